Source: an optimization exercise on an open RTL-to-GDS flow (aim: small area, a short achievable clock period and few clock cycles). Production flows keep margins and buffers that such runs may drop. In this exercise RTL edits were held to simulation tests only and were not proved equivalent to the original. Order is by start time. A run may have started before the one above it ended, and the first run may already hold edits. The series may have gaps, and a smaller design here may also do less where the tests do not look. Power figures rest on the tool's default switching activity, not on a simulated workload.

--- flow/design.v ---
/*verilator lint_off DECLFILENAME*/
module CPU (
    input             Clk,
    input             Reset,
    input      [31:0] Input_Data,
    output     [31:0] Address,
    output     [31:0] Output_Data,
    output     [ 3:0] Write_Enable
);
  wire        fetch_phase;
  wire        decode_phase;
  wire        execute_phase;
  wire        state_advance;
  reg  [ 1:0] fsm_instruction_state;
  wire        branch_taken;
  wire        signed_comparator;
  wire        unsigned_comparator;
  wire        equality_comparator;
  reg         combined_comparator;
  wire [31:0] branch_address;
  reg  [31:0] program_counter_r;
  reg  [31:0] fetch_data_r;
  wire [11:0] i_immediate;
  wire [11:0] s_immediate;
  wire [12:0] b_immediate;
  wire [20:0] j_immediate;
  reg  [31:0] immediate_r;
  wire [ 3:0] immediate_s;
  reg  [ 4:0] opcode_rs1_r;
  reg  [ 4:0] opcode_rs2_r;
  reg  [ 4:0] opcode_rd_r;
  reg  [ 2:0] funct3_r;
  reg  [ 6:0] funct7_r;
  wire        format_r;
  wire        format_i;
  wire        format_s;
  wire        format_b;
  wire        format_u;
  wire        format_j;
  wire        jarl;
  wire        auipc;
  wire        valid_funct7;
  reg  [31:0] r_regs [1:31];
  wire        r_write;
  wire [31:0] rd_data;
  wire [31:0] rs1_data;
  wire [31:0] rs2_data;
  reg  [31:0] alu_output;
  wire [31:0] alu_input;
  wire        alu_op;
  wire        alu_sub;
  wire [31:0] alu_add;
  wire [31:0] alu_xor;
  wire [31:0] alu_or;
  wire [31:0] alu_and;
  wire [31:0] alu_slti;
  wire [31:0] alu_sltiu;
  wire        shift_op;
  wire        shift_done;
  wire [ 1:0] shift_type;
  reg  [ 4:0] shift_amount_r;
  reg  [31:0] shifted_data;
  reg         shift_right_r;
  reg         shift_arythmetic_r;
  reg  [31:0] shift_output_r;
  reg         shift_fetch_r;
  wire        memory_load;
  wire        memory_store;
  wire        memory_access;
  wire [31:0] access_address;
  wire [ 1:0] access_offset;
  wire        ovb_access;
  reg  [ 3:0] access_width;
  wire        ovb_access_phase;
  reg         ovb_access_phase_done_r;
  wire [ 7:0] store_write_enable;
  wire [31:0] internal_store_data;
  wire [ 3:0] internal_write_enable;
  reg  [31:0] load_reg_r;
  wire [31:0] internal_load_data;
  wire [ 7:0] mux_load_data_3;
  wire [ 7:0] mux_load_data_2;
  wire [ 7:0] mux_load_data_1;
  wire [ 7:0] mux_load_data_0;
  wire [ 7:0] masked_load_data_3;
  wire [ 7:0] masked_load_data_2;
  wire [ 7:0] masked_load_data_1;
  wire [ 7:0] masked_load_data_0;
  wire [31:0] extended_load_data;
  wire [ 7:0] ext_byte;
  wire [ 7:0] ext_half;
  wire [31:0] internal_address;
  wire [ 2:0] ovb_offset;
  always @(posedge Clk) begin
    if (Reset) begin
      fsm_instruction_state <= 2'b00;
    end else if (state_advance) begin
      case (fsm_instruction_state)
        2'b00:   fsm_instruction_state <= 2'b01;
        2'b01:   fsm_instruction_state <= 2'b10;
        default: fsm_instruction_state <= 2'b00;
      endcase
    end
  end
  assign fetch_phase   = (fsm_instruction_state == 2'b00);
  assign decode_phase  = (fsm_instruction_state == 2'b01);
  assign execute_phase = (fsm_instruction_state == 2'b10);
  assign state_advance = shift_done & ~shift_fetch_r &
                         (~ovb_access_phase | ovb_access_phase_done_r);
  always @(posedge Clk) begin
    if (Reset) begin
      program_counter_r <= 32'h00000000;
    end else if (fetch_phase) begin
      program_counter_r <= program_counter_r + 32'h00000004;
    end else if (execute_phase & branch_taken & format_b) begin
      program_counter_r <= branch_address;
    end else if (execute_phase & format_j) begin
      program_counter_r <= branch_address;
    end else if (execute_phase & jarl) begin
      program_counter_r <= alu_output;
    end
  end
  assign branch_address = program_counter_r + immediate_r - 32'h00000004;
  assign signed_comparator   = ($signed(rs1_data) < $signed(rs2_data));
  assign unsigned_comparator = (rs1_data < rs2_data);
  assign equality_comparator = (rs1_data == rs2_data);
  always @(*) begin
    case (funct3_r[2:1])
      2'b11:   combined_comparator = unsigned_comparator;
      2'b10:   combined_comparator = signed_comparator;
      default: combined_comparator = equality_comparator;
    endcase
  end
  assign branch_taken = combined_comparator ^ funct3_r[0];
  always @(posedge Clk) begin
    if (Reset) begin
      fetch_data_r <= 32'h00000000;
    end else if (fetch_phase) begin
      fetch_data_r <= Input_Data;
    end
  end
  always @(posedge Clk) begin
    if (Reset) begin
      opcode_rs1_r <= 5'b00000;
      opcode_rs2_r <= 5'b00000;
      opcode_rd_r  <= 5'b00000;
      funct3_r     <= 3'b000;
      funct7_r     <= 7'b0000000;
      immediate_r  <= 32'h00000000;
    end else if (decode_phase) begin
      opcode_rd_r  <= fetch_data_r[11:7];
      opcode_rs1_r <= fetch_data_r[19:15];
      opcode_rs2_r <= fetch_data_r[24:20];
      funct3_r     <= fetch_data_r[14:12];
      funct7_r     <= fetch_data_r[31:25];
      case (immediate_s)
        4'b1000: immediate_r <= {{20{i_immediate[11]}}, i_immediate};
        4'b0100: immediate_r <= {{20{s_immediate[11]}}, s_immediate};
        4'b0010: immediate_r <= {{19{b_immediate[12]}}, b_immediate};
        4'b0001: immediate_r <= {{11{j_immediate[20]}}, j_immediate};
        default: immediate_r <= {fetch_data_r[31:12], 12'h000};
      endcase
    end
  end
  assign i_immediate = fetch_data_r[31:20];
  assign s_immediate = {fetch_data_r[31:25], fetch_data_r[11:7]};
  assign b_immediate = {fetch_data_r[31], fetch_data_r[7],
                        fetch_data_r[30:25], fetch_data_r[11:8], 1'b0};
  assign j_immediate = {fetch_data_r[31], fetch_data_r[19:12],
                        fetch_data_r[20], fetch_data_r[30:25],
                        fetch_data_r[24:21], 1'b0};
  assign immediate_s = {format_i, format_s, format_b, format_j};
  assign format_r = (fetch_data_r[6:0] == 7'b0110011);
  assign format_i = (fetch_data_r[6:0] == 7'b0000011) |
                    (fetch_data_r[6:0] == 7'b0010011) | jarl;
  assign format_s = (fetch_data_r[6:0] == 7'b0100011);
  assign format_b = (fetch_data_r[6:0] == 7'b1100011);
  assign format_u = (fetch_data_r[6:0] == 7'b0010111) |
                    (fetch_data_r[6:0] == 7'b0110111);
  assign format_j = (fetch_data_r[6:0] == 7'b1101111);
  assign jarl  = (fetch_data_r[6:0] == 7'b1100111);
  assign auipc = (fetch_data_r[6:0] == 7'b0010111);
  assign valid_funct7 = (funct7_r == 7'b0000000) | (funct7_r == 7'b0100000);
  always @(posedge Clk) begin
    if (r_write && opcode_rd_r != 5'b00000)
      r_regs[opcode_rd_r] <= rd_data;
  end
  assign rs1_data = (opcode_rs1_r == 5'd0) ? 32'h00000000 : r_regs[opcode_rs1_r];
  assign rs2_data = (opcode_rs2_r == 5'd0) ? 32'h00000000 : r_regs[opcode_rs2_r];
  assign r_write = (opcode_rd_r != 5'b00000 && execute_phase) &
                   ((((format_i | (format_r & valid_funct7)) & shift_done &
                      ~shift_fetch_r)) |
                    (format_u | format_j | jarl | auipc | memory_load)) &
                   (~ovb_access_phase | ovb_access_phase_done_r);
  assign rd_data = auipc            ? branch_address :
                   memory_load      ? extended_load_data :
                   format_u         ? immediate_r :
                   (format_j | jarl) ? program_counter_r :
                   alu_op           ? alu_output : shift_output_r;
  assign alu_sub   = funct7_r[5] & format_r;
  assign alu_add   = alu_sub ? (rs1_data - alu_input) : (rs1_data + alu_input);
  assign alu_xor   = rs1_data ^ alu_input;
  assign alu_and   = rs1_data & alu_input;
  assign alu_or    = rs1_data | alu_input;
  assign alu_slti  = {31'd0, ($signed(rs1_data) < $signed(alu_input))};
  assign alu_sltiu = {31'd0, (rs1_data < alu_input)};
  always @(*) begin
    case (funct3_r)
      3'b000:  alu_output = alu_add;
      3'b010:  alu_output = alu_slti;
      3'b011:  alu_output = alu_sltiu;
      3'b100:  alu_output = alu_xor;
      3'b110:  alu_output = alu_or;
      3'b111:  alu_output = alu_and;
      default: alu_output = 32'h00000000;
    endcase
  end
  assign alu_op    = (funct3_r[1:0] != 2'b01);
  assign alu_input = (format_i | jarl) ? immediate_r : rs2_data;
  always @(posedge Clk) begin
    if (Reset) begin
      shift_amount_r     <= 5'b00000;
      shift_right_r      <= 1'b0;
      shift_arythmetic_r <= 1'b0;
      shift_output_r     <= 32'h00000000;
      shift_fetch_r      <= 1'b0;
    end else if (shift_op & decode_phase) begin
      shift_right_r      <= fetch_data_r[14];
      shift_arythmetic_r <= fetch_data_r[30];
      shift_fetch_r      <= 1'b1;
    end else if (shift_op & execute_phase) begin
      if (shift_fetch_r) begin
        shift_fetch_r  <= 1'b0;
        shift_output_r <= rs1_data;
        shift_amount_r <= alu_input[4:0];
      end else begin
        if (!shift_done)
          shift_amount_r <= shift_amount_r - 5'd1;
        shift_output_r <= shifted_data;
      end
    end
  end
  assign shift_op   = ~fetch_data_r[13] & fetch_data_r[12] & fetch_data_r[4] &
                      (format_i | format_r);
  assign shift_done = (shift_amount_r == 5'b00000);
  assign shift_type = {shift_right_r, shift_arythmetic_r};
  always @(*) begin
    case (shift_type)
      2'b10:   shifted_data = {1'b0, shift_output_r[31:1]};                
      2'b11:   shifted_data = {shift_output_r[31], shift_output_r[31:1]};  
      default: shifted_data = {shift_output_r[30:0], 1'b0};                
    endcase
  end
  assign access_address = rs1_data + immediate_r;
  assign access_offset  = access_address[1:0];
  assign memory_load    = execute_phase & (fetch_data_r[6:0] == 7'b0000011);
  assign memory_store   = execute_phase & format_s;
  assign memory_access  = memory_store | memory_load;
  assign ovb_access = (funct3_r[1:0] == 2'b10) ? (access_address[0] | access_address[1]) :
                      (funct3_r[1:0] == 2'b01) ? (access_address[0] & access_address[1]) :
                      1'b0;
  always @(*) begin
    case (funct3_r[1:0])
      2'b00:   access_width = 4'h1;
      2'b01:   access_width = 4'h3;
      2'b10:   access_width = 4'hf;
      default: access_width = 4'h0;
    endcase
  end
  assign ovb_access_phase = memory_access & ovb_access;
  always @(posedge Clk) begin
    if (Reset)
      ovb_access_phase_done_r <= 1'b0;
    else
      ovb_access_phase_done_r <= ovb_access_phase;
  end
  assign store_write_enable =
      (access_offset == 2'b11) ? {1'b0,    access_width, 3'b000} :
      (access_offset == 2'b10) ? {2'b00,   access_width, 2'b00 } :
      (access_offset == 2'b01) ? {3'b000,  access_width, 1'b0  } :
                                 {4'b0000, access_width        };
  assign internal_store_data =
      (access_offset == 2'b11) ? {rs2_data[ 7: 0], rs2_data[31:24], rs2_data[23:16], rs2_data[15: 8]} :
      (access_offset == 2'b10) ? {rs2_data[15: 8], rs2_data[ 7: 0], rs2_data[31:24], rs2_data[23:16]} :
      (access_offset == 2'b01) ? {rs2_data[23:16], rs2_data[15: 8], rs2_data[ 7: 0], rs2_data[31:24]} :
                                 {rs2_data[31:24], rs2_data[23:16], rs2_data[15: 8], rs2_data[ 7: 0]};
  assign internal_write_enable = ovb_access_phase_done_r ? store_write_enable[7:4] :
                                                           store_write_enable[3:0];
  always @(posedge Clk) begin
    if (Reset)
      load_reg_r <= 32'h00000000;
    else if (!ovb_access_phase_done_r)
      load_reg_r <= internal_load_data;
  end
  assign internal_load_data =
      (access_offset == 2'b11) ? {Input_Data[23:16], Input_Data[15: 8], Input_Data[ 7: 0], Input_Data[31:24]} :
      (access_offset == 2'b10) ? {Input_Data[15: 8], Input_Data[ 7: 0], Input_Data[31:24], Input_Data[23:16]} :
      (access_offset == 2'b01) ? {Input_Data[ 7: 0], Input_Data[31:24], Input_Data[23:16], Input_Data[15: 8]} :
                                 {Input_Data[31:24], Input_Data[23:16], Input_Data[15: 8], Input_Data[ 7: 0]};
  assign mux_load_data_3 = (store_write_enable[0] & ovb_access) ? load_reg_r[31:24] : internal_load_data[31:24];
  assign mux_load_data_2 = (store_write_enable[1] & ovb_access) ? load_reg_r[23:16] : internal_load_data[23:16];
  assign mux_load_data_1 = (store_write_enable[2] & ovb_access) ? load_reg_r[15: 8] : internal_load_data[15: 8];
  assign mux_load_data_0 = (store_write_enable[3] & ovb_access) ? load_reg_r[ 7: 0] : internal_load_data[ 7: 0];
  assign masked_load_data_3 = access_width[3] ? mux_load_data_3 : 8'h00;
  assign masked_load_data_2 = access_width[2] ? mux_load_data_2 : 8'h00;
  assign masked_load_data_1 = access_width[1] ? mux_load_data_1 : 8'h00;
  assign masked_load_data_0 = access_width[0] ? mux_load_data_0 : 8'h00;
  assign ext_byte = (funct3_r == 3'b000 && internal_load_data[7]) ? 8'hff : 8'h00;
  assign ext_half = ((funct3_r == 3'b001 && internal_load_data[15]) || ext_byte[0]) ? 8'hff : 8'h00;
  assign extended_load_data = {masked_load_data_3 | ext_half,
                               masked_load_data_2 | ext_half,
                               masked_load_data_1 | ext_byte,
                               masked_load_data_0};
  assign ovb_offset = {ovb_access_phase_done_r, 2'b00};
  assign internal_address = memory_access ? (access_address + {29'd0, ovb_offset})
                                          : program_counter_r;
  assign Address      = internal_address;
  assign Output_Data  = (memory_access & format_s) ? internal_store_data : 32'h00000000;
  assign Write_Enable = (memory_access & format_s) ? internal_write_enable : 4'b0000;
endmodule
--- flow/run.sh ---
#!/bin/bash
# synth_recipe.tcl (not shown) runs the flow's synth.tcl, then flattens the netlist and writes it again
# the make line also repeats each setting of config.mk as NAME=value (left out here)
make -C /OpenROAD-flow-scripts/flow DESIGN_CONFIG=/design/flow/config.mk WORK_HOME=/design/flow/orfs CLKGATE_MAP_FILE= SYNTH_SCRIPT=/design/flow/synth_recipe.tcl finish
--- flow/config.mk ---
export PLATFORM = sky130hd
export DESIGN_NAME = CPU
export DESIGN_NICKNAME = CPU
export VERILOG_FILES = /design/flow/design.v
export SDC_FILE = /design/flow/constraint.sdc
export NUM_CORES = 4
export LEC_CHECK = 0
export CAP_MARGIN = 20
export CORE_MARGIN = 2
export CORE_UTILIZATION = 40
export SLEW_MARGIN = 20
--- flow/constraint.sdc ---
create_clock -name core_clock -period 15.0 [get_ports {Clk}]
set_input_delay 3.0000 -clock core_clock [delete_from_list [all_inputs] [get_ports {Clk}]]
set_output_delay 3.0000 -clock core_clock [all_outputs]
set_load 0.01 [all_outputs]
==> qor.csv, run 1 <==
metric,value,unit
Layout fillers,15423,
die width,419.7,um
Synth Flop Type,edfxtp_1,
clk sinks,1189,
vias per cell,6.428,
Clock Skew,38.02,ps
run status,timing/DRC/antenna clean,
Synth Instances,5471,
LEAKAGE,0.02561,uW
Post-DP HPWL,170200,um
Final Core Density,0.4508,
vias post-DR,50613,
drt total wl,258800,um
Netlist cell types,103,
sequential share of the synthesized area,0.4881,
area share of the largest cell type after synthesis,0.4310,
top-count cell post-synth,edfxtp_1,
share of layout cells above drive strength 1,0.2012,
Die Y,419.7,um
die footprint,176100,um^2
CTS Buf Count,121,
initial antenna violation count,5,
"EDFF count, synth",992,
Detailed Routing Iterations Pass 1,8,
routed len/inst,32.87,um
Max-Cap Viols,0,
max reg flops,992,
#FFs+latches synth,1189,
Slowest Stage Delay on Critical Path,950,ps
synth cell count leaders,"edfxtp_1, mux4_2, a21oi_1",
Slew headroom,0.2220,
CTS tree,built,
first-pass GRT wire length,362300,um
Post-Syn Area,69110,um^2
routability cong.,1.027,
I/O Buffers,101,
clk root buf,clkbuf_16,
First DRT Iteration DRCs,6718,
Worst-Margin Slew,1163,ps
endpoints failing setup,0,
CP Data Required Time,12000,ps
"Slowest-stage cell, CP",dfxtp_4,
io pins,102,
Biggest register,r_regs,
pwr dens,115.7,nW/um^2
fraction of registers with async set/reset,0,
total track usage,0.2898,
Starting Density,0.4029,
Row Count,152,
Hold WS,456.1,ps
power consumption,8947,uW
synthesis-to-layout area growth,11.89,%
final hold violations,0,
vias in the first global route,47973,
Most common cell on crit path,mux4_2,
hold buffers post-CTS,0,
setup bufs post-CTS,0,
Worst Path Buf+Inv,2,
maximum VDD drop,99.15,uV
Syn Nets,5740,
clk slew on worst S/H paths,60,ps
synthesized area per cell,12.63,um^2
CP Data Arrival Time,8620,ps
startpoint type of the worst setup path,flop,
post-CTS sizing,0,
Worst path top cell family by delay,simple AND/OR/NAND/NOR gates,
H-tree Lvls,3,
CTS max path bufs,3,
synth top area cells,"edfxtp_1, mux4_2, dfxtp_1",
worst-path maximum fanout,61,
post-layout min period,11620,ps
Worst Hold Class,reg2reg,
GRT overflow,0,
Setup CP Type,reg2out,
cell taking the most area after synthesis,edfxtp_1,
DRC,0,
setup TNS,0,ps
clk latency of the worst-skew pair,770,ps
Yosys warnings,1,
"Slew Viols, Final",0,
final net count,5726,
Core Region,171500,um^2
RSZ-0062 raised after global routing,false,
largest net degree at the start of global routing,140,
Detail Route Antenna Nets,0,
Peak Freq,86.08,MHz
crit-path cells,buf_4 -> mux4_2 -> mux4_2 -> mux2i_1 -> nor2_1 -> ha_4 -> fa_4 -> a211oi_2 -> o211ai_2 -> a311o_1 -> a21o_1 -> xor2_2 -> nor4b_4 -> or4b_4 -> nor4_4 -> nand3_1 -> xor2_1 -> o21ai_1 -> clkdlybuf4s50_1,
period utilization,0.7745,
Worst Setup End Kind,output port,
cell type report:
cell class | count | area, um^2 | area share
tap | 2310 | 2890 | 0.03738
sequential | 1189 | 33770 | 0.4367
antenna | 2 | 5.005 | 0.00006472
clock inverter | 83 | 865.8 | 0.01120
inverter | 276 | 1036 | 0.01340
multi-input combinational | 3605 | 33290 | 0.4305
clock buffer | 145 | 3158 | 0.04084
timing repair buffer | 264 | 2311 | 0.02989
worst paths after layout:
check / start / endpoint / slack [ps] / cells after the start
setup / recovery: flop / Address[27] / 3380 / 19
hold / removal: funct7_r[1] / funct7_r[1] / 460 / 2
setup reg to reg: flop / r_regs[22][20] / 5900 / 22
hold reg to reg: funct7_r[1] / funct7_r[1] / 460 / 2
worst reg2reg max path, cell delays in order (launching register included):
cell       delay [ps]
dfxtp_4           350
buf_12            450
buf_4            1000
buf_4             900
mux4_2            440
mux4_2            470
mux2i_1           140
nor2_1             60
buf_4             210
a21o_1            210
ha_1              460
nand3_1           120
o2111ai_1         380
a41oi_1           430
o31ai_1           680
a41o_1            420
and3_1            200
a31oi_1            50
xnor2_1           180
o22ai_1           570
mux2i_1           390
o31ai_4           270
buf_4             390
where the power goes:
group	internal, uW	leakage, uW	switching (uW)	total, uW
logic	665	0.0129	1340	2010
registers	3770	0.0107	76.4	3850
clock network	1760	0.00196	1340	3100
kinds of logic (layout without fill, tap and decap cells):
family	Yosys count	count (layout)	share of synthesized area
flip-flops	1189	1189	0.4881
buffers and inverters	677	768	0.03782
AND/OR/NAND/NOR	1276	1276	0.08433
multiplexers	822	822	0.2270
XOR/XNOR	108	108	0.01412
other	0	2	0
AO/OA/AOI/OAI	1164	1164	0.1056
adder cells (fa/ha/maj)	235	235	0.04298
routing by layer:
metal,global-route usage,part of all wire,vias up
met1,0.3793,0.39,25935
met2,0.4613,0.46,2770
met5,0,0.00021,-
met3,0.04435,0.086,626
li1,-,-,21274
met4,0.1634,0.065,8
metrics by stage:
stage	instances	setup WS [ps]	cell area, um^2
2_1_floorplan	5471	5740	69110
3_3_place_gp	7643	4054	73290
3_5_place_dp	7644	4102	73290
4_1_cts	7872	3248	77320
5_1_grt	7872	2855	77320
6_report	7874	3383	77330
placed cells by master, fill, tap and decap left out, types with 32 or more instances in the layout:
master,instances
a211oi_1,125
a21o_1,68
a21oi_1,446
a221oi_1,32
a31oi_1,35
and3_1,46
buf_4,157
clkbuf_16,121
clkdlybuf4s50_1,100
dfxtp_1,184
edfxtp_1,992
ha_1,230
inv_1,273
mux2_2,53
mux2i_1,178
mux4_2,591
nand2_1,392
nand3_1,77
nor2_1,420
nor2b_1,49
nor3_1,81
o21ai_0,168
xnor2_1,72
xor2_1,32
Testbench counts, summed over its fixed seeds: cycles 393,809.
==> run 2, diff against run 1 <==
==> flow/design.v (replaced) <==
/*verilator lint_off DECLFILENAME*/
module CPU (
    input             Clk,
    input             Reset,
    input      [31:0] Input_Data,
    output     [31:0] Address,
    output     [31:0] Output_Data,
    output     [ 3:0] Write_Enable
);
  reg  [31:0] addr_r;      
  reg  [31:2] pc_r;        
  reg  [31:2] ir_r;        
  reg         ir_v;        
  reg  [31:0] dout_r;      
  reg  [ 3:0] we_r;        
  reg         ph1;         
  reg         ph2;         
  reg         m_load;      
  reg         m_cross;     
  reg  [ 4:0] m_rd;        
  reg  [ 2:0] m_f3;        
  reg  [ 3:0] m_we2;       
  wire [31:0] ir = {ir_r, 2'b11};
  wire [ 4:0] opc = ir[6:2];
  wire [ 2:0] f3  = ir[14:12];
  wire [ 4:0] rd  = ir[11:7];
  wire [ 4:0] ra  = ir[19:15];
  wire [ 4:0] rb  = ir[24:20];
  wire op_lui    = (opc == 5'b01101);
  wire op_auipc  = (opc == 5'b00101);
  wire op_jal    = (opc == 5'b11011);
  wire op_jalr   = (opc == 5'b11001);
  wire op_branch = (opc == 5'b11000);
  wire op_load   = (opc == 5'b00000);
  wire op_store  = (opc == 5'b01000);
  wire op_imm    = (opc == 5'b00100);
  wire op_reg    = (opc == 5'b01100);
  wire [31:0] imm_i = {{20{ir[31]}}, ir[31:20]};
  wire [31:0] imm_s = {{20{ir[31]}}, ir[31:25], ir[11:7]};
  wire [31:0] imm_b = {{19{ir[31]}}, ir[31], ir[7], ir[30:25], ir[11:8], 1'b0};
  wire [31:0] imm_j = {{11{ir[31]}}, ir[31], ir[19:12], ir[20], ir[30:21], 1'b0};
  wire [31:0] imm_u = {ir[31:12], 12'h000};
  wire normal = ~ph1 & ~ph2;
  wire exec   = normal & ir_v;
  reg  [31:0] r_regs [1:31];
  wire        rf_we;
  wire [ 4:0] rf_wa;
  wire [31:0] rf_wd;
  always @(posedge Clk) begin
    if (rf_we && rf_wa != 5'd0)
      r_regs[rf_wa] <= rf_wd;
  end
  wire [31:0] rs1 = (ra == 5'd0) ? 32'h00000000 : r_regs[ra];
  wire [31:0] rs2 = (rb == 5'd0) ? 32'h00000000 : r_regs[rb];
  wire [31:0] opb = (op_reg | op_branch) ? rs2 :
                    op_store ? imm_s : imm_i;
  wire        sub = (op_reg & ir[30] & (f3 == 3'b000)) |
                    ((op_reg | op_imm) & (f3[2:1] == 2'b01)) | op_branch;
  wire [32:0] sum = {1'b0, rs1} + {1'b0, opb ^ {32{sub}}} + {32'd0, sub};
  wire        ltu = ~sum[32];
  wire        lts = (rs1[31] ^ opb[31]) ? rs1[31] : sum[31];
  wire [ 4:0] shamt = opb[4:0];
  wire        sh_left = ~f3[2];
  reg  [31:0] sh_in;
  reg  [31:0] sh_res;
  integer i;
  always @(*) begin
    for (i = 0; i < 32; i = i + 1)
      sh_in[i] = sh_left ? rs1[31 - i] : rs1[i];
  end
  wire [31:0] sh_r = $signed({ir[30] & ~sh_left & rs1[31], sh_in}) >>> shamt;
  always @(*) begin
    for (i = 0; i < 32; i = i + 1)
      sh_res[i] = sh_left ? sh_r[31 - i] : sh_r[i];
  end
  reg  [31:0] alu;
  always @(*) begin
    case (f3)
      3'b000:  alu = sum[31:0];
      3'b001:  alu = sh_res;
      3'b010:  alu = {31'd0, lts};
      3'b011:  alu = {31'd0, ltu};
      3'b100:  alu = rs1 ^ opb;
      3'b101:  alu = sh_res;
      3'b110:  alu = rs1 | opb;
      default: alu = rs1 & opb;
    endcase
  end
  wire        c_eq  = (rs1 == rs2);
  reg         cond;
  always @(*) begin
    case (f3[2:1])
      2'b11:   cond = ltu;
      2'b10:   cond = lts;
      default: cond = c_eq;
    endcase
  end
  wire        taken = op_jal | op_jalr | (op_branch & (cond ^ f3[0]));
  wire [31:0] pc_imm = op_jal ? imm_j : op_branch ? imm_b : imm_u;
  wire [31:0] pc_add = (op_lui ? 32'd0 : {pc_r, 2'b00}) + pc_imm;
  wire [31:2] target = op_jalr ? sum[31:2] : pc_add[31:2];
  wire [ 1:0] off = sum[1:0];
  wire [ 3:0] size_mask = (f3[1:0] == 2'b00) ? 4'b0001 :
                          (f3[1:0] == 2'b01) ? 4'b0011 : 4'b1111;
  wire [ 7:0] lane_mask = {4'b0000, size_mask} << off;
  wire        crosses = (lane_mask[7:4] != 4'b0000);
  reg  [31:0] st_data;
  always @(*) begin
    case (off)
      2'b00:   st_data = rs2;
      2'b01:   st_data = {rs2[23:0], rs2[31:24]};
      2'b10:   st_data = {rs2[15:0], rs2[31:16]};
      default: st_data = {rs2[ 7:0], rs2[31: 8]};
    endcase
  end
  wire [ 1:0] m_off = addr_r[1:0];
  wire [31:0] merged;
  genvar g;
  generate
    for (g = 0; g < 4; g = g + 1) begin : g_merge
      assign merged[8*g+7:8*g] = (ph2 && g >= m_off) ? dout_r[8*g+7:8*g]
                                                      : Input_Data[8*g+7:8*g];
    end
  endgenerate
  reg  [31:0] ld_rot;
  always @(*) begin
    case (m_off)
      2'b00:   ld_rot = merged;
      2'b01:   ld_rot = {merged[ 7:0], merged[31: 8]};
      2'b10:   ld_rot = {merged[15:0], merged[31:16]};
      default: ld_rot = {merged[23:0], merged[31:24]};
    endcase
  end
  reg  [31:0] ld_data;
  always @(*) begin
    case (m_f3)
      3'b000:  ld_data = {{24{ld_rot[7]}}, ld_rot[7:0]};
      3'b001:  ld_data = {{16{ld_rot[15]}}, ld_rot[15:0]};
      3'b100:  ld_data = {24'd0, ld_rot[7:0]};
      3'b101:  ld_data = {16'd0, ld_rot[15:0]};
      default: ld_data = ld_rot;
    endcase
  end
  wire ld_last = m_load & ((ph1 & ~m_cross) | ph2);
  wire wb_exec = exec & (op_lui | op_auipc | op_jal | op_jalr | op_imm | op_reg);
  assign rf_we = wb_exec | ld_last;
  assign rf_wa = normal ? rd : m_rd;
  assign rf_wd = ~normal ? ld_data :
                 (op_lui | op_auipc) ? pc_add :
                 (op_jal | op_jalr) ? {addr_r[31:2], 2'b00} : alu;
  wire        mem_op = exec & (op_load | op_store);
  wire        redirect = exec & taken;
  wire [31:2] inc_in = (ph1 & m_cross) ? addr_r[31:2] :
                       ~normal ? pc_r : addr_r[31:2];
  wire [31:2] inc = inc_in + 30'd1;
  always @(posedge Clk) begin
    if (Reset) begin
      addr_r  <= 32'h00000000;
      ir_v    <= 1'b0;
      we_r    <= 4'b0000;
      ph1     <= 1'b0;
      ph2     <= 1'b0;
    end else if (normal) begin
      ir_r <= Input_Data[31:2];
      pc_r <= addr_r[31:2];
      if (mem_op) begin
        addr_r  <= sum;
        ir_v    <= 1'b1;
        ph1     <= 1'b1;
        we_r    <= op_store ? lane_mask[3:0] : 4'b0000;
      end else if (redirect) begin
        addr_r  <= {target, 2'b00};
        ir_v    <= 1'b0;
      end else begin
        addr_r  <= {inc, 2'b00};
        ir_v    <= 1'b1;
      end
    end else if (ph1 & m_cross) begin
      addr_r  <= {inc, addr_r[1:0]};
      ph1     <= 1'b0;
      ph2     <= 1'b1;
      we_r    <= m_we2;
    end else begin
      addr_r  <= {inc, 2'b00};
      ph1     <= 1'b0;
      ph2     <= 1'b0;
      we_r    <= 4'b0000;
    end
  end
  always @(posedge Clk) begin
    if (mem_op) begin
      m_load  <= op_load;
      m_cross <= crosses;
      m_rd    <= rd;
      m_f3    <= f3;
      m_we2   <= op_store ? lane_mask[7:4] : 4'b0000;
      dout_r  <= st_data;
    end else if (ph1 & m_load) begin
      dout_r  <= Input_Data;
    end
  end
  assign Address      = addr_r;
  assign Output_Data  = dout_r;
  assign Write_Enable = we_r;
endmodule
==> run 2 against run 1 <==
- routed wire length increased by 7.5%
- largest cell class unchanged
- critical path depth increased by 3
- still clean on timing, DRC and antenna
- cell count decreased by 7.2%
- core utilization increased by 0.14 points
- clock power increased by 4%
- combinational power increased by 15%
- worst hold slack improved by 49 ps
- register-to-register slack got worse by 140 ps
- global-route usage increased by 3.3 points
==> qor.csv, run 2 <==
metric,value,unit,change
run status,timing/DRC/antenna clean,,
Die Y,411.2,um,-2.0%
Worst-Margin Slew,1216,ps,+53.60 ps
period utilization,0.6160,,-0.1584
clk slew on worst S/H paths,60,ps,about the same
Layout fillers,14770,,-4.2%
fraction of registers with async set/reset,0,,unchanged
Synth Instances,4922,,-10%
"EDFF count, synth",1097,,+11%
Slew headroom,0.1806,,-0.04144
share of layout cells above drive strength 1,0.2084,,+0.007261
"commonest cells after routing, fill and taps aside","edfxtp_1, mux4_2, nand2_1",,
final net count,5170,,-9.7%
io pins,102,,unchanged
"Slowest-stage cell, CP",dfxtp_4,,
"Slew Viols, Final",0,,unchanged
I/O Buffers,101,,unchanged
Syn Nets,5083,,-11%
die width,411.2,um,-2.0%
sequential share of the synthesized area,0.5115,,+0.02336
startpoint of the worst hold path,we_r[0],,
Clk network pwr share,0.346,,about the same
Detailed Routing Iterations Pass 1,11,,+3
Worst Setup End Kind,flop,,
vias per cell,6.818,,+6.1%
Clock Skew,44.73,ps,+6.713 ps
Most common cell on crit path,buf_4,,
routability cong.,1.045,,+1.8%
Peak Freq,108.2,MHz,+26%
drt total wl,278200,um,+7.5%
Core Region,164800,um^2,-3.9%
multi-input gate area in the final layout,30440,um^2,-8.6%
first-pass GRT wire length,380600,um,+5.1%
Netlist cell types,107,,+3.9%
Comb power frac,0.249,,+0.025
Starting Density,0.4024,,-0.0004129
pwr dens,124.8,nW/um^2,+7.8%
switching share of power,0.3279,,+0.01997
setup ws final,5759,ps,+2377 ps
"most common cell after layout, fill and taps aside",edfxtp_1,,
initial antenna violation count,15,,+10
register share of total power,0.405,,-0.025
First DRT Iteration DRCs,8318,,+24%
Hold WS,504.9,ps,+48.80 ps
Storage cell area,33960,um^2,+0.54%
Synth Flop Type,edfxtp_1,,
Slowest Stage Delay on Critical Path,740,ps,-210 ps
die footprint,169100,um^2,-4.0%
power consumption,9298,uW,+3.9%
vias in the first global route,47921,,-0.11%
hold path depth,2,,unchanged
H-tree Lvls,4,,+1
crit-path cells,buf_4 -> buf_4 -> buf_4 -> mux4_2 -> mux2_2 -> o22ai_1 -> a2111oi_2 -> buf_4 -> a21oi_1 -> xnor2_1 -> ha_1 -> nand4_1 -> nor2_1 -> nand2_1 -> a311oi_1 -> o21ai_0 -> a21oi_1 -> nor3b_1 -> o22ai_1 -> xnor2_1 -> a221oi_1 -> nor2_4,,
Biggest register,r_regs,,
Worst path top cell family by delay,compound AO/OA/AOI/OAI gates,,
startpoint type of the worst setup path,flop,,
top-count cell post-synth,edfxtp_1,,
R2R depth,22,,unchanged
Worst Hold Class,reg2reg,,
setup TNS,0,ps,unchanged
Post-Syn Area,66320,um^2,-4.0%
Psw,3049,uW,+11%
Yosys warnings,1,,unchanged
final hold violations,0,,unchanged
post-layout min period,9241,ps,-2377 ps
hold buffers post-CTS,0,,unchanged
total track usage,0.3230,,+0.03320
DRC,0,,unchanged
synthesized area per cell,13.48,um^2,+6.7%
setup bufs post-CTS,0,,unchanged
Max-Cap Viols,0,,unchanged
worst-path maximum fanout,50,,-18%
maximum VDD drop,107.0,uV,+7.9%
CTS Buf Count,134,,+11%
synth cell count leaders,"edfxtp_1, mux4_2, nand2_1",,
CP Data Arrival Time,9740,ps,+1120 ps
area share of the largest cell type after synthesis,0.4967,,+0.06563
flop2flop setup slack,5760,ps,-140 ps
cell taking the most area after synthesis,edfxtp_1,,
Setup CP Type,reg2reg,,
clk latency of the worst-skew pair,820,ps,+50 ps
RSZ-0062 raised after global routing,false,,
Post-DP HPWL,178800,um,+5.1%
vias post-DR,49826,,-1.6%
largest net degree at the start of global routing,99,,-29%
reg-to-reg endpoint,r_regs[12][29],,
CTS tree,built,,
GRT overflow,0,,unchanged
routed len/inst,38.07,um,+16%
clk root buf,clkbuf_16,,
CTS max path bufs,3,,unchanged
post-CTS sizing,0,,unchanged
Row Count,149,,-2.0%
clk sinks,1146,,-3.6%
Int Pwr,6249,uW,+0.92%
LEAKAGE,0.02565,uW,+0.13%
endpoints failing setup,0,,unchanged
Worst Hold End,we_r[0],,
max reg flops,992,,unchanged
CP Data Required Time,15500,ps,+3500 ps
synthesis-to-layout area growth,12.35,%,
Worst Path Buf+Inv,4,,+2
synth top area cells,"edfxtp_1, mux4_2, mux2i_1",,
Detail Route Antenna Nets,0,,unchanged
dpl ws,5639,ps,+1536 ps
biggest registers after layout,"r_regs (992), addr_r (32), dout_r (32)",,
#FFs+latches synth,1146,,-3.6%
==> run 2: changes by cell type after synthesis, sizes merged, moves of 65 or more <==
cell / delta
a21oi: -230
inv: -174
dfxtp: -148
clkbuf: -134
mux2i: +130
mux4: -112
ha: -106
edfxtp: +105
buf: +96
nor2: -80
o22ai: +65
==> run 2: per-layer routing <==
metal / vias up / track usage / part of all wire / routed length [um]
met5: - / 0 / 0.00036 / 100
met4: 10 / 0.1981 / 0.072 / 20040
met3: 882 / 0.07378 / 0.11 / 31980
met2: 3739 / 0.4824 / 0.44 / 121600
met1: 25399 / 0.4280 / 0.38 / 104500
li1: 19796 / - / - / -
==> run 2: area by class of cell <==
cell class	count	area share
Inverter	105	0.005289
Sequential cell	1146	0.4557
Timing Repair Buffer	315	0.03580
Multi-Input combinational cell	3307	0.4085
Tap cell	2189	0.03676
Antenna cell	5	0.0001679
Clock buffer	163	0.04660
Clock inverter	78	0.01120
==> run 2: how the worst max path moves through the flow <==
stage | slack, ps | depth (start not counted) | endpoint
finish | 5760 | 22 | r_regs[12][29]
global route | 5570 | 22 | r_regs[2][29]
detailed placement | 5640 | 21 | r_regs[13][29]
global placement | 5680 | 20 | r_regs[12][29]
CTS | 5600 | 21 | r_regs[12][29]
floorplan | 7580 | 28 | r_regs[10][30]
==> run 2: stage by stage <==
stage	cell area (um^2)	std cells	utilization
3_5_place_dp	70180	7062	0.4258
5_1_grt	74500	7303	0.4521
2_1_floorplan	66320	4922	-
3_3_place_gp	70150	7062	0.4257
4_1_cts	74490	7303	0.4520
6_report	74510	7308	0.4521
==> run 2: logic make-up after synthesis <==
kind of cell / count (synthesis) / synth area share
flip-flops: 1146 / 0.5115
AND/OR/NAND/NOR: 1124 / 0.07785
AO/OA/AOI/OAI: 1079 / 0.1109
multiplexers: 834 / 0.2180
buffers and inverters: 469 / 0.03875
XOR/XNOR: 143 / 0.01888
adder cells (fa/ha/maj): 127 / 0.02418
==> run 2: power by group through the flow <==
stage	Combinational, uW	Clock [uW]	Sequential [uW]
floorplan	1330	0	3780
detailed placement	2220	0	3830
finish	2310	3220	3770
global route	2380	3370	3760
global placement	2220	0	3830
CTS	2230	3250	3760
==> run 2: tightest hold or removal path: stages, from the launching register on <==
cell and delay (ps):
dfxtp_1 310, nor2_1 100, a211oi_1 50
Testbench counts for the RTL of run 2, summed over its fixed seeds: cycles 128,057.
==> run 3, diff against run 2 <==
--- a/flow/design.v
+++ b/flow/design.v
@@ -24,8 +24,6 @@
   wire [ 4:0] opc = ir[6:2];
   wire [ 2:0] f3  = ir[14:12];
   wire [ 4:0] rd  = ir[11:7];
-  wire [ 4:0] ra  = ir[19:15];
-  wire [ 4:0] rb  = ir[24:20];
   wire op_lui    = (opc == 5'b01101);
   wire op_auipc  = (opc == 5'b00101);
   wire op_jal    = (opc == 5'b11011);
@@ -50,8 +48,17 @@
     if (rf_we && rf_wa != 5'd0)
       r_regs[rf_wa] <= rf_wd;
   end
-  wire [31:0] rs1 = (ra == 5'd0) ? 32'h00000000 : r_regs[ra];
-  wire [31:0] rs2 = (rb == 5'd0) ? 32'h00000000 : r_regs[rb];
+  reg  [31:1] ra_oh, rb_oh;
+  reg  [31:0] rs1, rs2;
+  integer k;
+  always @(*) begin
+    rs1 = 32'h00000000;
+    rs2 = 32'h00000000;
+    for (k = 1; k < 32; k = k + 1) begin
+      rs1 = rs1 | (r_regs[k] & {32{ra_oh[k]}});
+      rs2 = rs2 | (r_regs[k] & {32{rb_oh[k]}});
+    end
+  end
   wire [31:0] opb = (op_reg | op_branch) ? rs2 :
                     op_store ? imm_s : imm_i;
   wire        sub = (op_reg & ir[30] & (f3 == 3'b000)) |
@@ -162,6 +169,10 @@
       ph2     <= 1'b0;
     end else if (normal) begin
       ir_r <= Input_Data[31:2];
+      for (k = 1; k < 32; k = k + 1) begin
+        ra_oh[k] <= (Input_Data[19:15] == k[4:0]);
+        rb_oh[k] <= (Input_Data[24:20] == k[4:0]);
+      end
       pc_r <= addr_r[31:2];
       if (mem_op) begin
         addr_r  <= sum;
==> flow/flow/run.sh (new file) <==
#!/bin/bash
set -euo pipefail
MARGIN=$(cat flow/margin.txt)
bash standard.sh SETUP_SLACK_MARGIN=$MARGIN finish > standard_flow.log 2>&1
==> flow/flow/margin.txt (new file) <==
9.5
==> flow/standard.sh (new file) <==
#!/bin/bash
# synth_recipe.tcl (not shown) runs the flow's synth.tcl, then flattens the netlist and writes it again
# the make line also repeats each setting of config.mk as NAME=value (left out here)
make -C /OpenROAD-flow-scripts/flow DESIGN_CONFIG=/design/flow/config.mk WORK_HOME=/design/flow/orfs CLKGATE_MAP_FILE= SYNTH_SCRIPT=/design/flow/synth_recipe.tcl "${@:-finish}"
removed: flow/run.sh
==> run 3 against run 2 <==
- still clean
- synthesized cell count is 4.1% higher
- core utilization is 5.5 points higher
- total power shrank 6.4%
- routed wire length grew 22%
- non-clock buffer count is 363 higher
- design area increased by 4.6%
- synthesized area fell by 6.8%
- combinational power is 31% lower
- register-to-register slack improved by 3400 ps
- critical path depth down 2
- sequential power increased by 2%
- global-route usage rose by 8.7 points
- critical path type unchanged
- largest cell class unchanged
==> qor.csv, run 3 <==
metric,value,unit,change
"commonest cells after routing, fill and taps aside","edfxtp_1, a22oi_1, buf_4",,
initial antenna violation count,15,,unchanged
Row Count,144,,-3.4%
synth cell count leaders,"edfxtp_1, a22oi_1, nand2_1",,
die width,397.1,um,-3.4%
I/O Buffers,101,,unchanged
synthesized area per cell,12.06,um^2,-10%
vias in the first global route,53120,,+11%
largest net degree at the start of global routing,56,,-43%
maximum VDD drop,105.6,uV,-1.2%
Netlist cell types,90,,-16%
register share of total power,0.442,,+0.037
"EDFF count, synth",1159,,+5.7%
CTS max path bufs,3,,unchanged
Yosys warnings,1,,unchanged
synth top area cells,"edfxtp_1, a22oi_1, mux4_2",,
top-count cell post-synth,edfxtp_1,,
Detailed Routing Iterations Pass 1,13,,+2
LEAKAGE,0.02687,uW,+4.8%
die footprint,157700,um^2,-6.8%
post-route cell area,77970,um^2,+4.6%
GRT overflow,0,,unchanged
drt total wl,340700,um,+22%
Worst path top cell family by delay,simple AND/OR/NAND/NOR gates,,
hold buffers post-CTS,0,,unchanged
Clk network pwr share,0.375,,+0.029
Biggest register,r_regs,,
endpoints failing setup,0,,unchanged
Max-Cap Viols,0,,unchanged
share of layout cells above drive strength 1,0.2347,,+0.02628
startpoint type of the worst setup path,flop,,
CP Data Required Time,15680,ps,+180 ps
sequential share of the synthesized area,0.5758,,+0.06436
worst-path maximum fanout,15,,-70%
post-layout min period,5861,ps,-3379 ps
switching share of power,0.2831,,-0.04484
Slowest Stage Delay on Critical Path,680,ps,-60 ps
DRC,0,,unchanged
Peak Freq,170.6,MHz,+58%
io pins,102,,unchanged
first-pass GRT wire length,444800,um,+17%
routability cong.,1.028,,-1.6%
biggest registers after layout,"r_regs (992), addr_r (32), dout_r (32)",,
clk sinks,1198,,+4.5%
R2R depth,20,,-9.1%
#FFs+latches synth,1198,,+4.5%
area share of the largest cell type after synthesis,0.5632,,+0.06652
clk slew on worst S/H paths,70,ps,about the same
Int Pwr,6242,uW,-0.11%
hold path depth,2,,unchanged
clk root buf,clkbuf_16,,
Die Y,397.1,um,-3.4%
RSZ-0062 raised after global routing,true,,
"Slowest-stage cell, CP",or4_4,,
Comb power frac,0.183,,-0.066
synthesis-to-layout area growth,26.17,%,
CTS tree,built,,
run status,timing/DRC/antenna clean,,
"Slew Viols, Final",0,,unchanged
clk latency of the worst-skew pair,810,ps,about the same
Post-Syn Area,61800,um^2,-6.8%
Psw,2465,uW,-19%
pwr dens,111.7,nW/um^2,-11%
total track usage,0.4098,,+0.08685
Worst Path Buf+Inv,5,,+1
Slew headroom,0.1775,,-0.003114
Syn Nets,5283,,+3.9%
max reg flops,992,,unchanged
Worst Setup End Kind,flop,,
Inst Count DP,7087,,+0.35%
crit-path cells,buf_12 -> buf_8 -> a221oi_1 -> nand3_1 -> or4_4 -> o21a_1 -> xor2_1 -> ha_1 -> nand4_1 -> nor4_4 -> or4_1 -> o211ai_1 -> buf_4 -> or4_4 -> and3_4 -> a211oi_4 -> buf_4 -> buf_6 -> a221oi_2 -> o21a_1,,
Synth Instances,5122,,+4.1%
routed len/inst,44.33,um,+16%
Core Region,153700,um^2,-6.7%
vias post-DR,58514,,+17%
Synth Flop Type,edfxtp_1,,
H-tree Lvls,3,,-1
"most common cell after layout, fill and taps aside",edfxtp_1,,
Post-DP HPWL,194300,um,+8.6%
setup TNS,0,ps,unchanged
vias per cell,7.613,,+12%
period utilization,0.3908,,-0.2253
Setup CP Type,reg2reg,,
Worst-Margin Slew,1231,ps,+14.60 ps
"non-filler cells, final",7686,,+5.2%
cell taking the most area after synthesis,edfxtp_1,,
First DRT Iteration DRCs,13560,,+63%
CP Data Arrival Time,6540,ps,-3200 ps
Worst Hold Class,reg2reg,,
CTS Buf Count,121,,-9.7%
final hold violations,0,,unchanged
Clock Skew,117.0,ps,+72.26 ps
cell count along the critical path,20,,-9.1%
Starting Density,0.4021,,about the same
fraction of registers with async set/reset,0,,unchanged
placed inst area,66130,um^2,-5.8%
final net count,5688,,+10%
Detail Route Antenna Nets,0,,unchanged
-- run 3: changes by cell type in the layout (fill, tap and decap cells not counted), moves of 96 or more --
cell and delta:
a22oi_1 +690, buf_4 +153, mux2i_1 -190, mux4_2 -391, nand3_1 +96, nand4_1 +119
nor2_1 -98
-- run 3: metal layers --
layer | routed length [um] | part of all wire | vias to the layer above | global-route usage
met3 | 60530 | 0.18 | 2239 | 0.1948
met2 | 134600 | 0.40 | 6807 | 0.5792
li1 | - | - | 21415 | -
met1 | 108500 | 0.32 | 28029 | 0.4810
met4 | 36440 | 0.11 | 24 | 0.3065
met5 | 687 | 0.0020 | - | 0.01150
-- run 3: kinds of logic after synthesis --
| logic type | synth area share |
|---|---|
| muxes | 0.05339 |
| xor gates and xnor gates | 0.02154 |
| and+or+nand+nor | 0.09725 |
| DFF | 0.5758 |
| buffers and inverters | 0.03270 |
| adders and majority gates | 0.02596 |
| AOI/OAI and AO/OA | 0.1933 |
-- run 3: worst min-delay path, stage by stage, from the launching register on --
cell and delay (ps):
dfxtp_1 320, nand3_1 70, a21oi_1 60
-- run 3: area by class of cell --
type                            instances  area [um^2]
Fill cell                           13013        75720
Sequential cell                      1198        35590
Multi-Input combinational cell       3419        27430
Timing Repair Buffer                  678         7612
Clock buffer                          144         3177
Tap cell                             2044         2557
Clock inverter                         84         1086
Inverter                              106        456.7
Timing Repair inverter                  3        41.29
Antenna cell                           10        25.02
-- run 3: through the flow --
stage                     setup WS [ps]  hold slack, ps  utilization  total power, uW
after floorplan                    9500           420.6            -             4480
after global placement             7384           490.3       0.4303             4976
after detailed placement           7313           484.5       0.4303             4976
after CTS                          9359           502.7       0.4875             8398
after global routing               9024           521.1       0.5072             8817
final                              9139           488.8       0.5073             8707
-- run 3: power groups by stage --
| stage | Combinational, uW | Sequential (uW) | Clock [uW] |
|---|---|---|---|
| global placement | 1050 | 3930 | 0 |
| global route | 1590 | 3840 | 3390 |
| finish | 1590 | 3850 | 3270 |
| CTS | 1300 | 3840 | 3260 |
| floorplan | 581 | 3900 | 0 |
| detailed placement | 1050 | 3930 | 0 |
-- run 3: final timing paths --
kind | slack, ps | end | start
worst max-delay path | 9140 | addr_r[3] | rb_oh[17]
worst min-delay path | 490 | we_r[3] | we_r[3]
worst max register to register | 9140 | addr_r[3] | rb_oh[17]
worst min register to register | 490 | we_r[3] | we_r[3]
-- run 3: timing repair --
item                                    CTS  global route
setup endpoints to repair              1057           961
endpoints found under the hold margin     0             0
cloned                                   27            33
buffers inserted                        187           111
resized for setup                       474           285
pin swaps                               122           141
Testbench counts for the RTL of run 3, summed over its fixed seeds: cycles 128,057.
==> run 4, diff against run 3 <==
--- a/flow/design.v
+++ b/flow/design.v
@@ -44,16 +44,20 @@
   wire        rf_we;
   wire [ 4:0] rf_wa;
   wire [31:0] rf_wd;
-  always @(posedge Clk) begin
-    if (rf_we && rf_wa != 5'd0)
-      r_regs[rf_wa] <= rf_wd;
+  reg  [31:0] wb_d;
+  reg  [ 4:0] wb_rd;
+  reg         wb_v;
+  always @(posedge Clk) begin
+    if (wb_v)
+      r_regs[wb_rd] <= wb_d;
   end
   reg  [31:1] ra_oh, rb_oh;
+  reg         ra_fw, rb_fw;
   reg  [31:0] rs1, rs2;
   integer k;
   always @(*) begin
-    rs1 = 32'h00000000;
-    rs2 = 32'h00000000;
+    rs1 = wb_d & {32{ra_fw}};
+    rs2 = wb_d & {32{rb_fw}};
     for (k = 1; k < 32; k = k + 1) begin
       rs1 = rs1 | (r_regs[k] & {32{ra_oh[k]}});
       rs2 = rs2 | (r_regs[k] & {32{rb_oh[k]}});
@@ -149,7 +153,8 @@
     endcase
   end
   wire ld_last = m_load & ((ph1 & ~m_cross) | ph2);
-  wire wb_exec = exec & (op_lui | op_auipc | op_jal | op_jalr | op_imm | op_reg);
+  wire wb_kind = op_lui | op_auipc | op_jal | op_jalr | op_imm | op_reg;
+  wire wb_exec = exec & wb_kind;
   assign rf_we = wb_exec | ld_last;
   assign rf_wa = normal ? rd : m_rd;
   assign rf_wd = ~normal ? ld_data :
@@ -160,6 +165,17 @@
   wire [31:2] inc_in = (ph1 & m_cross) ? addr_r[31:2] :
                        ~normal ? pc_r : addr_r[31:2];
   wire [31:2] inc = inc_in + 30'd1;
+  wire        rd_w = exec & (wb_kind | op_load) & (rd != 5'd0);
+  wire        fw_a = rd_w & (Input_Data[19:15] == rd);
+  wire        fw_b = rd_w & (Input_Data[24:20] == rd);
+  always @(posedge Clk) begin
+    if (Reset)
+      wb_v <= 1'b0;
+    else
+      wb_v <= rf_we & (rf_wa != 5'd0);
+    wb_d  <= rf_wd;
+    wb_rd <= rf_wa;
+  end
   always @(posedge Clk) begin
     if (Reset) begin
       addr_r  <= 32'h00000000;
@@ -168,10 +184,12 @@
       ph1     <= 1'b0;
       ph2     <= 1'b0;
     end else if (normal) begin
-      ir_r <= Input_Data[31:2];
+      ir_r  <= Input_Data[31:2];
+      ra_fw <= fw_a;
+      rb_fw <= fw_b;
       for (k = 1; k < 32; k = k + 1) begin
-        ra_oh[k] <= (Input_Data[19:15] == k[4:0]);
-        rb_oh[k] <= (Input_Data[24:20] == k[4:0]);
+        ra_oh[k] <= (Input_Data[19:15] == k[4:0]) & ~fw_a;
+        rb_oh[k] <= (Input_Data[24:20] == k[4:0]) & ~fw_b;
       end
       pc_r <= addr_r[31:2];
       if (mem_op) begin
==> flow/flow/run.sh (replaced) <==
#!/bin/bash
set -euo pipefail
read -r MARGIN TNS < flow/repair.txt
bash standard.sh SETUP_SLACK_MARGIN=$MARGIN TNS_END_PERCENT=$TNS finish > standard_flow.log 2>&1
==> flow/flow/repair.txt (new file) <==
10.5 20
removed: flow/flow/margin.txt
==> run 4 against run 3 <==
- synthesized area is 1.1% higher
- non-clock buffer count fell by 80
- count of clock-buffer cells in the layout rose by 18
- routed wire length hardly changed
- sequential power up 5.5%
- clock skew decreased by 73 ps
- design area down 2.2%
- maximum frequency grew 1.3%
- clock power rose by 5%
- register-to-register slack improved by 70 ps
- setup slack gained 73 ps
- critical endpoint is now addr_r[2]
- largest cell class unchanged
- largest power group unchanged
- highest routed layer unchanged
==> qor.csv, run 4 <==
metric,value,unit,change
post-synthesis compound-gate area fraction,0.1975,,+0.004150
CTS max path bufs,3,,unchanged
fraction of registers with async set/reset,0,,unchanged
Row Count,145,,+0.69%
I/O Buffers,101,,unchanged
RSZ-0062 raised after global routing,true,,
endpoints failing setup,0,,unchanged
First DRT Iteration DRCs,13397,,-1.2%
clk slew on worst S/H paths,60,ps,about the same
Inst Count DP,7255,,+2.4%
Detail Route Antenna Nets,0,,unchanged
dpl ws,6952,ps,-360.2 ps
setup ws final,9211,ps,+72.87 ps
post-layout min period,5789,ps,-72.87 ps
drt total wl,340800,um,about the same
total track usage,0.4135,,+0.003716
Setup CP Type,reg2reg,,
RR Startpoint,ra_oh[9],,
CTS tree,built,,
Yosys warnings,1,,unchanged
met2 Track Usage GR,0.5943,,+0.01505
Clock Skew,44.30,ps,-72.70 ps
area share of the largest cell type after synthesis,0.5580,,-0.005152
setup TNS,0,ps,unchanged
Worst Hold End,wb_rd[0],,
mux share of post-synthesis cell area,0.04126,,-0.01214
R2R depth,21,,+5.0%
hold buffers post-CTS,0,,unchanged
die width,399.2,um,+0.54%
largest family of logic cells by synthesized area,compound AO/OA/AOI/OAI gates,,
startpoint of the worst hold path,m_rd[0],,
clk sinks,1238,,+3.3%
Starting Density,0.4014,,-0.0007435
Max-Cap Viols,0,,unchanged
CTS Buf Count,137,,+13%
run status,timing/DRC/antenna clean,,
"EDFF count, synth",1161,,+0.17%
Layout fillers,13671,,+5.1%
Post-DP HPWL,202400,um,+4.2%
flop2flop setup slack,9210,ps,+70 ps
largest net degree at the start of global routing,61,,+8.9%
Worst Hold Class,reg2reg,,
Peak Freq,172.8,MHz,+1.3%
GR Util met1,0.4984,,+0.01738
"commonest cells after routing, fill and taps aside","edfxtp_1, a22oi_1, buf_4",,
worst-path maximum fanout,17,,+2
clk root buf,clkbuf_16,,
"non-filler cells, final",7780,,+1.2%
Worst Setup End Kind,flop,,
synthesized area per cell,11.97,um^2,-0.76%
Post-Synth XOR/XNOR Area,0.02229,,+0.0007475
GR Util met3,0.1664,,-0.02840
final hold violations,0,,unchanged
vias post-DR,58011,,-0.86%
vias per cell,7.456,,-2.1%
Worst-Margin Slew,1181,ps,-49.78 ps
routability cong.,1.034,,+0.54%
max reg flops,992,,unchanged
hold path depth,2,,unchanged
clk latency of the worst-skew pair,800,ps,about the same
share of layout cells above drive strength 1,0.2037,,-0.03105
Netlist cell types,86,,-4.4%
CP Data Arrival Time,6500,ps,-40 ps
cell taking the most area after synthesis,edfxtp_1,,
routed len/inst,43.81,um,-1.2%
vias in the first global route,53838,,+1.4%
Slew headroom,0.2115,,+0.03406
Adder-Cell Fraction of Synth Area,0.02567,,-0.0002818
startpoint type of the worst setup path,flop,,
initial antenna violation count,25,,+10
Syn Nets,5379,,+1.8%
GRT overflow,0,,unchanged
sequential share of the synthesized area,0.5827,,+0.006887
Post-Syn Area,62470,um^2,+1.1%
"Slew Viols, Final",0,,unchanged
LEAKAGE,0.02605,uW,-3.0%
maximum VDD drop,130.8,uV,+24%
io pins,102,,unchanged
Detailed Routing Iterations Pass 1,11,,-2
Synth Instances,5218,,+1.9%
Most Crowded Layer GR,met2,,
top-count cell post-synth,edfxtp_1,,
Synth Flop Type,edfxtp_1,,
CP Data Required Time,15710,ps,+30 ps
final net count,5762,,+1.3%
period utilization,0.3859,,-0.004858
synth top area cells,"edfxtp_1, a22oi_1, ha_1",,
pwr dens,114.8,nW/um^2,+2.8%
die footprint,159400,um^2,+1.1%
Die Y,399.2,um,+0.54%
Biggest register,r_regs,,
synthesis-to-layout area growth,22.02,%,
reg-to-reg endpoint,addr_r[2],,
synth cell count leaders,"edfxtp_1, a22oi_1, nor2_1",,
simple-gate area share of the yosys netlist,0.1010,,+0.003711
Core Region,155700,um^2,+1.3%
#FFs+latches synth,1238,,+3.3%
DRC,0,,unchanged
"most common cell after layout, fill and taps aside",edfxtp_1,,
first-pass GRT wire length,452000,um,+1.6%
H-tree Lvls,4,,+1
==> run 4: cell count changes after synthesis, moves of 62 or more <==
cell / delta
a222oi_1: -62
a22oi_1: +171
clkbuf_1: -89
nand3_1: -67
nand4_1: +77
nor2_1: +80
==> run 4: final cells by class <==
| cell class | instances | area [um^2] | area share |
|---|---|---|---|
| clock buffer | 162 | 3605 | 0.04729 |
| timing repair buffer | 598 | 5714 | 0.07496 |
| clock inverter | 86 | 863.3 | 0.01133 |
| sequential | 1238 | 36430 | 0.4778 |
| multi-input combinational | 3515 | 26500 | 0.3476 |
| inverter | 106 | 473.0 | 0.006204 |
| tap | 2058 | 2575 | 0.03378 |
| timing repair inverter | 5 | 46.29 | 0.0006073 |
| antenna | 12 | 30.03 | 0.0003939 |
==> run 4: stage by stage <==
step	instance area (um^2)	total power [uW]	hold slack [ps]	utilization
after floorplan	62660	4598	424.4	-
after global placement	66870	5095	465.8	0.4296
after detailed placement	66900	5098	464.2	0.4298
after CTS	75070	8608	485.3	0.4823
after global routing	76200	8885	533.7	0.4896
final	76230	8750	488.8	0.4897
==> run 4: how the worst max path moves through the flow <==
stage               from        end  slack [ps]
6_report        ra_oh[9]  addr_r[2]        9210
5_1_grt         rb_oh[1]  addr_r[2]        9150
4_1_cts            rb_fw  addr_r[2]        9430
3_5_place_dp   rb_oh[28]  addr_r[2]        6950
3_3_place_gp   rb_oh[11]  addr_r[2]        7060
2_1_floorplan    ir_r[4]  addr_r[2]        9660
==> run 4: kinds of logic (layout without fill, tap and decap cells) <==
logic type | after synthesis | after routing
buf+inv | 465 | 957
simple gates | 1306 | 1306
mux | 200 | 200
flops | 1238 | 1238
fa+ha+maj | 127 | 127
xor+xnor | 159 | 159
compound gates | 1723 | 1723
other cells | 0 | 12
==> run 4: power breakdown <==
group          internal, uW  total [uW]  switching [uW]
Sequential             3920        4060             138
Clock                  1930        3440            1510
Combinational           415        1250             835
==> run 4: critical path, cell delays in order, from the launching register on <==
cell      delay, ps
edfxtp_1        360
buf_4           300
buf_4           400
a22oi_1         240
nand4_1         180
nor2_1          390
nand2_1         370
ha_1            420
o21a_1          110
o31a_1          150
o41ai_4         280
o211ai_1        210
a21oi_2         320
o21ai_4          90
a311o_1         340
nand2b_1        110
o31a_1          130
nand4_1         180
a31o_4          340
buf_12          160
mux2_4          300
a221oi_2        220
==> run 4: metal layers <==
metal	vias to the layer above	wire, um
li1	21714	-
met1	27902	114100
met2	6334	139800
met3	2032	53020
met4	29	33460
met5	-	478
==> run 4: what timing repair did <==
action,in CTS,in global routing
endpoints found under the setup margin,248,220
pin swaps,142,72
setup buffers,179,64
gates resized for setup,414,106
cloned,17,5
Testbench counts for the RTL of run 4, summed over its fixed seeds: cycles 128,057.
==> run 5, diff against run 4 <==
--- a/flow/design.v
+++ b/flow/design.v
@@ -63,11 +63,12 @@
       rs2 = rs2 | (r_regs[k] & {32{rb_oh[k]}});
     end
   end
-  wire [31:0] opb = (op_reg | op_branch) ? rs2 :
+  wire [31:0] opb = op_reg ? rs2 :
                     op_store ? imm_s : imm_i;
   wire        sub = (op_reg & ir[30] & (f3 == 3'b000)) |
-                    ((op_reg | op_imm) & (f3[2:1] == 2'b01)) | op_branch;
-  wire [32:0] sum = {1'b0, rs1} + {1'b0, opb ^ {32{sub}}} + {32'd0, sub};
+                    ((op_reg | op_imm) & (f3[2:1] == 2'b01));
+  wire [32:0] sum;
+  add32 u_add (.a(rs1), .b(opb ^ {32{sub}}), .ci(sub), .s(sum));
   wire        ltu = ~sum[32];
   wire        lts = (rs1[31] ^ opb[31]) ? rs1[31] : sum[31];
   wire [ 4:0] shamt = opb[4:0];
@@ -98,11 +99,13 @@
     endcase
   end
   wire        c_eq  = (rs1 == rs2);
+  wire        c_ltu = (rs1 < rs2);
+  wire        c_lt  = ($signed(rs1) < $signed(rs2));
   reg         cond;
   always @(*) begin
     case (f3[2:1])
-      2'b11:   cond = ltu;
-      2'b10:   cond = lts;
+      2'b11:   cond = c_ltu;
+      2'b10:   cond = c_lt;
       default: cond = c_eq;
     endcase
   end
@@ -232,3 +235,28 @@
   assign Output_Data  = dout_r;
   assign Write_Enable = we_r;
 endmodule
+module add32 (
+    input  [31:0] a,
+    input  [31:0] b,
+    input         ci,
+    output [32:0] s
+);
+  wire [31:0] p0 = a ^ b;
+  reg  [31:0] g, p;
+  integer l, i, j;
+  always @(*) begin
+    g = a & b;
+    p = p0;
+    g[0] = g[0] | (p0[0] & ci);
+    for (l = 0; l < 5; l = l + 1) begin
+      for (i = 0; i < 32; i = i + 1) begin
+        if (i[l]) begin
+          j = ((i >> l) << l) - 1;
+          g[i] = g[i] | (p[i] & g[j]);
+          p[i] = p[i] & p[j];
+        end
+      end
+    end
+  end
+  assign s = {g[31], p0 ^ {g[30:0], ci}};
+endmodule
==> flow/flow/run.sh (replaced) <==
#!/bin/bash
set -euo pipefail
read -r MARGIN TNS < flow/repair.txt
bash standard.sh SETUP_SLACK_MARGIN=$MARGIN TNS_END_PERCENT=$TNS MATCH_CELL_FOOTPRINT=0 finish > standard_flow.log 2>&1
==> run 5 against run 4 <==
- critical path type unchanged
- combinational power barely moved
- register-to-register slack improved by 390 ps
- critical endpoint is now wb_d[29]
- design area rose by 3.2%
- synthesized cell count rose by 2.6%
==> qor.csv, run 5 <==
metric,value,unit,change
Yosys warnings,2,,+1
GR Util met3,0.1794,,+0.01294
routability cong.,1.064,,+2.9%
largest net degree at the start of global routing,78,,+28%
"non-filler cells, final",7952,,+2.2%
I/O Buffers,101,,unchanged
initial antenna violation count,23,,-8.0%
synth top area cells,"edfxtp_1, a22oi_1, ha_1",,
vias per cell,7.606,,+2.0%
dpl ws,7633,ps,+681.0 ps
DRC,0,,unchanged
post-layout min period,5400,ps,-388.7 ps
Synth Flop Type,edfxtp_1,,
"EDFF count, synth",1161,,unchanged
startpoint of the worst hold path,m_rd[4],,
met2 Track Usage GR,0.6104,,+0.01616
CTS Buf Count,135,,-1.5%
First DRT Iteration DRCs,14551,,+8.6%
LEAKAGE,0.02732,uW,+4.9%
die footprint,163300,um^2,+2.4%
synthesized area per cell,11.95,um^2,-0.17%
synthesis-to-layout area growth,22.88,%,
final hold violations,0,,unchanged
share of layout cells above drive strength 1,0.2169,,+0.01324
Slowest Stage Delay on Critical Path,690,ps,+270 ps
clk latency of the worst-skew pair,820,ps,+20 ps
clk sinks,1238,,unchanged
final net count,5951,,+3.3%
period utilization,0.3600,,-0.02591
Biggest register,r_regs,,
Peak Freq,185.2,MHz,+7.2%
H-tree Lvls,4,,unchanged
#FFs+latches synth,1238,,unchanged
fraction of registers with async set/reset,0,,unchanged
crit-path cells,buf_6 -> buf_12 -> a22oi_2 -> nand4_1 -> nor4_4 -> buf_6 -> a21oi_4 -> buf_12 -> clkinv_16 -> a21oi_4 -> fa_2 -> nor2b_2 -> o31a_1 -> o211ai_1 -> a21o_1 -> o2bb2ai_4 -> a21oi_4 -> a311oi_4 -> buf_4 -> xnor2_4 -> nor2_2 -> a2111oi_2 -> o221ai_1,,
vias in the first global route,56470,,+4.9%
hold path depth,2,,unchanged
startpoint type of the worst setup path,flop,,
"Slowest-stage cell, CP",nor4_4,,
CTS tree,built,,
Die Y,404.1,um,+1.2%
Int Pwr,6280,uW,+0.24%
register share of total power,0.461,,-0.003
Netlist cell types,90,,+4.7%
Core Region,158700,um^2,+2.0%
Worst-Margin Slew,1200,ps,+19.17 ps
io pins,102,,unchanged
routed len/inst,45.19,um,+3.2%
clk slew on worst S/H paths,60,ps,about the same
GRT overflow,0,,unchanged
endpoints failing setup,0,,unchanged
power consumption,8776,uW,+0.29%
drt total wl,359400,um,+5.4%
Final Core Density,0.4956,,+0.005827
max reg flops,992,,unchanged
setup ws final,9600,ps,+388.7 ps
GR Util met1,0.4979,,about the same
first-pass GRT wire length,478000,um,+5.7%
flop2flop setup slack,9600,ps,+390 ps
Most Crowded Layer GR,met2,,
Post-Syn Area,64020,um^2,+2.5%
Clk network pwr share,0.397,,+0.004
"Slew Viols, Final",0,,unchanged
Syn Nets,5552,,+3.2%
worst-path maximum fanout,5,,-12
Setup CP Type,reg2reg,,
Post-DP HPWL,217500,um,+7.5%
CP Data Arrival Time,6060,ps,-440 ps
Slew headroom,0.1983,,-0.01325
die width,404.1,um,+1.2%
"most common cell after layout, fill and taps aside",edfxtp_1,,
Clock Skew,65.36,ps,+21.05 ps
clk root buf,clkbuf_16,,
Worst Hold Class,reg2reg,,
maximum VDD drop,124.9,uV,-4.5%
Detailed Routing Iterations Pass 1,14,,+3
Synth Instances,5356,,+2.6%
Detail Route Antenna Nets,0,,unchanged
R2R depth,23,,+9.5%
Row Count,146,,+0.69%
Inst Count DP,7392,,+1.9%
"commonest cells after routing, fill and taps aside","edfxtp_1, a22oi_1, buf_4",,
Psw,2495,uW,+0.41%
switching share of power,0.2844,,+0.0003447
Worst Setup End Kind,flop,,
sequential share of the synthesized area,0.5686,,-0.01406
reg-to-reg endpoint,wb_d[29],,
area share of the largest cell type after synthesis,0.5446,,-0.01347
Starting Density,0.4033,,+0.001940
setup TNS,0,ps,unchanged
top-count cell post-synth,edfxtp_1,,
Most common cell on crit path,a21oi_4,,
Max-Cap Viols,0,,unchanged
total track usage,0.4270,,+0.01342
Comb power frac,0.142,,about the same
pwr dens,111.6,nW/um^2,-2.8%
Worst Hold End,wb_rd[4],,
RR Startpoint,rb_oh[21],,
vias post-DR,60479,,+4.3%
run status,timing/DRC/antenna clean,,
CTS max path bufs,3,,unchanged
RSZ-0062 raised after global routing,true,,
cell taking the most area after synthesis,edfxtp_1,,
CP Data Required Time,15660,ps,-50 ps
synth cell count leaders,"edfxtp_1, a22oi_1, nand2_1",,
==> run 5: cell types whose count changed after synthesis, sizes merged, moves of 17 or more <==
cell,previous run,this run
nor2,359,286
o21ai,144,206
mux2,34,55
a22oi,913,930
buf,118,170
ha,125,156
inv,103,129
xnor2,97,54
clkbuf,241,216
mux2i,124,96
a211oi,24,55
==> run 5: power groups by stage <==
stage / combinational, uW / clock [uW] / sequential, uW
after floorplan: 491 / 0 / 4080
after global placement: 938 / 0 / 4120
after detailed placement: 943 / 0 / 4120
after CTS: 1120 / 3470 / 4040
after global routing: 1240 / 3610 / 4050
final: 1240 / 3480 / 4050
==> run 5: final cells by class <==
type | count | area, um^2
flip-flops and latches | 1238 | 36420
repair buffers | 639 | 6573
clock buffers | 165 | 3552
diodes | 16 | 40.04
repair inverters | 4 | 50.05
multi-input cells | 3608 | 27870
fillers | 13835 | 80080
clock inverters | 81 | 980.9
well taps | 2072 | 2592
inverters | 129 | 585.6
==> run 5: metrics by stage <==
step / cell area (um^2) / hold WS, ps
2_1_floorplan: 64040 / 424.4
3_3_place_gp: 67990 / 465.5
3_5_place_dp: 68020 / 470.7
4_1_cts: 77340 / 489.3
5_1_grt: 78630 / 518.2
6_report: 78670 / 491.7
==> run 5: worst max-delay path by stage <==
stage	to	cells past startpoint	startpoint
finish	wb_d[29]	23	rb_oh[21]
floorplan	addr_r[26]	4	Reset
global placement	addr_r[12]	18	ra_oh[29]
CTS	Address[1]	2	addr_r[1]
global route	wb_d[29]	23	rb_oh[29]
detailed placement	addr_r[12]	18	ra_oh[29]
==> run 5: metal layers <==
metal / part of all wire / vias up
met1: 0.33 / 29069
li1: - / 22438
met5: 0.00071 / -
met4: 0.11 / 26
met3: 0.16 / 2238
met2: 0.41 / 6708
==> run 5: worst max-delay path: cells and delay by family, from the launching register on <==
family | cells | cell delay, ps
AND/OR/NAND/NOR | 4 | 1080
adder cells (fa/ha/maj) | 1 | 480
flip-flops | 1 | 580
XOR/XNOR | 1 | 130
buffers and inverters | 6 | 970
AO/OA/AOI/OAI | 11 | 2000
==> run 5: repair_timing <==
| item | CTS | global route |
|---|---|---|
| gates resized for setup | 620 | 152 |
| gates cloned | 24 | 1 |
| setup endpoints to repair | 260 | 234 |
| buffers inserted | 207 | 66 |
| pin swaps | 135 | 87 |
| hold buffers | 0 | 0 |
==> run 5: kinds of logic (layout without fill, tap and decap cells) <==
kind of cell / Yosys count / in the layout / synth area share
compound gates: 1879 / 1879 / 0.2105
simple gates: 1259 / 1264 / 0.09922
flops: 1238 / 1238 / 0.5686
buf+inv: 515 / 1018 / 0.03678
mux: 183 / 183 / 0.03606
fa+ha+maj: 162 / 162 / 0.03236
xor+xnor: 120 / 120 / 0.01642
other cells: 0 / 16 / 0
Testbench counts for the RTL of run 5, summed over its fixed seeds: cycles 128,057.
==> run 6, diff against run 5 <==
--- a/flow/design.v
+++ b/flow/design.v
@@ -20,6 +20,7 @@
   reg  [ 4:0] m_rd;        
   reg  [ 2:0] m_f3;        
   reg  [ 3:0] m_we2;       
+  reg  [ 1:0] m_off;       
   wire [31:0] ir = {ir_r, 2'b11};
   wire [ 4:0] opc = ir[6:2];
   wire [ 2:0] f3  = ir[14:12];
@@ -51,16 +52,16 @@
     if (wb_v)
       r_regs[wb_rd] <= wb_d;
   end
-  reg  [31:1] ra_oh, rb_oh;
-  reg         ra_fw, rb_fw;
+  reg  [31:1] ra_oh, rb_oh, ra_oh_h, rb_oh_h;
+  reg         ra_fw, rb_fw, ra_fw_h, rb_fw_h;
   reg  [31:0] rs1, rs2;
   integer k;
   always @(*) begin
-    rs1 = wb_d & {32{ra_fw}};
-    rs2 = wb_d & {32{rb_fw}};
+    rs1 = {wb_d[31:16] & {16{ra_fw_h}}, wb_d[15:0] & {16{ra_fw}}};
+    rs2 = {wb_d[31:16] & {16{rb_fw_h}}, wb_d[15:0] & {16{rb_fw}}};
     for (k = 1; k < 32; k = k + 1) begin
-      rs1 = rs1 | (r_regs[k] & {32{ra_oh[k]}});
-      rs2 = rs2 | (r_regs[k] & {32{rb_oh[k]}});
+      rs1 = rs1 | (r_regs[k] & {{16{ra_oh_h[k]}}, {16{ra_oh[k]}}});
+      rs2 = rs2 | (r_regs[k] & {{16{rb_oh_h[k]}}, {16{rb_oh[k]}}});
     end
   end
   wire [31:0] opb = op_reg ? rs2 :
@@ -85,19 +86,6 @@
     for (i = 0; i < 32; i = i + 1)
       sh_res[i] = sh_left ? sh_r[31 - i] : sh_r[i];
   end
-  reg  [31:0] alu;
-  always @(*) begin
-    case (f3)
-      3'b000:  alu = sum[31:0];
-      3'b001:  alu = sh_res;
-      3'b010:  alu = {31'd0, lts};
-      3'b011:  alu = {31'd0, ltu};
-      3'b100:  alu = rs1 ^ opb;
-      3'b101:  alu = sh_res;
-      3'b110:  alu = rs1 | opb;
-      default: alu = rs1 & opb;
-    endcase
-  end
   wire        c_eq  = (rs1 == rs2);
   wire        c_ltu = (rs1 < rs2);
   wire        c_lt  = ($signed(rs1) < $signed(rs2));
@@ -127,7 +115,6 @@
       default: st_data = {rs2[ 7:0], rs2[31: 8]};
     endcase
   end
-  wire [ 1:0] m_off = addr_r[1:0];
   wire [31:0] merged;
   genvar g;
   generate
@@ -160,17 +147,54 @@
   wire wb_exec = exec & wb_kind;
   assign rf_we = wb_exec | ld_last;
   assign rf_wa = normal ? rd : m_rd;
-  assign rf_wd = ~normal ? ld_data :
-                 (op_lui | op_auipc) ? pc_add :
-                 (op_jal | op_jalr) ? {addr_r[31:2], 2'b00} : alu;
+  wire s_alu  = normal & (op_reg | op_imm);
+  wire s_sum  = s_alu & (f3 == 3'b000);
+  wire s_sh   = s_alu & (f3[1:0] == 2'b01);
+  wire s_slt  = s_alu & (f3 == 3'b010);
+  wire s_sltu = s_alu & (f3 == 3'b011);
+  wire s_xor  = s_alu & (f3 == 3'b100);
+  wire s_or   = s_alu & (f3 == 3'b110);
+  wire s_and  = s_alu & (f3 == 3'b111);
+  wire s_pc   = normal & (op_lui | op_auipc);
+  wire s_link = normal & (op_jal | op_jalr);
+  wire s_ld   = ~normal;
+  assign rf_wd = (sum[31:0]             & {32{s_sum}})  |
+                 (sh_res                & {32{s_sh}})   |
+                 {31'd0, (lts & s_slt) | (ltu & s_sltu)} |
+                 ((rs1 ^ opb)           & {32{s_xor}})  |
+                 ((rs1 | opb)           & {32{s_or}})   |
+                 ((rs1 & opb)           & {32{s_and}})  |
+                 (pc_add                & {32{s_pc}})   |
+                 ({addr_r[31:2], 2'b00} & {32{s_link}}) |
+                 (ld_data               & {32{s_ld}});
   wire        mem_op = exec & (op_load | op_store);
   wire        redirect = exec & taken;
   wire [31:2] inc_in = (ph1 & m_cross) ? addr_r[31:2] :
                        ~normal ? pc_r : addr_r[31:2];
   wire [31:2] inc = inc_in + 30'd1;
-  wire        rd_w = exec & (wb_kind | op_load) & (rd != 5'd0);
-  wire        fw_a = rd_w & (Input_Data[19:15] == rd);
-  wire        fw_b = rd_w & (Input_Data[24:20] == rd);
+  wire        rd_w = normal ? exec & (wb_kind | op_load) & (rd != 5'd0)
+                            : m_load & (m_rd != 5'd0);
+  wire [ 4:0] rd_ref = normal ? rd : m_rd;
+  wire [ 4:0] sel_a = normal ? Input_Data[19:15] : ir_r[19:15];
+  wire [ 4:0] sel_b = normal ? Input_Data[24:20] : ir_r[24:20];
+  wire        fw_a = rd_w & (sel_a == rd_ref);
+  wire        fw_b = rd_w & (sel_b == rd_ref);
+  wire [31:0] dec_a = 32'd1 << sel_a;
+  wire [31:0] dec_b = 32'd1 << sel_b;
+  wire        fw_a_h = rd_w & ~|(sel_a ^ rd_ref);
+  wire        fw_b_h = rd_w & ~|(sel_b ^ rd_ref);
+  always @(posedge Clk) begin
+    ra_fw   <= fw_a;
+    rb_fw   <= fw_b;
+    ra_fw_h <= fw_a_h;
+    rb_fw_h <= fw_b_h;
+    for (k = 1; k < 32; k = k + 1) begin
+      ra_oh[k]   <= (sel_a == k[4:0]) & ~fw_a;
+      rb_oh[k]   <= (sel_b == k[4:0]) & ~fw_b;
+      ra_oh_h[k] <= dec_a[k] & ~fw_a_h;
+      rb_oh_h[k] <= dec_b[k] & ~fw_b_h;
+    end
+  end
   always @(posedge Clk) begin
     if (Reset)
       wb_v <= 1'b0;
@@ -188,12 +212,6 @@
       ph2     <= 1'b0;
     end else if (normal) begin
       ir_r  <= Input_Data[31:2];
-      ra_fw <= fw_a;
-      rb_fw <= fw_b;
-      for (k = 1; k < 32; k = k + 1) begin
-        ra_oh[k] <= (Input_Data[19:15] == k[4:0]) & ~fw_a;
-        rb_oh[k] <= (Input_Data[24:20] == k[4:0]) & ~fw_b;
-      end
       pc_r <= addr_r[31:2];
       if (mem_op) begin
         addr_r  <= sum;
@@ -225,6 +243,7 @@
       m_cross <= crosses;
       m_rd    <= rd;
       m_f3    <= f3;
+      m_off   <= sum[1:0];
       m_we2   <= op_store ? lane_mask[7:4] : 4'b0000;
       dout_r  <= st_data;
     end else if (ph1 & m_load) begin
==> flow/flow/run.sh (replaced) <==
#!/bin/bash
set -euo pipefail
read -r MARGIN TNS < flow/repair.txt
DONT_USE=$(cat flow/dont_use.txt)
bash standard.sh SETUP_SLACK_MARGIN=$MARGIN TNS_END_PERCENT=$TNS MATCH_CELL_FOOTPRINT=0 \
  "DONT_USE_CELLS=$DONT_USE" finish > standard_flow.log 2>&1
==> flow/flow/dont_use.txt (new file) <==
DONT_USE_CELLS: sky130_fd_sc_hd__probe_p_8 sky130_fd_sc_hd__probec_p_8 sky130_fd_sc_hd__lpflow_bleeder_1 sky130_fd_sc_hd__lpflow_clkbufkapwr_1 sky130_fd_sc_hd__lpflow_clkbufkapwr_16 sky130_fd_sc_hd__lpflow_clkbufkapwr_2 sky130_fd_sc_hd__lpflow_clkbufkapwr_4 sky130_fd_sc_hd__lpflow_clkbufkapwr_8 sky130_fd_sc_hd__lpflow_clkinvkapwr_1 sky130_fd_sc_hd__lpflow_clkinvkapwr_16 sky130_fd_sc_hd__lpflow_clkinvkapwr_2 sky130_fd_sc_hd__lpflow_clkinvkapwr_4 sky130_fd_sc_hd__lpflow_clkinvkapwr_8 sky130_fd_sc_hd__lpflow_decapkapwr_12 sky130_fd_sc_hd__lpflow_decapkapwr_3 sky130_fd_sc_hd__lpflow_decapkapwr_4 sky130_fd_sc_hd__lpflow_decapkapwr_6 sky130_fd_sc_hd__lpflow_decapkapwr_8 sky130_fd_sc_hd__lpflow_inputiso0n_1 sky130_fd_sc_hd__lpflow_inputiso0p_1 sky130_fd_sc_hd__lpflow_inputiso1n_1 sky130_fd_sc_hd__lpflow_inputiso1p_1 sky130_fd_sc_hd__lpflow_inputisolatch_1 sky130_fd_sc_hd__lpflow_isobufsrc_1 sky130_fd_sc_hd__lpflow_isobufsrc_16 sky130_fd_sc_hd__lpflow_isobufsrc_2 sky130_fd_sc_hd__lpflow_isobufsrc_4 sky130_fd_sc_hd__lpflow_isobufsrc_8 sky130_fd_sc_hd__lpflow_isobufsrckapwr_16 sky130_fd_sc_hd__lpflow_lsbuf_lh_hl_isowell_tap_1 sky130_fd_sc_hd__lpflow_lsbuf_lh_hl_isowell_tap_2 sky130_fd_sc_hd__lpflow_lsbuf_lh_hl_isowell_tap_4 sky130_fd_sc_hd__lpflow_lsbuf_lh_isowell_4 sky130_fd_sc_hd__lpflow_lsbuf_lh_isowell_tap_1 sky130_fd_sc_hd__lpflow_lsbuf_lh_isowell_tap_2 sky130_fd_sc_hd__lpflow_lsbuf_lh_isowell_tap_4 sky130_fd_sc_hd__ha_1 sky130_fd_sc_hd__ha_2 sky130_fd_sc_hd__ha_4 sky130_fd_sc_hd__fa_1 sky130_fd_sc_hd__fa_2 sky130_fd_sc_hd__fa_4 sky130_fd_sc_hd__clkdlybuf4s15_1 sky130_fd_sc_hd__clkdlybuf4s15_2 sky130_fd_sc_hd__clkdlybuf4s18_1 sky130_fd_sc_hd__clkdlybuf4s18_2 sky130_fd_sc_hd__clkdlybuf4s25_1 sky130_fd_sc_hd__clkdlybuf4s25_2 sky130_fd_sc_hd__clkdlybuf4s50_1 sky130_fd_sc_hd__clkdlybuf4s50_2 sky130_fd_sc_hd__dlymetal6s2s_1 sky130_fd_sc_hd__dlymetal6s4s_1 sky130_fd_sc_hd__dlymetal6s6s_1
==> flow/flow/repair.txt (replaced) <==
10.3 10
--- a/flow/config.mk
+++ b/flow/config.mk
@@ -7,5 +7,5 @@
 export LEC_CHECK = 0
 export CAP_MARGIN = 20
 export CORE_MARGIN = 2
-export CORE_UTILIZATION = 40
+export CORE_UTILIZATION = 45
 export SLEW_MARGIN = 20
==> run 6 against run 5 <==
- non-clock buffer count increased by 78
- maximum frequency up 9.2%
- core utilization up 4.3 points
- cell count grew 2.2%
- synthesized cell count increased by 6.8%
- worst hold slack got worse by 10 ps
- combinational power increased by 23%
- global-route usage grew 3.5 points
- via count rose by 1.7%
- clock power is 5% higher
==> qor.csv, run 6 <==
metric,value,unit,change
RSZ-0062 raised after global routing,true,,
Detailed Routing Iterations Pass 1,13,,-1
Worst path top cell family by delay,simple AND/OR/NAND/NOR gates,,
post-route cell area,77110,um^2,-2.0%
Slowest Stage Delay on Critical Path,480,ps,-210 ps
post-layout min period,4944,ps,-455.6 ps
largest family of logic cells by synthesized area,compound AO/OA/AOI/OAI gates,,
share of layout cells above drive strength 1,0.1831,,-0.03378
Int Pwr,6552,uW,+4.3%
Adder-Cell Fraction of Synth Area,0.007060,,-0.02530
DRC,0,,unchanged
sequential share of the synthesized area,0.5714,,+0.002781
"non-filler cells, final",8127,,+2.2%
flop2flop setup slack,10130,ps,+530 ps
Max-Cap Viols,0,,unchanged
pwr dens,120.1,nW/um^2,+7.6%
Setup CP Type,in2reg,,
CTS tree,built,,
switching share of power,0.2923,,+0.007955
vias per cell,7.571,,-0.45%
Hold WS,481.5,ps,-10.19 ps
CP Data Arrival Time,5600,ps,-460 ps
clk sinks,1302,,+5.2%
clk slew on worst S/H paths,60,ps,about the same
Worst-Margin Slew,1283,ps,+82.80 ps
CTS Buf Count,141,,+4.4%
"Slew Viols, Final",0,,unchanged
setup TNS,0,ps,unchanged
Syn Nets,5756,,+3.7%
endpoints failing setup,0,,unchanged
post-synthesis compound-gate area fraction,0.2070,,-0.003532
R2R depth,18,,-22%
Worst Setup End Kind,flop,,
total track usage,0.4618,,+0.03481
area share of the largest cell type after synthesis,0.5088,,-0.03579
routability cong.,1.042,,-2.0%
Worst Hold Class,reg2reg,,
Die Y,383.7,um,-5.0%
CP Data Required Time,15650,ps,about the same
synthesis-to-layout area growth,18.88,%,
run status,timing/DRC/antenna clean,,
worst-path maximum fanout,8,,+3
synth cell count leaders,"edfxtp_1, a22oi_1, nand2_1",,
Starting Density,0.4526,,+0.04934
"commonest cells after routing, fill and taps aside","edfxtp_1, a22oi_1, nand2_1",,
Worst Path Buf+Inv,2,,-4
vias post-DR,61531,,+1.7%
LEAKAGE,0.02566,uW,-6.1%
Peak Freq,202.3,MHz,+9.2%
maximum VDD drop,101.0,uV,-19%
Clk network pwr share,0.393,,-0.004
die width,383.7,um,-5.0%
Post-DP HPWL,226000,um,+3.9%
initial antenna violation count,15,,-35%
top-count cell post-synth,edfxtp_1,,
Post-Syn Area,64860,um^2,+1.3%
register share of total power,0.442,,-0.019
largest net degree at the start of global routing,72,,-7.7%
Comb power frac,0.165,,+0.023
placed inst area,67580,um^2,-0.65%
crit-path cells,buf_1 -> buf_1 -> mux2i_1 -> xnor2_1 -> nand4_1 -> nor3_4 -> nor2_1 -> nand2_1 -> nor2_1,,
max reg flops,992,,unchanged
first-pass GRT wire length,467600,um,-2.2%
hold path depth,1,,-1
"Slowest-stage cell, CP",nand2_1,,
startpoint type of the worst setup path,input port,,
GRT overflow,0,,unchanged
Psw,2706,uW,+8.5%
cell taking the most area after synthesis,edfxtp_1,,
H-tree Lvls,4,,unchanged
Layout fillers,12433,,-10%
Core Region,143300,um^2,-9.7%
Yosys warnings,2,,unchanged
final hold violations,0,,unchanged
Synth Flop Type,edfxtp_1,,
Netlist cell types,114,,+27%
clk root buf,clkbuf_16,,
Slew headroom,0.1426,,-0.05568
fraction of registers with async set/reset,0,,unchanged
"EDFF count, synth",1099,,-5.3%
#FFs+latches synth,1302,,+5.2%
io pins,102,,unchanged
Synth Instances,5722,,+6.8%
vias in the first global route,55661,,-1.4%
final net count,6132,,+3.0%
drt total wl,353000,um,-1.8%
CTS max path bufs,3,,unchanged
synthesized area per cell,11.34,um^2,-5.2%
Detail Route Antenna Nets,0,,unchanged
Biggest register,r_regs,,
Row Count,139,,-4.8%
I/O Buffers,101,,unchanged
simple-gate area share of the yosys netlist,0.1125,,+0.01325
synth top area cells,"edfxtp_1, a22oi_1, dfxtp_1",,
cell count along the critical path,9,,-61%
Inst Count DP,7520,,+1.7%
mux share of post-synthesis cell area,0.03960,,+0.003543
Post-Synth XOR/XNOR Area,0.02699,,+0.01057
period utilization,0.3296,,-0.03037
hold buffers post-CTS,0,,unchanged
Clock Skew,48.86,ps,-16.50 ps
clk latency of the worst-skew pair,820,ps,about the same
die footprint,147200,um^2,-9.8%
power consumption,9259,uW,+5.5%
First DRT Iteration DRCs,12710,,-13%
routed len/inst,43.43,um,-3.9%
"most common cell after layout, fill and taps aside",edfxtp_1,,
==> run 6: cell count changes after synthesis, sizes merged, moves of 54 or more <==
cell / change
dfxtp: +126
a22o: -54
clkbuf: +151
ha: -156
xnor2: +104
nand4: +57
a22oi: +100
o21ai: +75
nor2: +106
inv: -63
edfxtp: -62
mux2i: +131
==> run 6: worst register-to-register path: cells and delay by family (launching register included) <==
family / cells / cell delay (ps)
adders and majority gates: 2 / 710
DFF: 1 / 660
muxes: 1 / 260
and+or+nand+nor: 2 / 220
AOI/OAI and AO/OA: 9 / 1900
xor gates and xnor gates: 1 / 290
buffers and inverters: 3 / 700
==> run 6: layout make-up <==
cell class / count / area (um^2) / area share
antenna: 10 / 25.02 / 0.0003245
clock buffer: 181 / 3802 / 0.04931
clock inverter: 78 / 996.0 / 0.01292
inverter: 69 / 272.8 / 0.003537
multi-input combinational: 3866 / 27740 / 0.3598
sequential: 1302 / 37410 / 0.4851
tap: 1903 / 2381 / 0.03088
timing repair buffer: 717 / 4478 / 0.05807
timing repair inverter: 1 / 5.005 / 0.00006490
==> run 6: power groups by stage <==
stage	clock network, uW	registers (uW)	logic [uW]
after CTS	3640	4090	1330
after global placement	0	4170	1240
after detailed placement	0	4170	1230
after floorplan	0	4090	766
final	3640	4090	1530
after global routing	3770	4090	1570
==> run 6: per-layer routing <==
layer,share of wire,GRT usage
met5,0.0017,0.006823
met2,0.40,0.6412
met3,0.16,0.1995
met4,0.097,0.3366
met1,0.34,0.5691
==> run 6: logic make-up after synthesis <==
family	after synthesis
mux	249
buf+inv	563
simple gates	1446
xor+xnor	199
flops	1302
compound gates	1918
fa+ha+maj	45
==> run 6: final timing paths <==
| check | start | end |
|---|---|---|
| worst min register to register | addr_r[1] | addr_r[1] |
| worst min-delay path | addr_r[1] | addr_r[1] |
| worst max-delay path | Input_Data[21] | rb_oh[4] |
| worst max register to register | rb_oh[23] | wb_d[21] |
==> run 6: stage by stage <==
stage	worst slack [ps]	utilization
floorplan	10020	-
global placement	7335	0.4706
detailed placement	7754	0.4716
CTS	10200	0.5185
global route	10040	0.5379
finish	10060	0.5381
==> run 6: repair_timing <==
| action | CTS | global route |
|---|---|---|
| gates resized for setup | 602 | 543 |
| setup buffers | 94 | 228 |
| gates cloned | 9 | 4 |
| endpoints found under the setup margin | 222 | 186 |
| pin swaps | 35 | 117 |
Testbench counts for the RTL of run 6, summed over its fixed seeds: cycles 128,057.
==> run 7, diff against run 6 <==
--- a/flow/design.v
+++ b/flow/design.v
@@ -204,6 +204,12 @@
     wb_rd <= rf_wa;
   end
   always @(posedge Clk) begin
+    if (normal) begin
+      ir_r <= Input_Data[31:2];
+      pc_r <= addr_r[31:2];
+    end
+  end
+  always @(posedge Clk) begin
     if (Reset) begin
       addr_r  <= 32'h00000000;
       ir_v    <= 1'b0;
@@ -211,8 +217,6 @@
       ph1     <= 1'b0;
       ph2     <= 1'b0;
     end else if (normal) begin
-      ir_r  <= Input_Data[31:2];
-      pc_r <= addr_r[31:2];
       if (mem_op) begin
         addr_r  <= sum;
         ir_v    <= 1'b1;
--- a/flow/config.mk
+++ b/flow/config.mk
@@ -8,4 +8,6 @@
 export CAP_MARGIN = 20
 export CORE_MARGIN = 2
 export CORE_UTILIZATION = 45
+export CTS_CLUSTER_DIAMETER = 80
+export CTS_CLUSTER_SIZE = 22
 export SLEW_MARGIN = 20
==> run 7 against run 6 <==
- clock power fell by 35%
- total power fell by 15%
- synthesized cell count fell by 0.51%
- cell count fell by 2.1%
- sequential share of layout area rose by 1.5 points
- global-route usage fell by 1.2 points
- routed wire length fell by 3.1%
- still clean
- maximum frequency rose by 0.76%
==> qor.csv, run 7 <==
metric,value,unit,change
final hold violations,0,,unchanged
run status,timing/DRC/antenna clean,,
Worst Setup SP,rb_oh_h[20],,
DRC,0,,unchanged
routed len/inst,42.98,um,-1.0%
vias per cell,7.591,,+0.26%
synth top area cells,"edfxtp_1, a22oi_1, dfxtp_1",,
Syn Nets,5727,,-0.50%
synthesized area per cell,11.35,um^2,+0.15%
Worst Hold End,pc_r[4],,
synthesis-to-layout area growth,14.96,%,
Peak Freq,203.8,MHz,+0.76%
period utilization,0.3271,,-0.002500
first-pass GRT wire length,455700,um,-2.5%
worst-path maximum fanout,6,,-2
Post-DP HPWL,221500,um,-2.0%
Setup CP Type,reg2reg,,
reg-to-reg endpoint,wb_d[31],,
clk root buf,clkbuf_16,,
CTS Buf Count,77,,-45%
Worst Setup End Kind,flop,,
Row Count,139,,unchanged
CP Data Required Time,15650,ps,about the same
final net count,6029,,-1.7%
fraction of registers with async set/reset,0,,unchanged
Slew headroom,0.1428,,+0.0001970
Netlist cell types,103,,-9.6%
RR Startpoint,rb_oh_h[20],,
Clock Skew,43.25,ps,-5.610 ps
Max-Cap Viols,0,,unchanged
clk sinks,1302,,unchanged
Inst Count DP,7519,,-0.013%
"commonest cells after routing, fill and taps aside","edfxtp_1, a22oi_1, nand2_1",,
area share of the largest cell type after synthesis,0.4967,,-0.01212
Starting Density,0.4516,,-0.001067
die footprint,146700,um^2,-0.35%
setup ws final,10090,ps,+37.50 ps
Core Region,143100,um^2,-0.12%
maximum VDD drop,113.6,uV,+12%
hold buffers post-CTS,0,,unchanged
drt total wl,342100,um,-3.1%
Synth Flop Type,edfxtp_1,,
top-count cell post-synth,edfxtp_1,,
endpoints failing setup,0,,unchanged
startpoint type of the worst setup path,flop,,
First DRT Iteration DRCs,12296,,-3.3%
RSZ-0062 raised after global routing,true,,
synth cell count leaders,"edfxtp_1, a22oi_1, nand2_1",,
initial antenna violation count,18,,+3
post-route cell area,74300,um^2,-3.6%
placed inst area,67500,um^2,-0.11%
CP Data Arrival Time,5550,ps,-50 ps
total track usage,0.4500,,-0.01172
pwr dens,106.5,nW/um^2,-11%
Post-Syn Area,64630,um^2,-0.36%
"most common cell after layout, fill and taps aside",edfxtp_1,,
io pins,102,,unchanged
CTS tree,built,,
"EDFF count, synth",1069,,-2.7%
setup TNS,0,ps,unchanged
clk slew on worst S/H paths,100,ps,+40 ps
routability cong.,1.054,,+1.1%
Yosys warnings,2,,unchanged
die width,383.0,um,-0.18%
Detail Route Antenna Nets,0,,unchanged
hold path depth,2,,+1
sequential share of the synthesized area,0.5688,,-0.002600
GRT overflow,0,,unchanged
max reg flops,992,,unchanged
cell taking the most area after synthesis,edfxtp_1,,
R2R depth,18,,unchanged
Worst Hold Class,reg2reg,,
Die Y,383.0,um,-0.18%
LEAKAGE,0.02437,uW,-5.0%
#FFs+latches synth,1302,,unchanged
H-tree Lvls,3,,-1
Worst-Margin Slew,1286,ps,+2.748 ps
"non-filler cells, final",7959,,-2.1%
share of layout cells above drive strength 1,0.1707,,-0.01242
startpoint of the worst hold path,pc_r[4],,
Synth Instances,5693,,-0.51%
flop2flop setup slack,10090,ps,-40 ps
vias in the first global route,54909,,-1.4%
dpl ws,8237,ps,+483.2 ps
"Slew Viols, Final",0,,unchanged
Biggest register,r_regs,,
post-layout min period,4907,ps,-37.50 ps
Detailed Routing Iterations Pass 1,10,,-3
clk latency of the worst-skew pair,760,ps,-60 ps
vias post-DR,60414,,-1.8%
CTS max path bufs,3,,unchanged
I/O Buffers,101,,unchanged
largest net degree at the start of global routing,67,,-6.9%
==> run 7: cell types whose count changed after synthesis, moves of 16 or more <==
cell,delta
o21ai_0,-28
a21oi_1,-18
xor2_1,+19
nand3_1,-18
mux2_2,+16
nor2_1,-28
edfxtp_1,-30
or3_1,+29
dfxtp_1,+30
==> run 7: timing repair <==
| action | 4_1_cts | 5_1_grt |
|---|---|---|
| cloned | 6 | 1 |
| hold endpoints to repair | 0 | 0 |
| pin swaps | 57 | 34 |
| endpoints found under the setup margin | 233 | 190 |
| resized for setup | 867 | 240 |
| setup buffers | 161 | 130 |
==> run 7: power breakdown <==
| part | total, uW | switching, uW | internal, uW |
|---|---|---|---|
| Combinational | 1510 | 1010 | 499 |
| Sequential | 4030 | 108 | 3930 |
| Clock | 2370 | 1330 | 1040 |
| Total | 7910 | 2450 | 5470 |
==> run 7: worst max-delay path, cell delays in order, from the launching register on <==
cell	delay [ps]
dfxtp_4	380
buf_1	350
a22oi_1	320
nand4_1	230
nor4_4	310
buf_6	190
buf_1	150
clkbuf_2	180
nand2_1	60
nand2_1	150
xnor2_2	150
maj3_1	370
maj3_2	350
maj3_1	370
maj3_2	340
maj3_2	360
o21a_2	190
xnor2_1	140
o211ai_1	220
==> run 7: routing by layer <==
layer / wire length, um / GRT usage / vias to the layer above
met4: 34880 / 0.3438 / 13
met1: 113400 / 0.5416 / 28892
met5: 242 / 0 / -
met2: 138200 / 0.6384 / 6341
li1: - / - / 23212
met3: 55340 / 0.1874 / 1956
==> run 7: cells by family (layout without fill, tap and decap cells) <==
logic type	after synthesis	count (layout)	synth area share
compound gates	1906	1908	0.2074
simple gates	1429	1432	0.1126
flops	1302	1302	0.5688
buf+inv	547	894	0.03432
mux	257	257	0.04176
xor+xnor	215	215	0.02925
fa+ha+maj	37	37	0.005885
other cells	0	11	0
==> run 7: how the worst max path moves through the flow <==
stage                        to  slack, ps  cells past startpoint
floorplan              wb_d[19]      10130                      9
global placement       wb_d[28]       8130                     14
detailed placement   addr_r[18]       8240                     16
CTS                 rb_oh_h[17]      10030                      9
global route           wb_d[19]      10060                     16
finish                 wb_d[31]      10090                     18
==> run 7: stage by stage <==
stage	util	hold slack, ps	power (uW)
2_1_floorplan	-	424.4	4837
3_3_place_gp	0.4702	447.9	5387
3_5_place_dp	0.4716	453.4	5387
4_1_cts	0.5084	467.5	7758
5_1_grt	0.5190	496.2	8056
6_report	0.5191	470.8	7913
==> run 7: final cells by class <==
type | instances | area [um^2]
tap | 1903 | 2381
sequential | 1302 | 37170
antenna | 11 | 27.53
clock inverter | 27 | 371.6
clock buffer | 102 | 2061
fill | 12483 | 68830
inverter | 60 | 245.2
timing repair buffer | 705 | 4543
multi-input combinational | 3849 | 27510
Testbench counts for the RTL of run 7, summed over its fixed seeds: cycles 128,057.
==> run 8, diff against run 7 <==
--- a/flow/design.v
+++ b/flow/design.v
@@ -21,6 +21,9 @@
   reg  [ 2:0] m_f3;        
   reg  [ 3:0] m_we2;       
   reg  [ 1:0] m_off;       
+  reg         d_reg;       
+  reg         d_sub;       
+  reg         d_sum, d_sh, d_xor, d_or, d_and;  
   wire [31:0] ir = {ir_r, 2'b11};
   wire [ 4:0] opc = ir[6:2];
   wire [ 2:0] f3  = ir[14:12];
@@ -64,10 +67,9 @@
       rs2 = rs2 | (r_regs[k] & {{16{rb_oh_h[k]}}, {16{rb_oh[k]}}});
     end
   end
-  wire [31:0] opb = op_reg ? rs2 :
+  wire [31:0] opb = d_reg ? rs2 :
                     op_store ? imm_s : imm_i;
-  wire        sub = (op_reg & ir[30] & (f3 == 3'b000)) |
-                    ((op_reg | op_imm) & (f3[2:1] == 2'b01));
+  wire        sub = d_sub;
   wire [32:0] sum;
   add32 u_add (.a(rs1), .b(opb ^ {32{sub}}), .ci(sub), .s(sum));
   wire        ltu = ~sum[32];
@@ -148,13 +150,13 @@
   assign rf_we = wb_exec | ld_last;
   assign rf_wa = normal ? rd : m_rd;
   wire s_alu  = normal & (op_reg | op_imm);
-  wire s_sum  = s_alu & (f3 == 3'b000);
-  wire s_sh   = s_alu & (f3[1:0] == 2'b01);
+  wire s_sum  = normal & d_sum;
+  wire s_sh   = normal & d_sh;
   wire s_slt  = s_alu & (f3 == 3'b010);
   wire s_sltu = s_alu & (f3 == 3'b011);
-  wire s_xor  = s_alu & (f3 == 3'b100);
-  wire s_or   = s_alu & (f3 == 3'b110);
-  wire s_and  = s_alu & (f3 == 3'b111);
+  wire s_xor  = normal & d_xor;
+  wire s_or   = normal & d_or;
+  wire s_and  = normal & d_and;
   wire s_pc   = normal & (op_lui | op_auipc);
   wire s_link = normal & (op_jal | op_jalr);
   wire s_ld   = ~normal;
@@ -203,10 +205,22 @@
     wb_d  <= rf_wd;
     wb_rd <= rf_wa;
   end
+  wire [ 4:0] in_opc = Input_Data[6:2];
+  wire [ 2:0] in_f3  = Input_Data[14:12];
+  wire        in_reg = (in_opc == 5'b01100);
+  wire        in_alu = in_reg | (in_opc == 5'b00100);
   always @(posedge Clk) begin
     if (normal) begin
-      ir_r <= Input_Data[31:2];
-      pc_r <= addr_r[31:2];
+      ir_r  <= Input_Data[31:2];
+      pc_r  <= addr_r[31:2];
+      d_reg <= in_reg;
+      d_sub <= (in_reg & Input_Data[30] & (in_f3 == 3'b000)) |
+               (in_alu & (in_f3[2:1] == 2'b01));
+      d_sum <= in_alu & (in_f3 == 3'b000);
+      d_sh  <= in_alu & (in_f3[1:0] == 2'b01);
+      d_xor <= in_alu & (in_f3 == 3'b100);
+      d_or  <= in_alu & (in_f3 == 3'b110);
+      d_and <= in_alu & (in_f3 == 3'b111);
     end
   end
   always @(posedge Clk) begin
==> run 8 against run 7 <==
- first-iteration DRC count rose by 3.9%
- sequential share of layout area rose by 0.21 points
- setup slack got worse by 67 ps
- flip-flop and latch count rose by 7
- global-route usage rose by 0.55 points
- critical endpoint is now addr_r[12]
- critical path depth rose by 1
- count of clock-buffer cells in the layout rose by 9
- still clean
- die area barely moved
==> qor.csv, run 8 <==
metric,value,unit,change
clk latency of the worst-skew pair,770,ps,about the same
post-route cell area,74300,um^2,unchanged
total track usage,0.4555,,+0.005489
Core Region,143100,um^2,unchanged
vias post-DR,60394,,-0.033%
RSZ-0062 raised after global routing,true,,
Most Crowded Layer GR,met2,,
endpoints failing setup,0,,unchanged
drt total wl,346900,um,+1.4%
synthesis-to-layout area growth,14.93,%,about the same
Starting Density,0.4517,,about the same
final hold violations,0,,unchanged
Yosys warnings,2,,unchanged
cell taking the most area after synthesis,edfxtp_1,,
"commonest cells after routing, fill and taps aside","edfxtp_1, a22oi_1, nor2_1",,
top-count cell post-synth,edfxtp_1,,
Comb power frac,0.192,,about the same
setup TNS,0,ps,unchanged
"most common cell after layout, fill and taps aside",edfxtp_1,,
synth cell count leaders,"edfxtp_1, a22oi_1, nor2_1",,
routed len/inst,43.39,um,+0.94%
I/O Buffers,101,,unchanged
vias per cell,7.553,,-0.50%
clk root buf,clkbuf_16,,
share of layout cells above drive strength 1,0.1616,,-0.009148
Die Y,383.0,um,about the same
Worst path top cell family by delay,compound AO/OA/AOI/OAI gates,,
switching share of power,0.3199,,+0.01074
crit-path cells,clkbuf_16 -> buf_1 -> a22oi_1 -> nand4_1 -> nor4_2 -> clkbuf_2 -> nand2b_1 -> maj3_1 -> maj3_1 -> maj3_1 -> o21ai_0 -> nand2b_1 -> and4_4 -> o31ai_4 -> nand3b_4 -> buf_1 -> a221oi_1 -> o21ai_0 -> a21oi_1,,
dpl ws,8494,ps,+256.6 ps
Most common cell on crit path,maj3_1,,
GR Util met3,0.1962,,+0.008764
Row Count,139,,unchanged
register share of total power,0.503,,-0.007
multi-input gate area in the final layout,27140,um^2,-1.3%
Inst Count DP,7555,,+0.48%
H-tree Lvls,3,,unchanged
first-pass GRT wire length,459600,um,+0.86%
die footprint,146700,um^2,about the same
Worst Path Buf+Inv,4,,unchanged
Slew headroom,0.1336,,-0.009148
Slowest Stage Delay on Critical Path,490,ps,+110 ps
Storage cell area,37320,um^2,+0.41%
Detailed Routing Iterations Pass 1,11,,+1
Syn Nets,5780,,+0.93%
Worst Hold Class,reg2reg,,
Peak Freq,201.1,MHz,-1.3%
GR Util met1,0.5633,,+0.02165
Detail Route Antenna Nets,0,,unchanged
Final Core Density,0.5191,,unchanged
sequential share of the synthesized area,0.5719,,+0.003086
io pins,102,,unchanged
clk sinks,1309,,+0.54%
final net count,6051,,+0.36%
setup ws final,10030,ps,-66.70 ps
Worst Setup End Kind,flop,,
synthesized area per cell,11.25,um^2,-0.89%
Clock Skew,69.38,ps,+26.14 ps
hold path depth,2,,unchanged
Psw,2654,uW,+8.5%
cell count along the critical path,19,,+1
max reg flops,992,,unchanged
First DRT Iteration DRCs,12775,,+3.9%
routability cong.,1.054,,about the same
#FFs+latches synth,1309,,+0.54%
clk slew on worst S/H paths,90,ps,about the same
Synth Flop Type,edfxtp_1,,
area share of the largest cell type after synthesis,0.4998,,+0.003107
Netlist cell types,108,,+4.9%
die width,383.0,um,about the same
placed inst area,67290,um^2,-0.31%
largest net degree at the start of global routing,70,,+4.5%
maximum VDD drop,109.6,uV,-3.5%
Max-Cap Viols,0,,unchanged
Synth Instances,5746,,+0.93%
Post-Syn Area,64650,um^2,about the same
flop2flop setup slack,10030,ps,-70 ps
run status,timing/DRC/antenna clean,,
Int Pwr,5642,uW,+3.2%
synth top area cells,"edfxtp_1, a22oi_1, dfxtp_1",,
hold buffers post-CTS,0,,unchanged
Worst-Margin Slew,1296,ps,+10.65 ps
pwr dens,111.6,nW/um^2,+4.8%
CTS max path bufs,3,,unchanged
"Slew Viols, Final",0,,unchanged
worst-path maximum fanout,10,,+4
period utilization,0.3316,,+0.004447
CTS tree,built,,
post-layout min period,4973,ps,+66.70 ps
R2R depth,19,,+1
"EDFF count, synth",1076,,+0.65%
Clk network pwr share,0.305,,+0.006
met2 Track Usage GR,0.6281,,-0.01028
CP Data Required Time,15650,ps,about the same
CTS Buf Count,83,,+7.8%
startpoint type of the worst setup path,flop,,
initial antenna violation count,10,,-8
Setup CP Type,reg2reg,,
CP Data Arrival Time,5630,ps,+80 ps
LEAKAGE,0.02442,uW,+0.18%
DRC,0,,unchanged
"Slowest-stage cell, CP",dfxtp_4,,
GRT overflow,0,,unchanged
Biggest register,r_regs,,
Post-DP HPWL,222500,um,+0.47%
Layout fillers,12587,,+0.83%
vias in the first global route,54567,,-0.62%
"non-filler cells, final",7996,,+0.46%
fraction of registers with async set/reset,0,,unchanged
-- run 8: changes by cell type after synthesis, moves of 15 or more --
cell      before   now
a211oi_1      53    32
a21oi_1      223   245
a22oi_1     1031  1015
inv_1         55    73
mux2i_1      219   173
nor2_1       364   440
nor4_1        48    33
o211ai_1      31    47
o21ai_0      239   254
-- run 8: worst register-to-register path: stages (launching register included) --
cell	delay, ps
dfxtp_4	490
clkbuf_16	260
buf_1	250
a22oi_1	130
nand4_1	150
nor4_2	80
clkbuf_2	320
nand2b_1	280
maj3_1	360
maj3_1	410
maj3_1	360
o21ai_0	80
nand2b_1	90
and4_4	210
o31ai_4	250
nand3b_4	200
buf_1	170
a221oi_1	460
o21ai_0	170
a21oi_1	150
-- run 8: through the flow --
stage	total power [uW]	hold WS, ps
6_report	8296	479.9
5_1_grt	8459	488.9
4_1_cts	8126	478.7
3_5_place_dp	5593	457.9
3_3_place_gp	5593	453.8
2_1_floorplan	4985	424.4
-- run 8: worst paths after layout --
kind         startpoint          to
max               ra_fw  addr_r[12]
min             pc_r[4]     pc_r[4]
max reg2reg       ra_fw  addr_r[12]
min reg2reg     pc_r[4]     pc_r[4]
-- run 8: kinds of logic after synthesis --
kind of cell	share of synthesized area
muxes	0.03102
buffers and inverters	0.03528
xor gates and xnor gates	0.02994
AOI/OAI and AO/OA	0.2103
DFF	0.5719
adders and majority gates	0.008070
and+or+nand+nor	0.1135
-- run 8: cell type report --
class	instances	share of cell area
Clock inverter	41	0.007258
Clock buffer	111	0.02950
Inverter	82	0.004378
Tap cell	1903	0.03205
Timing Repair Buffer	665	0.05899
Multi-Input combinational cell	3876	0.3652
Antenna cell	9	0.0003031
Sequential cell	1309	0.5023
-- run 8: what timing repair did --
item,in CTS,in global routing
pin swaps,53,91
resized for setup,797,261
cloned,4,3
buffers inserted,153,120
setup endpoints to repair,105,116
hold endpoints to repair,0,0
-- run 8: per-layer routing --
metal / part of all wire / vias to the layer above
li1: - / 23142
met1: 0.34 / 29050
met2: 0.39 / 6382
met3: 0.16 / 1804
met4: 0.10 / 16
met5: 0.0011 / -
-- run 8: power by group through the flow --
stage / clock [uW] / sequential [uW] / combinational, uW
after global routing: 2650 / 4170 / 1640
after global placement: 0 / 4260 / 1330
after floorplan: 0 / 4180 / 801
after detailed placement: 0 / 4260 / 1330
after CTS: 2520 / 4160 / 1440
final: 2530 / 4170 / 1590
Testbench counts for the RTL of run 8, summed over its fixed seeds: cycles 128,057.
==> run 9, diff against run 8 <==
--- a/flow/config.mk
+++ b/flow/config.mk
@@ -7,7 +7,7 @@
 export LEC_CHECK = 0
 export CAP_MARGIN = 20
 export CORE_MARGIN = 2
-export CORE_UTILIZATION = 45
+export CORE_UTILIZATION = 50
 export CTS_CLUSTER_DIAMETER = 80
 export CTS_CLUSTER_SIZE = 22
 export SLEW_MARGIN = 20
==> run 9 against run 8 <==
- die area is 9.9% lower
- clock skew decreased by 24 ps
- critical endpoint is now addr_r[3]
- combinational power about the same
- worst hold slack worse by 5.6 ps
- sequential power about the same
- first-iteration DRC count fell by 0.39%
- clock power fell by 5%
- via count increased by 1.2%
- non-clock buffer count down 4
- cell count shrank 2.3%
==> qor.csv, run 9 <==
metric,value,unit,change
max reg flops,992,,unchanged
sequential share of the synthesized area,0.5719,,unchanged
run status,timing/DRC/antenna clean,,
Worst Path Buf+Inv,5,,+1
Post-Synth XOR/XNOR Area,0.02994,,unchanged
routed len/inst,44.84,um,+3.4%
Worst Setup End Kind,flop,,
"Slew Viols, Final",0,,unchanged
setup ws final,10030,ps,-1.600 ps
fraction of registers with async set/reset,0,,unchanged
post-layout min period,4975,ps,+1.600 ps
Biggest register,r_regs,,
Netlist cell types,108,,unchanged
dpl ws,8044,ps,-449.8 ps
Slew headroom,0.03060,,-0.1030
R2R depth,19,,unchanged
final net count,6047,,-0.066%
pwr dens,110.9,nW/um^2,-0.71%
Post-DP HPWL,228500,um,+2.7%
flop2flop setup slack,10030,ps,about the same
final hold violations,0,,unchanged
Row Count,131,,-5.8%
initial antenna violation count,13,,+3
clk latency of the worst-skew pair,740,ps,-30 ps
area share of the largest cell type after synthesis,0.4998,,unchanged
vias in the first global route,55178,,+1.1%
Max-Cap Viols,0,,unchanged
crit-path cells,buf_6 -> a22oi_1 -> nand4_1 -> nor4_4 -> buf_6 -> buf_1 -> xnor2_1 -> nand2_1 -> or4_4 -> o221ai_4 -> o21bai_1 -> and4_4 -> o31ai_4 -> nand3b_4 -> a21oi_4 -> buf_12 -> buf_4 -> mux2i_1 -> a221oi_1,,
worst-path maximum fanout,12,,+2
DRC,0,,unchanged
CP Data Required Time,15560,ps,-90 ps
share of layout cells above drive strength 1,0.1617,,about the same
"EDFF count, synth",1076,,unchanged
cell taking the most area after synthesis,edfxtp_1,,
CP Data Arrival Time,5530,ps,-100 ps
Syn Nets,5780,,unchanged
clk slew on worst S/H paths,100,ps,about the same
"most common cell after layout, fill and taps aside",edfxtp_1,,
mux share of post-synthesis cell area,0.03102,,unchanged
period utilization,0.3317,,about the same
io pins,102,,unchanged
synthesis-to-layout area growth,14.15,%,
total track usage,0.5138,,+0.05823
LEAKAGE,0.02421,uW,-0.84%
synth top area cells,"edfxtp_1, a22oi_1, dfxtp_1",,
Slowest Stage Delay on Critical Path,580,ps,+90 ps
routability cong.,1.076,,+2.1%
RR Startpoint,rb_oh[23],,
vias per cell,7.825,,+3.6%
Starting Density,0.5050,,+0.05336
startpoint type of the worst setup path,flop,,
die width,363.6,um,-5.1%
Worst-Margin Slew,1439,ps,+142.4 ps
hold buffers post-CTS,0,,unchanged
RSZ-0062 raised after global routing,true,,
simple-gate area share of the yosys netlist,0.1135,,unchanged
synthesized area per cell,11.25,um^2,unchanged
endpoints failing setup,0,,unchanged
Worst Hold Class,reg2reg,,
"Slowest-stage cell, CP",or4_4,,
vias post-DR,61114,,+1.2%
maximum VDD drop,109.8,uV,+0.12%
top-count cell post-synth,edfxtp_1,,
hold path depth,2,,unchanged
drt total wl,350200,um,+0.95%
Detailed Routing Iterations Pass 1,14,,+3
die footprint,132200,um^2,-9.9%
Yosys warnings,2,,unchanged
I/O Buffers,101,,unchanged
Core Region,128000,um^2,-11%
largest family of logic cells by synthesized area,compound AO/OA/AOI/OAI gates,,
clk root buf,clkbuf_16,,
#FFs+latches synth,1309,,unchanged
synth cell count leaders,"edfxtp_1, a22oi_1, nor2_1",,
First DRT Iteration DRCs,12725,,-0.39%
CTS tree,built,,
Worst path top cell family by delay,simple AND/OR/NAND/NOR gates,,
Adder-Cell Fraction of Synth Area,0.008070,,unchanged
"commonest cells after routing, fill and taps aside","edfxtp_1, a22oi_1, nor2_1",,
Synth Flop Type,edfxtp_1,,
largest net degree at the start of global routing,67,,-4.3%
startpoint of the worst hold path,we_r[3],,
first-pass GRT wire length,463000,um,+0.73%
Setup CP Type,reg2reg,,
setup TNS,0,ps,unchanged
CTS max path bufs,3,,unchanged
Most common cell on crit path,buf_6,,
Synth Instances,5746,,unchanged
post-synthesis compound-gate area fraction,0.2103,,unchanged
CTS Buf Count,80,,-3.6%
GRT overflow,0,,unchanged
Clock Skew,45.46,ps,-23.92 ps
power consumption,8181,uW,-1.4%
Peak Freq,201.0,MHz,about the same
Die Y,363.6,um,-5.1%
Post-Syn Area,64650,um^2,unchanged
Detail Route Antenna Nets,0,,unchanged
clk sinks,1309,,unchanged
H-tree Lvls,3,,unchanged
Worst Hold End,we_r[3],,
reg-to-reg endpoint,addr_r[3],,
==> run 9: cell counts after synthesis <==
Identical to the previous run, type by type.
==> run 9: worst max path at each step <==
stage               depth (start not counted)  slack [ps]         end           start
floorplan                                  10       10230    wb_d[23]  Input_Data[15]
global placement                           16        8020  addr_r[13]       rb_oh[13]
detailed placement                         17        8040  addr_r[18]       ra_oh[22]
CTS                                        12       10120    wb_d[12]  Input_Data[23]
global route                               16        9910    wb_d[31]         ir_r[2]
finish                                     19       10030   addr_r[3]       rb_oh[23]
==> run 9: cells by family (layout without fill, tap and decap cells) <==
group           after synthesis  in the layout
flops                      1309           1309
buf+inv                     564            880
mux                         195            196
compound gates             1936           1938
fa+ha+maj                    51             51
xor+xnor                    221            221
other cells                   0             14
simple gates               1470           1472
==> run 9: through the flow <==
step	hold WS [ps]	cell area, um^2	cells	util
6_report	474.3	73800	7810	0.5765
2_1_floorplan	424.4	64670	5746	-
3_3_place_gp	462.9	66980	7388	0.5232
4_1_cts	468.7	72250	7669	0.5644
3_5_place_dp	457.3	67120	7392	0.5243
5_1_grt	511.8	73770	7797	0.5763
==> run 9: worst register-to-register path: stages (launching register included) <==
cell and delay, ps:
dfxtp_2 430, buf_6 220, a22oi_1 240, nand4_1 200, nor4_4 320, buf_6 200
buf_1 530, xnor2_1 190, nand2_1 80, or4_4 580, o221ai_4 250, o21bai_1 120
and4_4 230, o31ai_4 260, nand3b_4 180, a21oi_4 210, buf_12 170, buf_4 130
mux2i_1 180, a221oi_1 90
==> run 9: layout make-up <==
| class | instances | area [um^2] |
|---|---|---|
| timing repair buffer | 661 | 4274 |
| inverter | 82 | 322.8 |
| fill | 10737 | 54210 |
| tap | 1729 | 2163 |
| clock inverter | 31 | 365.4 |
| timing repair inverter | 1 | 7.507 |
| clock buffer | 105 | 2171 |
| multi-input combinational | 3878 | 27110 |
| sequential | 1309 | 37350 |
| antenna | 14 | 35.03 |
==> run 9: power breakdown <==
| part | switching [uW] | internal (uW) | total (uW) |
|---|---|---|---|
| sequential | 164 | 4020 | 4180 |
| combinational | 1090 | 490 | 1580 |
| clock | 1350 | 1070 | 2410 |
==> run 9: timing repair <==
| action | CTS | global route |
|---|---|---|
| gates cloned | 5 | 3 |
| pin swaps | 64 | 82 |
| setup endpoints to repair | 123 | 118 |
| buffers inserted | 136 | 119 |
| resized for setup | 820 | 276 |
==> run 9: metal layers <==
metal,track usage,part of all wire,vias up
li1,-,-,23166
met1,0.6160,0.33,29199
met2,0.7063,0.39,6755
met3,0.2340,0.17,1976
met4,0.4175,0.11,18
met5,0.004357,0.0013,-

## separate check: timing with driven ports
The flow's constraints put no driver on any port. The routed layouts listed below were extracted and timed again, unchanged, in two steps. Step 1 assumes that a clkbuf_16 drives the clock port and a buf_2 every other input. Step 2 adds t to the input delays and takes it off the output delays; t is the mean of the earliest and latest rising clock arrival at the registers after step 1. Input paths then give back, and output paths get back, about the clock's delay inside the block. Slacks: ideal / step 1 / step 2; pairs: ideal / step 1.
| run | shift t [ns] | slack for setup (ns) | worst slew at a driven data input, ns | cell pins on the clock port's net |
|---|---|---|---|---|
| run 1 | 0.826 | 3.383 / 3.305 / 4.131 | 0.06 | 1 |
| run 2 | 0.887 | 5.759 / 5.759 / 5.759 | 0.04 | 1 |
| run 3 | 0.829 | 9.139 / 9.139 / 8.736 | 0.06 | 1 |
| run 4 | 0.868 | 9.211 / 9.211 / 8.902 | 0.04 | 1 |
| run 5 | 0.869 | 9.600 / 9.600 / 9.110 | 0.04 | 1 |
| run 6 | 0.883 | 10.056 / 10.120 / 9.237 | 0.07 | 1 |
| run 7 | 0.828 | 10.093 / 10.093 / 9.378 | 0.06 | 1 |
| run 8 | 0.817 | 10.027 / 10.027 / 9.337 | 0.05 | 1 |
| run 9 | 0.793 | 10.025 / 10.025 / 9.323 | 0.05 | 1 |
After both steps every run listed still meets setup and hold. For run 6, which loses most, drivers alone change the setup slack by +0.064 ns; drivers and shift together by -0.819 ns.
